From an optimization exercise on the open Yosys and OpenROAD flow, aimed at a short achievable clock period and few clock cycles; shortcuts taken in it are not production practice.
Only simulation tests tie the RTL to the original design; equivalence was not proved.
Runs are listed by start time; runs that overlapped did not see each other's results, and the first one shown may already differ from the original design.
The series may have gaps, and a smaller design here may also do less where the tests do not look.
Power is estimated from default activity; no workload was simulated.

--- design/flow/config.mk ---
export PLATFORM = sky130hd
export DESIGN_NAME = cpu
export DESIGN_NICKNAME = cpu
export VERILOG_FILES = /design/flow/design.v
export SDC_FILE = /design/flow/constraint.sdc
export NUM_CORES = 4
export LEC_CHECK = 0
export CAP_MARGIN = 20
export CORE_MARGIN = 2
export CORE_UTILIZATION = 40
export SLEW_MARGIN = 20
--- design/flow/constraint.sdc ---
create_clock -name core_clock -period 10.5 [get_ports {clk}]
set_input_delay 2.1000 -clock core_clock [delete_from_list [all_inputs] [get_ports {clk}]]
set_output_delay 2.1000 -clock core_clock [all_outputs]
set_load 0.01 [all_outputs]
--- design/flow/design.v ---
module register_file(clk, reset, rin1, rout1, rin2, rout2, we, waddr, win);
  input clk, reset, we;
  input [4:0] rin1, rin2, waddr;
  input [31:0] win;
  output [31:0] rout1, rout2;
  reg [31:0] R[31:0];
  assign rout1 = R[rin1];
  assign rout2 = R[rin2];
  integer i;
  always @(posedge clk) begin
    if (reset) begin
      for (i = 0; i <= 31; i = i + 1)
        R[i] <= 32'b0;
    end else begin
      if (we)
        if (waddr!=0)
          R[waddr] <= win;
    end
  end
endmodule
module fetch_stage(clk, reset, ctrbus, inst, imem_addr, imem_data);
  input clk, reset;
  input [34:0] ctrbus;
  output [31:0] inst;
  reg [31:0] inst;
  output [11:0] imem_addr;    
  input [31:0] imem_data;     
  reg [31:0] pc;
  wire valid;
  wire brch;
  wire kill;
  wire [31:0] brchaddr;
  assign valid = ctrbus[34];
  assign brch = ctrbus[33];
  assign kill = ctrbus[32];
  assign brchaddr = ctrbus[31:0];
  wire [31:0] rom_out;
  reg rom_en;
  assign imem_addr = pc[13:2];
  assign rom_out = imem_data;
  always @(posedge clk) begin
    if (reset)
      rom_en <= 0;
    else
      rom_en <= 1;
  end
  always @(posedge clk) begin
    if (reset) begin
      pc <= 0;
    end else if (brch) begin
      pc <= brchaddr;
    end else if (valid) begin
      pc <= pc + 4;
    end else begin
      pc <= pc;
    end
  end
  always @(posedge clk) begin
    if (reset)
      inst <= 0;
    else if (kill)
      inst <= 0;
    else
      inst <= rom_en ? rom_out : 32'h00000000;
  end
endmodule  
module decode_stage(clk, reset, inst, ex_dst, mem_dst, wb_dst, wbbus, ctrbus, idbus, halt);
  input clk, reset;
  output halt;   
  input [31:0] inst;
  input [4:0] ex_dst, mem_dst, wb_dst;
  input [37:0] wbbus;
  output [105:0] idbus;
  output [34:0] ctrbus;
  reg [105:0] idbus;
  reg kill;
  wire wbbus_valid;
  wire [4:0] wbbus_dst;
  wire [31:0] wbbus_data;
  reg idbus_valid;
  wire [3:0] idbus_op;
  reg [4:0] idbus_dst;
  wire [31:0] idbus_r1;
  wire [31:0] idbus_r2;
  reg [31:0] idbus_imm;
  reg ctrbus_valid;
  reg ctrbus_brch;
  reg ctrbus_kill;
  reg [31:0] ctrbus_addr;
  assign wbbus_valid = wbbus[37];
  assign wbbus_dst = wbbus[36:32];
  assign wbbus_data = wbbus[31:0];
  reg [31:0] saved_inst;
  reg saved;
  always @(posedge clk) begin
    if (reset) begin
      saved <= 1'b0;
      saved_inst <= 0;
    end else begin
      if (ctrbus_valid) begin
        saved <= 1'b0;
        saved_inst <= 0;
      end else if (!saved) begin
        saved <= 1'b1;
        saved_inst <= inst;
      end
    end
  end
  reg [31:0] cur_inst;
  always @(*) begin
    if (!saved)
      cur_inst <= inst;
    else
      cur_inst <= saved_inst;
  end
  reg [4:0] reg_addr1, reg_addr2;
  always @(*) begin
    if (cur_inst[31:28]==4'b1011 || cur_inst[31:28]==4'b1100 ||
        cur_inst[31:28]==4'b1101 || cur_inst[31:28]==4'b1110 || cur_inst[31:28]==4'b1111) begin
      reg_addr1 <= cur_inst[27:23];
      reg_addr2 <= 0;
      idbus_dst <= 0;
      idbus_imm <= {9'b000000000, cur_inst[22:0]};
    end else if (cur_inst[31:28]==4'b1001) begin
      reg_addr1 <= cur_inst[27:23];
      reg_addr2 <= cur_inst[22:18];
      idbus_dst <= 0;
      idbus_imm <= {{15{cur_inst[17]}}, cur_inst[16:0]};
    end else if (cur_inst[31:28]==4'b0100 || cur_inst[31:28]==4'b0101 ||
        cur_inst[31:28]==4'b0110 || cur_inst[31:28]==4'b0111 || cur_inst[31:28]==4'b1000) begin
      reg_addr1 <= cur_inst[22:18];
      reg_addr2 <= 0;
      idbus_dst <= cur_inst[27:23];
      idbus_imm <= {{15{cur_inst[17]}}, cur_inst[16:0]};
    end else if (cur_inst[31:28]==4'b0001 || cur_inst[31:28]==4'b0010 ||
        cur_inst[31:28]==4'b0011) begin
      reg_addr1 <= cur_inst[22:18];
      reg_addr2 <= cur_inst[17:13];
      idbus_dst <= cur_inst[27:23];
      idbus_imm <= 0;
    end else if (cur_inst[31:28]==4'b1010) begin
      reg_addr1 <= 0;
      reg_addr2 <= 0;
      idbus_dst <= 0;
      idbus_imm <= {4'b0000, cur_inst[27:0]};
    end else begin
      reg_addr1 <= 0;
      reg_addr2 <= 0;
      idbus_dst <= 0;
      idbus_imm <= 0;
    end
  end
  register_file registers(.clk(clk), .reset(reset), .rin1(reg_addr1), .rout1(idbus_r1),
  .rin2(reg_addr2), .rout2(idbus_r2), .we(wbbus_valid), .waddr(wbbus_dst), .win(wbbus_data));
  assign idbus_op = cur_inst[31:28];
  reg reset_over;
  always @(posedge clk) begin
    if (reset)
      reset_over <= 0;
    else
      reset_over <= 1;
  end
  always @(*) begin
    if (reset_over) begin
      ctrbus_valid <= 1'b1;
    end else begin
      ctrbus_valid <= 1'b0;
    end
    if (cur_inst[31:28]==4'b1111) begin
       ctrbus_valid <= 1'b0;
    end else if (cur_inst[31:28]==4'b1011 || cur_inst[31:28]==4'b1100 ||
        cur_inst[31:28]==4'b1101 || cur_inst[31:28]==4'b1110) begin
       if ((cur_inst[27:23]!=0)&&((cur_inst[27:23]==ex_dst)||(cur_inst[27:23]==mem_dst)||(cur_inst[27:23]==wb_dst)))
         ctrbus_valid <= 1'b0;
    end else if (cur_inst[31:28]==4'b1001) begin
      if (((cur_inst[27:23]!=0)&&((cur_inst[27:23]==ex_dst)||(cur_inst[27:23]==mem_dst)||(cur_inst[27:23]==wb_dst)))||
          ((cur_inst[22:18]!=0)&&((cur_inst[22:18]==ex_dst)||(cur_inst[22:18]==mem_dst)||(cur_inst[22:18]==wb_dst))))
         ctrbus_valid <= 1'b0;
    end else if (cur_inst[31:28]==4'b0100 || cur_inst[31:28]==4'b0101 ||
        cur_inst[31:28]==4'b0110 || cur_inst[31:28]==4'b0111 || cur_inst[31:28]==4'b1000) begin
      if ((cur_inst[22:18]!=0)&&((cur_inst[22:18]==ex_dst)||(cur_inst[22:18]==mem_dst)||(cur_inst[22:18]==wb_dst)))
         ctrbus_valid <= 1'b0;
    end else if (cur_inst[31:28]==4'b0001 || cur_inst[31:28]==4'b0010 || cur_inst[31:28]==4'b0011) begin
      if (((cur_inst[22:18]!=0)&&((cur_inst[22:18]==ex_dst)||(cur_inst[22:18]==mem_dst)||(cur_inst[22:18]==wb_dst)))||
          ((cur_inst[17:13]!=0)&&((cur_inst[17:13]==ex_dst)||(cur_inst[17:13]==mem_dst)||(cur_inst[17:13]==wb_dst))))
         ctrbus_valid <= 1'b0;
    end
  end
  always @(*) begin
    ctrbus_brch <= 1'b0;
    ctrbus_kill <= 1'b0;
    ctrbus_addr <= 32'h00000000;
    if (cur_inst[31:28]==4'b1010) begin
      ctrbus_brch <= 1'b1;
      ctrbus_addr <= {4'b0000, cur_inst[27:0]};
      ctrbus_kill <= 1'b1;
    end else if (cur_inst[31:28]==4'b1011 || cur_inst[31:28]==4'b1100 ||
        cur_inst[31:28]==4'b1101 || cur_inst[31:28]==4'b1110) begin
          if ((cur_inst[27:23]==0)||((cur_inst[27:23]!=ex_dst)&&(cur_inst[27:23]!=mem_dst)&&(cur_inst[27:23]!=wb_dst))) begin
            case(cur_inst[31:28])
              4'b1011:begin
                  if (idbus_r1==0) begin
                    ctrbus_brch <= 1'b1;
                    ctrbus_addr <= {9'b000000000, cur_inst[22:0]};
                    ctrbus_kill <= 1'b1;
                  end
                end
              4'b1100:begin
                  if (idbus_r1[31]==0&&idbus_r1[30:0]!=0) begin
                    ctrbus_brch <= 1'b1;
                    ctrbus_addr <= {9'b000000000, cur_inst[22:0]};
                    ctrbus_kill <= 1'b1;
                  end
                end
              4'b1101:begin
                  if (idbus_r1[31]==1) begin
                    ctrbus_brch <= 1'b1;
                    ctrbus_addr <= {9'b000000000, cur_inst[22:0]};
                    ctrbus_kill <= 1'b1;
                  end
                end
              4'b1110:begin
                  if (idbus_r1[31]==0) begin
                    ctrbus_brch <= 1'b1;
                    ctrbus_addr <= {9'b000000000, cur_inst[22:0]};
                    ctrbus_kill <= 1'b1;
                  end
                end
            endcase
          end
    end
  end
  always @(posedge clk) begin
    if (reset)
      idbus_valid <= 0;
    else
      idbus_valid <= ctrbus_valid;
  end
  assign halt = reset_over && (cur_inst[31:28]==4'b1111);
  assign ctrbus[34] = ctrbus_valid;
  assign ctrbus[33] = ctrbus_brch;
  assign ctrbus[32] = ctrbus_kill;
  assign ctrbus[31:0] = ctrbus_addr;
  always @(posedge clk) begin
    if (reset) begin
      idbus <= 0;
    end else begin
      idbus[105] <= (!reset)&(ctrbus_valid);
      idbus[104:101] <= idbus_op;
      idbus[100:96] <= idbus_dst;
      idbus[95:64] <= idbus_r1;
      idbus[63:32] <= idbus_r2;
      idbus[31:0] <= idbus_imm;
    end
  end
endmodule
module alu_stage(clk, reset, idbus, exbus, ex_dst, ex_bypass);
  input clk, reset;
  input [105:0] idbus;
  output [73:0] exbus;
  output [4:0] ex_dst;
  output [32:0] ex_bypass;
  reg [32:0] ex_bypass;
  reg [73:0] exbus;
  reg [4:0] ex_dst;
  wire idbus_valid;
  wire [3:0] idbus_op;
  wire [4:0] idbus_dst;
  wire [31:0] idbus_r1;
  wire [31:0] idbus_r2;
  wire [31:0] idbus_imm;
  reg exbus_valid;
  reg [3:0] exbus_op;
  reg [4:0] exbus_dst;
  reg [31:0] exbus_res;
  reg [31:0] exbus_stval;
  assign idbus_valid = idbus[105];
  assign idbus_op = idbus[104:101];
  assign idbus_dst = idbus[100:96];
  assign idbus_r1 = idbus[95:64];
  assign idbus_r2 = idbus[63:32];
  assign idbus_imm = idbus[31:0];
  always @(*) begin
    if (idbus_valid)
      ex_dst <= idbus_dst;
    else
      ex_dst <= 0;
  end
  always @(*) begin
    exbus_valid <= 0;
    exbus_op <= 0;
    exbus_dst <= 0;
    exbus_res <= 32'h00000000;
    exbus_stval <= 32'h00000000;
    if (idbus_valid) begin
      exbus_valid <= 1'b1;
      exbus_op <= idbus_op;
      exbus_dst <= idbus_dst;
      case(idbus_op)
        4'b0001:begin
          exbus_res <= idbus_r1 + idbus_r2;
        end
        4'b0010:begin
          exbus_res <= idbus_r1 - idbus_r2;
        end
        4'b0011:begin
          exbus_res <= idbus_r1 * idbus_r2;
        end
        4'b0100:begin
          exbus_res <= idbus_r1 + idbus_imm;
        end
        4'b0101:begin
          exbus_res <= idbus_r1 - idbus_imm;
        end
        4'b0110:begin
          exbus_res <= idbus_r1 * idbus_imm;
        end
        4'b0111:begin
          exbus_res <= idbus_r1 << idbus_imm[3:0];
        end
        4'b1000:begin
          exbus_res <= idbus_r1 + idbus_imm;
        end
        4'b1001:begin
          exbus_res <= idbus_r2 + idbus_imm;
          exbus_stval <= idbus_r1;
        end
      endcase
    end
  end
  always @(posedge clk) begin
    if (reset)
      exbus <= 0;
    else begin
      exbus[73] <= exbus_valid;
      exbus[72:69] <= exbus_op;
      exbus[68:64] <= exbus_dst;
      exbus[63:32] <= exbus_res;
      exbus[31:0] <= exbus_stval;
      if ((exbus_op[3]==1'b0)) begin
        ex_bypass[31:0] <= exbus_res;
        ex_bypass[32] <= exbus_valid;
      end else begin 
        ex_bypass <= 0;
      end
    end
  end
endmodule
module mem_stage(clk, reset, exbus, membus, mem_dst, mem_bypass, dmem_addr, dmem_we, dmem_wdata, dmem_rdata);
  input clk, reset;
  output [15:0] dmem_addr;    
  output dmem_we;             
  output [31:0] dmem_wdata;   
  input [31:0] dmem_rdata;    
  input [73:0] exbus;
  output [73:0] membus;
  output [4:0] mem_dst;
  output [32:0] mem_bypass;
  reg [73:0] membus;
  reg [4:0] mem_dst;
  reg [32:0] mem_bypass;
  wire exbus_valid;
  wire [3:0] exbus_op;
  wire [4:0] exbus_dst;
  wire [31:0] exbus_res;
  wire [31:0] exbus_stval;
  wire membus_valid;
  wire [3:0] membus_op;
  wire [5:0] membus_dst;
  wire [31:0] membus_res;
  wire [31:0] membus_memres;
  assign exbus_valid = exbus[73];
  assign exbus_op = exbus[72:69];
  assign exbus_dst = exbus[68:64];
  assign exbus_res = exbus[63:32];
  assign exbus_stval = exbus[31:0];
  always @(*) begin
    if (exbus_valid)
      mem_dst <= exbus_dst;
    else
      mem_dst <= 0;
  end
  reg rd_we;
  always @(*) begin
    rd_we <= 0;
    if (exbus_op==4'b1001)
      rd_we <= 1;
  end
  assign membus_valid = exbus_valid;
  assign membus_op = exbus_op;
  assign membus_dst = exbus_dst;
  assign membus_res = exbus_res;
  assign dmem_addr = exbus_res[17:2];
  assign dmem_we = rd_we;
  assign dmem_wdata = exbus_stval;
  assign membus_memres = dmem_rdata;
  always @(posedge clk) begin
    if (reset)
      membus <= 0;
    else begin
      membus[73] <= membus_valid;
      membus[72:69] <= membus_op;
      membus[68:64] <= membus_dst;
      membus[63:32] <= membus_res;
      membus[31:0] <= membus_memres;
      if ((membus_op[3]==1'b0)||(membus_op==4'b1000)) begin
        mem_bypass[31:0] <= (membus_op==4'b1000)? membus_memres:membus_res;
        mem_bypass[32] <= membus_valid;
      end else begin 
        mem_bypass <= 0;
      end
    end
  end
endmodule
module wb_stage(clk, reset, membus, wbbus, wb_dst);
  input clk, reset;
  input [73:0] membus;
  output [37:0] wbbus;
  output [4:0] wb_dst;
  reg [37:0] wbbus;
  reg [4:0] wb_dst;
  wire membus_valid;
  wire [3:0] membus_op;
  wire [5:0] membus_dst;
  wire [31:0] membus_res;
  wire [31:0] membus_memres;
  reg wbbus_valid;
  reg [4:0] wbbus_dst;
  reg [31:0] wbbus_data;
  assign membus_valid = membus[73];
  assign membus_op = membus[72:69];
  assign membus_dst = membus[68:64];
  assign membus_res = membus[63:32];
  assign membus_memres = membus[31:0];
  always @(*) begin
    if (membus_valid)
      wb_dst <= membus_dst;
    else
      wb_dst <= 0;
  end
  always @(*) begin
    wbbus_valid <= 0;
    wbbus_dst <= 0;
    wbbus_data <= 0;
    if (membus_valid) begin
      if ((membus_op[3]==1'b0)||(membus_op==4'b1000)) begin
        wbbus_valid <= 1'b1;
        wbbus_dst <= membus_dst;
        wbbus_data <= (membus_op==4'b1000)? membus_memres:membus_res;
      end
    end
  end
  always @(*) begin
    wbbus[37] <= wbbus_valid;
    wbbus[36:32] <= wbbus_dst;
    wbbus[31:0] <= wbbus_data;
  end
endmodule
module cpu(clk, reset, imem_addr, imem_data, dmem_addr, dmem_we, dmem_wdata, dmem_rdata, over);
  input clk, reset;
  output [11:0] imem_addr;
  input [31:0] imem_data;
  output [15:0] dmem_addr;
  output dmem_we;
  output [31:0] dmem_wdata;
  input [31:0] dmem_rdata;
  output over;
  reg over;
  wire [34:0] ctrbus;
  wire [31:0] inst;
  wire [4:0] ex_dst, mem_dst, wb_dst;
  wire [37:0] wbbus;
  wire [105:0] idbus;
  wire [73:0] exbus;
  wire [73:0] membus;
  wire halt;
  fetch_stage fetch(.clk(clk), .reset(reset), .ctrbus(ctrbus), .inst(inst), .imem_addr(imem_addr), .imem_data(imem_data));
  decode_stage decode(.clk(clk), .reset(reset), .inst(inst), .ex_dst(ex_dst), .mem_dst(mem_dst),
                      .wb_dst(wb_dst), .wbbus(wbbus), .ctrbus(ctrbus), .idbus(idbus), .halt(halt));
  alu_stage alu(.clk(clk), .reset(reset), .idbus(idbus), .exbus(exbus), .ex_dst(ex_dst));
  mem_stage mem(.clk(clk), .reset(reset), .exbus(exbus), .membus(membus), .mem_dst(mem_dst),
                .dmem_addr(dmem_addr), .dmem_we(dmem_we), .dmem_wdata(dmem_wdata), .dmem_rdata(dmem_rdata));
  wb_stage wb(.clk(clk), .reset(reset), .membus(membus), .wbbus(wbbus), .wb_dst(wb_dst));
  always @(posedge clk) begin
    if (reset)
      over <= 1'b0;
    else if (halt && !idbus[105] && !exbus[73])
      over <= 1'b1;
  end
endmodule
--- design/flow/run.sh ---
#!/bin/bash
# synth_recipe.tcl (not shown) runs the flow's synth.tcl, then flattens the netlist and writes it again
# the make line also repeats each setting of config.mk as NAME=value (left out here)
make -C /OpenROAD-flow-scripts/flow DESIGN_CONFIG=/design/flow/config.mk WORK_HOME=/design/flow/orfs CLKGATE_MAP_FILE= SYNTH_SCRIPT=/design/flow/synth_recipe.tcl finish
==> results of run 1 <==
-- path summary, 6_finish.rpt --
path | startpoint | end | slack, ns | cells after the start
max | decode.saved$_SDFF_PP0_ | fetch.inst[24]$_SDFF_PP0_ | 1.75 | 17
min | alu.exbus[50]$_SDFF_PP0_ | mem.membus[50]$_SDFF_PP0_ | 0.46 | 1
max reg2reg | decode.saved$_SDFF_PP0_ | fetch.inst[24]$_SDFF_PP0_ | 1.75 | 17
min reg2reg | alu.exbus[50]$_SDFF_PP0_ | mem.membus[50]$_SDFF_PP0_ | 0.46 | 1
-- state kept, by name, summed over array words and instances (netlist names) --
| register | count |
|---|---|
| decode.registers.R | 1024 |
| decode.idbus | 103 |
| alu.exbus | 74 |
| mem.membus | 74 |
| decode.saved_inst | 32 |
| fetch.inst | 32 |
| fetch.pc | 12 |
| decode.reset_over | 1 |
| decode.saved | 1 |
| over | 1 |
-- routing by layer --
layer / GRT usage (%) / vias up
met2: 49.1 / 6363
met3: 8.20 / 1713
met4: 21.5 / 32
met5: 0 / -
met1: 39.7 / 44300
li1: - / 37600
-- cell families (layout without fill, tap and decap cells) --
kind of cell,after synthesis,after routing
compound gates,1234,1234
xor+xnor,248,248
fa+ha+maj,1128,1128
buf+inv,1849,1524
flops,1354,1354
mux,325,325
other cells,1,50
simple gates,5439,5439
-- area by class of cell --
type	count	area, um^2
fill	24500	144000
multi-input combinational	8406	59800
sequential	1354	37400
clock buffer	194	4260
tap	3384	4230
timing repair buffer	374	3390
inverter	858	3220
clock inverter	98	963
antenna	18	45.0
-- cells in the mapped netlist, types with 20 or more instances --
master,count,share of area (%)
o21ai_0,137,0.66
mux2_2,43,0.47
edfxtp_1,1024,30
fa_1,818,16
a211oi_1,83,0.60
ha_1,310,3.7
buf_4,55,0.40
a21o_1,57,0.41
a31oi_1,158,0.95
nand2_1,2485,9.0
buf_2,46,0.22
a21oi_1,208,1.0
nand4_1,46,0.28
o211ai_1,30,0.22
xnor2_1,173,1.5
nor2b_1,100,0.60
a22oi_1,31,0.22
xor2_1,75,0.63
buf_1,49,0.18
a32oi_1,43,0.36
and2_1,559,3.4
nor4b_1,20,0.17
o22ai_1,29,0.18
nand2b_1,33,0.20
nor2_1,1270,4.6
mux2i_1,257,2.5
inv_1,856,3.1
nand3_1,508,2.5
nor4bb_1,35,0.34
nor3b_1,22,0.16
nor3_1,64,0.31
dfxtp_1,330,6.4
a221oi_1,59,0.50
and3_1,191,1.2
o2111ai_1,25,0.21
or3_1,44,0.27
a311oi_1,210,1.8
clkbuf_1,840,3.0
-- critical path, cell delays in order (launching register included) --
cell and delay (ns):
dfxtp_2 0.79, buf_4 0.55, mux2i_2 0.26, buf_4 0.32
a221o_1 0.67, o21a_4 0.63, buf_4 0.55, mux2i_1 0.26
mux2i_1 0.10, o2111ai_1 0.70, and4_1 0.69, nand4_1 0.15
nor4b_1 0.44, nand4b_1 0.39, mux2i_1 0.26, o21ai_1 0.46
nand2_2 0.69, nor4bb_1 0.57
-- power groups by stage --
stage | clock [W] | sequential (W) | combinational (W)
6_report | 0.00565 | 0.00621 | 0.00626
5_1_grt | 0.00586 | 0.00622 | 0.00686
4_1_cts | 0.00566 | 0.00620 | 0.00620
3_5_place_dp | 0 | 0.00631 | 0.00616
3_3_place_gp | 0 | 0.00630 | 0.00611
2_1_floorplan | 0 | 0.00614 | 0.00425
-- metrics by stage --
step | cell area, um^2 | setup slack (ns)
floorplan | 104000 | 2.54
global placement | 108000 | 1.84
detailed placement | 108000 | 1.96
CTS | 113000 | 1.90
global route | 113000 | 1.45
finish | 113000 | 1.75
==> impl_results.md, run 1 <==
- Status: no timing/DRC/antenna violations
- Gate Count Post-Synth: 11600
- Post-Synth Simple-Gate Area: 23.4%
- Number of iterations in the first detailed-routing pass: 6
- Adder-cell share of the synthesized area: 19.6%
- Clk buf depth: 3
- Synth warn: 7
- Fin. Hold Viols: 0
- P_sw: 0.00671 W
- Ys flop type: edfxtp_1
- Internal: 0.0114 W
- Clock power frac: 31.2%
- GPL Wtd Cong: 0.962
- XOR/XNOR Fraction of Synth Area: 2.10%
- Asr flop ratio synth: 0%
- Post-synth EDFFs: 1024
- Startpoint types: flop
- CTS Hold Buffers Added: 0
- Inst Count DP: 14400
- Sw Ratio: 37.0%
- Wire length on met1: 153000 um
- Overall Power: 0.0181 W
- Largest net degree at the start of global routing: 163
- DRC errors left: 0
- Seq/Total Area, Yosys: 36.1%
- Worst-Margin Slew: 1.24 ns
- Total clock sinks: 1354
- Die W: 513 um
- Max_cap viols: 0
- Mean post-synth cell area: 8.94 um^2
- CTS H-Tree Depth: 4
- Worst relative slew slack: 17.4%
- Final Cycle Share: 83.4%
- Drt wl/cell: 29.3 um
- LEAKAGE: 45.3 nW
- Gr usage total: 32.0%
- Worst skew pair latency: 0.88 ns
- Yosys reg bits: 1354
- Global-route wire length before repair: 616000 um
- Io pins: 128
- Area grow syn2layout: 9.43%
- Commonest non-fill, non-tap cell in the layout: nand2_1
- Hold WS: 0.462 ns
- Die Y: 513 um
- Flop pwr share: 34.3%
- RSZ-0062 raised after global routing: no
- IO buf count: 127
- HPWL after DPL: 265000 um
- Non-Filler Instances: 14700
- Post-synthesis compound-gate area fraction: 8.44%
- PD cells: 160 nW/um^2
- Die Area: 263000 um^2
- Hold Path Class: flop to flop
- Top layer in use: met5
- GRT overflow: 0
- Synthesized cell area: 104000 um^2
- Starting density of the core: 40.3%
- VDD IR-drop max: 0.402 mV
- Post-DRT Antenna Nets: 0
- Initial DRC Count: 12500
- Crit path required time: 11.19 ns
- Post-CTS Setup Inserts: 0
- Peak Freq: 0.114 GHz
- Crit. End Element: flop
- Worst EP arrival: 9.44 ns
- Crit Path Category: flop to flop
- CTS buffer count: 157
- Endpoints failing setup: 0
- CTS root buffer: clkbuf_16
- Main combinational cell family by area after synthesis: simple AND/OR/NAND/NOR gates
- Vias per inst: 6.13
- Number of gates resized after CTS: 0
- Routed WL: 430000 um
- Fin util: 44.1%
- Nets@finish: 12300
- Synth cell types: 92
- Commonest cells after routing, fill and taps aside: nand2_1 (2396), nor2_1 (1255), edfxtp_1 (1024)
- Tmin final: 8.75 ns
- Share of cells above drive strength 1: 6.58%
- WL met3: 53200 um
- Clk_skew: 0.0750 ns
- Initial antenna violation count: 41
- Detailed-route via count: 90100
- Vias in the first global route: 88200
- CTS tree: done
- Final Max Slew Viols: 0
- Logic pwr share: 34.6%
- Wire length on met2: 188000 um
- Clk slew on worst S/H paths: 0.06 ns
- Core footprint: 257000 um^2
- Total negative setup slack: 0 ns
- Placement Rows: 186
- Mux cell area share after synthesis: 3.41%
- Worst Path Max Fanout: 44
Testbench counts, summed over its fixed seeds: cycles 36,526.
--- run 2: outline of the changes from run 1 ---
design/flow/design.v: 490 -> 1396 lines; modules unchanged: 0
  register_file: edited, 20 -> 32 lines
  mul_pipe: new, 1193 lines, shown in part
  cpu: edited, 32 -> 171 lines
  removed: fetch_stage, decode_stage, alu_stage, mem_stage, wb_stage
==> module register_file as of run 2 <==
module register_file(clk, reset, ra1, rd1, ra2, rd2, ra3, rd3, we, waddr, wdata);
  input clk, reset, we;
  input [4:0] ra1, ra2, ra3, waddr;
  input [31:0] wdata;
  output [31:0] rd1, rd2, rd3;
  reg [31:0] R [1:31];
  integer i;
  always @(posedge clk) begin
    if (reset) begin
      for (i = 1; i <= 31; i = i + 1)
        R[i] <= 32'b0;
    end else if (we && waddr != 5'd0) begin
      R[waddr] <= wdata;
    end
  end
  reg [31:0] rd1, rd2, rd3;
  always @(*) begin
    if (ra1 == 5'd0) rd1 = 32'b0;
    else if (we && waddr == ra1) rd1 = wdata;
    else rd1 = R[ra1];
  end
  always @(*) begin
    if (ra2 == 5'd0) rd2 = 32'b0;
    else if (we && waddr == ra2) rd2 = wdata;
    else rd2 = R[ra2];
  end
  always @(*) begin
    if (ra3 == 5'd0) rd3 = 32'b0;
    else if (we && waddr == ra3) rd3 = wdata;
    else rd3 = R[ra3];
  end
endmodule
==> module mul_pipe as of run 2, first 27 of 1193 lines <==
module mul_pipe(clk, a, b, y);
  input clk;
  input [31:0] a, b;
  output [31:0] y;
  wire m1_s0 = (a[28] & b[0]) ^ (a[27] & b[1]);
  wire m1_c0 = (a[28] & b[0]) & (a[27] & b[1]);
  wire m1_s1 = (a[29] & b[0]) ^ (a[28] & b[1]) ^ (a[27] & b[2]);
  wire m1_c1 = ((a[29] & b[0]) & (a[28] & b[1])) | ((a[29] & b[0]) & (a[27] & b[2])) | ((a[28] & b[1]) & (a[27] & b[2]));
  wire m1_s2 = (a[26] & b[3]) ^ (a[25] & b[4]);
  wire m1_c2 = (a[26] & b[3]) & (a[25] & b[4]);
  wire m1_s3 = (a[30] & b[0]) ^ (a[29] & b[1]) ^ (a[28] & b[2]);
  wire m1_c3 = ((a[30] & b[0]) & (a[29] & b[1])) | ((a[30] & b[0]) & (a[28] & b[2])) | ((a[29] & b[1]) & (a[28] & b[2]));
  wire m1_s4 = (a[27] & b[3]) ^ (a[26] & b[4]) ^ (a[25] & b[5]);
  wire m1_c4 = ((a[27] & b[3]) & (a[26] & b[4])) | ((a[27] & b[3]) & (a[25] & b[5])) | ((a[26] & b[4]) & (a[25] & b[5]));
  wire m1_s5 = (a[24] & b[6]) ^ (a[23] & b[7]);
  wire m1_c5 = (a[24] & b[6]) & (a[23] & b[7]);
  wire m1_s6 = (a[31] & b[0]) ^ (a[30] & b[1]) ^ (a[29] & b[2]);
  wire m1_c6 = ((a[31] & b[0]) & (a[30] & b[1])) | ((a[31] & b[0]) & (a[29] & b[2])) | ((a[30] & b[1]) & (a[29] & b[2]));
  wire m1_s7 = (a[28] & b[3]) ^ (a[27] & b[4]) ^ (a[26] & b[5]);
  wire m1_c7 = ((a[28] & b[3]) & (a[27] & b[4])) | ((a[28] & b[3]) & (a[26] & b[5])) | ((a[27] & b[4]) & (a[26] & b[5]));
  wire m1_s8 = (a[25] & b[6]) ^ (a[24] & b[7]) ^ (a[23] & b[8]);
  wire m1_c8 = ((a[25] & b[6]) & (a[24] & b[7])) | ((a[25] & b[6]) & (a[23] & b[8])) | ((a[24] & b[7]) & (a[23] & b[8]));
  wire m1_s9 = (a[22] & b[9]) ^ (a[21] & b[10]);
  wire m1_c9 = (a[22] & b[9]) & (a[21] & b[10]);
  wire m1_s10 = (a[19] & b[0]) ^ (a[18] & b[1]);
  wire m1_c10 = (a[19] & b[0]) & (a[18] & b[1]);
  wire m1_s11 = (a[20] & b[0]) ^ (a[19] & b[1]) ^ (a[18] & b[2]);
==> module cpu as of run 2 <==
module cpu(clk, reset, imem_addr, imem_data, dmem_addr, dmem_we, dmem_wdata, dmem_rdata, over);
  input clk, reset;
  output [11:0] imem_addr;
  input [31:0] imem_data;
  output [15:0] dmem_addr;
  output dmem_we;
  output [31:0] dmem_wdata;
  input [31:0] dmem_rdata;
  output over;
  reg over;
  localparam OP_NOP = 4'b0000, OP_ADD = 4'b0001, OP_SUB = 4'b0010, OP_MUL = 4'b0011,
             OP_ADDI = 4'b0100, OP_SUBI = 4'b0101, OP_MULI = 4'b0110, OP_SLLI = 4'b0111,
             OP_LD = 4'b1000, OP_ST = 4'b1001, OP_JMP = 4'b1010, OP_BZ = 4'b1011,
             OP_BGTZ = 4'b1100, OP_BLTZ = 4'b1101, OP_BGEZ = 4'b1110, OP_HALT = 4'b1111;
  reg  [11:0] pc;           
  reg         vD;
  reg  [31:0] ir;
  reg  [11:0] pcD;
  reg         predD;        
  reg         vE;
  reg         wrE, ldE, stE, mulE, brE, subE, shE;
  reg  [3:0]  opE;
  reg  [4:0]  rdE;
  reg  [31:0] aE, bE, sE;   
  reg         aM_E, aW_E, bM_E, bW_E, sM_E, sW_E;   
  reg         predE;
  reg  [11:0] altE;         
  reg         wrM, ldM, mulM;
  reg  [4:0]  rdM;
  reg  [31:0] resM;
  reg  [15:0] daddrM;
  reg         weM;
  reg  [31:0] wdataM;
  reg         wrW;
  reg  [4:0]  rdW;
  reg  [31:0] resW;
  wire [31:0] a = aM_E ? resM : (aW_E ? resW : aE);
  wire [31:0] b = bM_E ? resM : (bW_E ? resW : bE);
  wire [31:0] s = sM_E ? resM : (sW_E ? resW : sE);
  wire [31:0] sum = a + b;
  wire [31:0] dif = a - b;
  wire [31:0] shl = a << b[3:0];
  wire [31:0] aluE = shE ? shl : (subE ? dif : sum);
  wire s_zero = (s == 32'd0);
  wire s_neg = s[31];
  reg  takenE;
  always @(*) begin
    case (opE[1:0])
      2'b11: takenE = s_zero;              
      2'b00: takenE = !s_neg && !s_zero;   
      2'b01: takenE = s_neg;               
      default: takenE = !s_neg;            
    endcase
  end
  wire redir = vE && brE && (takenE != predE);
  wire [31:0] mulres;
  mul_pipe mul(.clk(clk), .a(a), .b(b), .y(mulres));
  wire [3:0] op = ir[31:28];
  wire [4:0] f_rd = ir[27:23];
  wire [4:0] f_rs = ir[22:18];
  wire [4:0] f_rt = ir[17:13];
  wire [31:0] immD = {{14{ir[17]}}, ir[17:0]};
  wire isR  = (op == OP_ADD) || (op == OP_SUB) || (op == OP_MUL);
  wire isI  = (op >= OP_ADDI) && (op <= OP_LD);
  wire isST = (op == OP_ST);
  wire isBR = (op >= OP_BZ) && (op <= OP_BGEZ);
  wire isHALT = (op == OP_HALT);
  wire useA = isR || isI || isST;
  wire useB = isR;
  wire useS = isST || isBR;
  wire wrD  = (isR || isI) && (f_rd != 5'd0);
  wire [31:0] rf1, rf2, rf3;
  register_file regs(.clk(clk), .reset(reset),
                     .ra1(f_rs), .rd1(rf1), .ra2(f_rt), .rd2(rf2), .ra3(f_rd), .rd3(rf3),
                     .we(wrW), .waddr(rdW), .wdata(resW));
  wire aE_hit = useA && vE && wrE && (rdE == f_rs);
  wire bE_hit = useB && vE && wrE && (rdE == f_rt);
  wire sE_hit = useS && vE && wrE && (rdE == f_rd);
  wire aM_hit = useA && wrM && (rdM == f_rs);
  wire bM_hit = useB && wrM && (rdM == f_rt);
  wire sM_hit = useS && wrM && (rdM == f_rd);
  wire slowE = ldE || mulE;    
  wire hazard = (aE_hit || bE_hit || sE_hit) && slowE;
  wire stallD = vD && (hazard || isHALT);
  wire issue = vD && !stallD && !redir;
  wire [3:0] fop = imem_data[31:28];
  wire [11:0] ftgt = imem_data[13:2];
  wire f_jmp = (fop == OP_JMP);
  wire f_br = (fop >= OP_BZ) && (fop <= OP_BGEZ);
  wire f_r0 = (imem_data[27:23] == 5'd0);
  wire f_back = (ftgt <= pc);
  wire f_pred = f_jmp || (f_br && (f_r0 ? (fop == OP_BZ || fop == OP_BGEZ) : f_back));
  always @(posedge clk) begin
    if (reset)
      pc <= 12'd0;
    else if (redir)
      pc <= altE;
    else if (!stallD)
      pc <= f_pred ? ftgt : pc + 12'd1;
  end
  always @(posedge clk) begin
    if (reset || redir)
      vD <= 1'b0;
    else if (!stallD)
      vD <= 1'b1;
    if (!stallD) begin
      ir <= imem_data;
      pcD <= pc;
      predD <= f_pred;
    end
  end
  always @(posedge clk) begin
    if (reset)
      vE <= 1'b0;
    else
      vE <= issue && (isR || isI || isST || isBR);
    wrE  <= wrD;
    ldE  <= (op == OP_LD);
    stE  <= isST;
    mulE <= (op == OP_MUL) || (op == OP_MULI);
    brE  <= isBR;
    subE <= (op == OP_SUB) || (op == OP_SUBI);
    shE  <= (op == OP_SLLI);
    opE  <= op;
    rdE  <= f_rd;
    aE   <= rf1;
    bE   <= isR ? rf2 : immD;
    sE   <= rf3;
    aM_E <= aE_hit;
    aW_E <= !aE_hit && aM_hit;
    bM_E <= bE_hit;
    bW_E <= !bE_hit && bM_hit;
    sM_E <= sE_hit;
    sW_E <= !sE_hit && sM_hit;
    predE <= predD;
    altE <= predD ? pcD + 12'd1 : ir[13:2];
  end
  always @(posedge clk) begin
    if (reset) begin
      wrM <= 1'b0;
      weM <= 1'b0;
    end else begin
      wrM <= vE && wrE;
      weM <= vE && stE;
    end
    ldM <= ldE;
    mulM <= mulE;
    rdM <= rdE;
    resM <= aluE;
    daddrM <= aluE[17:2];
    wdataM <= s;
  end
  assign dmem_addr = daddrM;
  assign dmem_we = weM;
  assign dmem_wdata = wdataM;
  always @(posedge clk) begin
    if (reset)
      wrW <= 1'b0;
    else
      wrW <= wrM;
    rdW <= rdM;
    resW <= ldM ? dmem_rdata : (mulM ? mulres : resM);
  end
  always @(posedge clk) begin
    if (reset)
      over <= 1'b0;
    else if (vD && isHALT && !vE)
      over <= 1'b1;
  end
  assign imem_addr = pc;
endmodule
==> impl_results.md, run 2 <==
- Status: no timing/DRC/antenna violations
- Starting density of the core: 40.2% (-0.10 points)
- Ys flop type: edfxtp_1
- VDD IR-drop max: 0.752 mV (+87%)
- # fillers: 21900 (-11%)
- Post-CTS Setup Inserts: 0 (unchanged)
- Top cells by area, synth: edfxtp_1 (33%), mux4_2 (22%), dfxtp_1 (11%)
- RR Endpoint: resM[30]$_DFF_P_
- CTS root buffer: clkbuf_16
- Worst skew pair latency: 0.88 ns (about the same)
- Max reg flops: 1024 (unchanged)
- Die Y: 500 um (-2.4%)
- Clk slew on worst S/H paths: 0.06 ns (about the same)
- Area grow syn2layout: 10.9%
- Gate Count Post-Synth: 7631 (-34%)
- Vias in the first global route: 67400 (-24%)
- Worst Path Max Fanout: 79 (+80%)
- Synth top cells by count: edfxtp_1 (1069), and2_1 (1003), mux4_2 (961)
- Io pins: 128 (unchanged)
- Count leader, synth: edfxtp_1
- Initial DRC Count: 9354 (-25%)
- IO buf count: 127 (unchanged)
- Post-synth EDFFs: 1069 (+4.4%)
- Worst Hold Launch: ldE$_DFF_P_
- CTS buffer count: 177 (+13%)
- Number of gates resized after CTS: 0 (unchanged)
- Synth cell types: 82 (-11%)
- Commonest non-fill, non-tap cell in the layout: edfxtp_1
- Synthesized cell area: 98600 um^2 (-4.8%)
- Asr flop ratio synth: 0% (unchanged)
- Total negative setup slack: 0 ns (unchanged)
- Seq/Total Area, Yosys: 43.2% (+7.1 points)
- Worst relative slew slack: 17.8% (+0.35 points)
- Final Cycle Share: 55.4% (-28 points)
- Fin. Hold Viols: 0 (unchanged)
- CTS H-Tree Depth: 4 (unchanged)
- Clk_skew: 0.0566 ns (-0.0184 ns)
- Die W: 500 um (-2.4%)
- Global-route wire length before repair: 516000 um (-16%)
- Total clock sinks: 1591 (+18%)
- R2R Setup Slk: 4.68 ns (+2.94 ns)
- Post-DRT Antenna Nets: 0 (unchanged)
- Vias per inst: 6.13 (about the same)
- Endpoints failing setup: 0 (unchanged)
- DRC errors left: 0 (unchanged)
- Synth area leader: edfxtp_1
- Synth top area share: 32.6% (+2.9 points)
- RSZ-0062 raised after global routing: no
- Placement Rows: 182 (-2.2%)
- Peak Freq: 0.172 GHz (+51%)
- CTS tree: done
- Hold Path Sink: ldM$_DFF_P_
- Startpoint types: flop
- Detailed-route via count: 66700 (-26%)
- HPWL after DPL: 243000 um (-8.5%)
- Commonest cells after routing, fill and taps aside: edfxtp_1 (1069), and2_1 (1003), mux4_2 (961)
- CTS Hold Buffers Added: 0 (unchanged)
- Initial antenna violation count: 31 (-24%)
- Yosys reg bits: 1591 (+18%)
- Overall Power: 0.0292 W (+61%)
- Routed WL: 368000 um (-14%)
- Mean post-synth cell area: 12.9 um^2 (+44%)
- Clk buf depth: 3 (unchanged)
- PD cells: 267 nW/um^2 (+67%)
- Reg2Reg Depth: 16 (-1)
- Core footprint: 245000 um^2 (-4.5%)
- Top reg by flops: regs.R
- Worst-Margin Slew: 1.23 ns (-0.00814 ns)
- GPL Wtd Cong: 0.978 (+1.7%)
- Die Area: 250000 um^2 (-4.7%)
- Drt wl/cell: 33.8 um (+16%)
- Worst EP arrival: 6.59 ns (-2.85 ns)
- Max_cap viols: 0 (unchanged)
- Share of cells above drive strength 1: 21.2% (+15 points)
- R2r startpoint: bM_E$_DFF_P_
- Number of iterations in the first detailed-routing pass: 10 (+4)
- Crit. End Element: flop
- LEAKAGE: 41.5 nW (-8.4%)
- Gr usage total: 29.2% (-2.8 points)
- Top flop regs: regs.R: 1024 flops, mul.q: 252 flops
- Tmin final: 5.82 ns (-2.94 ns)
- Largest net degree at the start of global routing: 141 (-13%)
- Nets@finish: 8069 (-35%)
- GRT overflow: 0 (unchanged)
- Hold Path Class: flop to flop
- Crit path required time: 11.27 ns (+0.08 ns)
- Crit Path Category: flop to flop
- Final Max Slew Viols: 0 (unchanged)
- Synth warn: 3 (-4)
- Hold Crit Depth: 0 (-1)
## run 2: cell types whose count changed after synthesis, sizes merged, moves of 208 or more
cell	change
a311oi	-208
and2	+443
clkbuf	-349
fa	-410
inv	-335
mux4	+944
nand2	-2086
nand3	-466
nor2	-667
## run 2: cell families (layout without fill, tap and decap cells)
kind of cell               count (synthesis)  after routing  share of synthesized area (%)
AOI/OAI and AO/OA                        627            627                           4.03
xor gates and xnor gates                 191            191                           1.70
adders and majority gates                515            515                           9.64
buffers and inverters                   1209           1187                           4.80
DFF                                     1591           1591                           43.2
muxes                                   1239           1239                           24.8
other                                      1             47                        0.00380
and+or+nand+nor                         2258           2258                           11.8
## run 2: routing by layer
layer | global-route usage (%) | routed length [um] | vias up
met4 | 16.1 | 24100 | 8
met5 | 0 | 56 | -
li1 | - | - | 27100
met3 | 6.59 | 39100 | 971
met2 | 45.3 | 167000 | 4202
met1 | 38.0 | 137000 | 34400
## run 2: worst max-delay path by stage
stage | from | endpoint | slack (ns) | cells past startpoint
final | bM_E$_DFF_P_ | resM[30]$_DFF_P_ | 4.68 | 16
after global placement | reset | regs.R[11][20]$_SDFFCE_PN0P_ | 4.51 | 5
after global routing | bM_E$_DFF_P_ | resM[30]$_DFF_P_ | 4.43 | 16
after CTS | bM_E$_DFF_P_ | resM[30]$_DFF_P_ | 4.83 | 16
after floorplan | bW_E$_DFF_P_ | resM[30]$_DFF_P_ | 5.58 | 24
after detailed placement | reset | regs.R[11][21]$_SDFFCE_PN0P_ | 4.45 | 5
## run 2: per-stage QoR
stage	utilization [%]	cells	area (um^2)	setup slack, ns	hold slack, ns
2_1_floorplan	-	7662	98700	5.58	0.343
3_3_place_gp	42.0	10500	103000	4.51	0.357
3_5_place_dp	42.1	10500	103000	4.45	0.353
4_1_cts	44.5	10900	109000	4.83	0.391
5_1_grt	44.5	10900	109000	4.43	0.395
6_report	44.5	10900	109000	4.68	0.385
## run 2: final cells by class
class	instances	area (um^2)	area share, %
flip-flops and latches	1591	42600	39.0
repair buffers	330	2890	2.64
diodes	15	37.5	0.0343
clock inverters	92	1020	0.933
inverters	526	1970	1.81
well taps	3220	4030	3.69
clock buffers	239	4960	4.54
multi-input cells	4862	51800	47.4
## run 2: worst max-delay path, stage by stage (launching register included)
cell and delay, ns:
dfxtp_4 0.91, o21a_2 0.43, buf_4 0.51, ha_1 0.30
and4_1 0.27, and4_1 0.30, and3_1 0.30, a21oi_1 0.11
xnor2_1 0.17, ha_1 0.44, and3_1 0.22, nand3_1 0.20
a211oi_1 0.30, o21ai_1 0.19, o21ai_1 0.41, mux2_1 0.36
a211oi_1 0.22
## run 2: power breakdown
group	internal (W)	switching [W]	leakage, nW	total (W)
clock network	0.00371	0.00280	2.93	0.00651
registers	0.00741	0.000800	15.4	0.00821
logic	0.00519	0.00928	23.2	0.0145
Testbench counts for the RTL of run 2, summed over its fixed seeds: cycles 25,767.
==> run 3, diff against run 2 <==
--- a/design/flow/design.v
+++ b/design/flow/design.v
@@ -1,39 +1,32 @@
-module register_file(clk, reset, ra1, rd1, ra2, rd2, ra3, rd3, we, waddr, wdata);
-  input clk, reset, we;
+module register_file(clk, reset, ra1, rd1, ra2, rd2, ra3, rd3, z3, we, waddr, wdata, wzero);
+  input clk, reset, we, wzero;
   input [4:0] ra1, ra2, ra3, waddr;
   input [31:0] wdata;
   output [31:0] rd1, rd2, rd3;
+  output z3;
   reg [31:0] R [1:31];
+  reg Z [1:31];
   integer i;
   always @(posedge clk) begin
     if (reset) begin
-      for (i = 1; i <= 31; i = i + 1)
+      for (i = 1; i <= 31; i = i + 1) begin
         R[i] <= 32'b0;
+        Z[i] <= 1'b1;
+      end
     end else if (we && waddr != 5'd0) begin
       R[waddr] <= wdata;
+      Z[waddr] <= wzero;
     end
   end
-  reg [31:0] rd1, rd2, rd3;
-  always @(*) begin
-    if (ra1 == 5'd0) rd1 = 32'b0;
-    else if (we && waddr == ra1) rd1 = wdata;
-    else rd1 = R[ra1];
-  end
-  always @(*) begin
-    if (ra2 == 5'd0) rd2 = 32'b0;
-    else if (we && waddr == ra2) rd2 = wdata;
-    else rd2 = R[ra2];
-  end
-  always @(*) begin
-    if (ra3 == 5'd0) rd3 = 32'b0;
-    else if (we && waddr == ra3) rd3 = wdata;
-    else rd3 = R[ra3];
-  end
+  assign rd1 = (ra1 == 5'd0) ? 32'b0 : R[ra1];
+  assign rd2 = (ra2 == 5'd0) ? 32'b0 : R[ra2];
+  assign rd3 = (ra3 == 5'd0) ? 32'b0 : R[ra3];
+  assign z3 = (ra3 == 5'd0) ? 1'b1 : Z[ra3];
 endmodule
-module mul_pipe(clk, a, b, y);
+module mul_pipe(clk, a, b, ra, rb);
   input clk;
   input [31:0] a, b;
-  output [31:0] y;
+  output [31:0] ra, rb;
   wire m1_s0 = (a[28] & b[0]) ^ (a[27] & b[1]);
   wire m1_c0 = (a[28] & b[0]) & (a[27] & b[1]);
   wire m1_s1 = (a[29] & b[0]) ^ (a[28] & b[1]) ^ (a[27] & b[2]);
@@ -1219,9 +1212,8 @@
   wire m2_c463 = (m2_s433 & m2_c401) | (m2_s433 & m2_c432) | (m2_c401 & m2_c432);
   wire m2_s464 = m2_s434 ^ m2_c403 ^ m2_c433;
   wire m2_c464 = (m2_s434 & m2_c403) | (m2_s434 & m2_c433) | (m2_c403 & m2_c433);
-  wire [31:0] ra = {m2_s464, m2_s463, m2_s462, m2_s461, m2_s460, m2_s459, m2_s458, m2_s457, m2_s456, m2_s455, m2_s454, m2_s453, m2_s452, m2_s451, m2_s450, m2_s449, m2_s448, m2_s447, m2_s446, m2_s445, m2_s444, m2_s443, m2_s442, m2_s441, m2_s440, m2_s439, m2_s438, m2_s437, m2_s436, m2_s435, q[1], q[0]};
-  wire [31:0] rb = {m2_c463, m2_c462, m2_c461, m2_c460, m2_c459, m2_c458, m2_c457, m2_c456, m2_c455, m2_c454, m2_c453, m2_c452, m2_c451, m2_c450, m2_c449, m2_c448, m2_c447, m2_c446, m2_c445, m2_c444, m2_c443, m2_c442, m2_c441, m2_c440, m2_c439, m2_c438, m2_c437, m2_c436, m2_c435, q[5], q[2], 1'b0};
-  assign y = ra + rb;
+  assign ra = {m2_s464, m2_s463, m2_s462, m2_s461, m2_s460, m2_s459, m2_s458, m2_s457, m2_s456, m2_s455, m2_s454, m2_s453, m2_s452, m2_s451, m2_s450, m2_s449, m2_s448, m2_s447, m2_s446, m2_s445, m2_s444, m2_s443, m2_s442, m2_s441, m2_s440, m2_s439, m2_s438, m2_s437, m2_s436, m2_s435, q[1], q[0]};
+  assign rb = {m2_c463, m2_c462, m2_c461, m2_c460, m2_c459, m2_c458, m2_c457, m2_c456, m2_c455, m2_c454, m2_c453, m2_c452, m2_c451, m2_c450, m2_c449, m2_c448, m2_c447, m2_c446, m2_c445, m2_c444, m2_c443, m2_c442, m2_c441, m2_c440, m2_c439, m2_c438, m2_c437, m2_c436, m2_c435, q[5], q[2], 1'b0};
 endmodule
 module cpu(clk, reset, imem_addr, imem_data, dmem_addr, dmem_we, dmem_wdata, dmem_rdata, over);
   input clk, reset;
@@ -1242,44 +1234,32 @@
   reg  [31:0] ir;
   reg  [11:0] pcD;
   reg         predD;        
+  reg         hEa, hEb, hEs, hMa, hMb, hMs, hWa, hWb, hWs;
   reg         vE;
-  reg         wrE, ldE, stE, mulE, brE, subE, shE;
-  reg  [3:0]  opE;
+  reg         wrE, ldE, stE, mulE, subE, shE;
   reg  [4:0]  rdE;
   reg  [31:0] aE, bE, sE;   
-  reg         aM_E, aW_E, bM_E, bW_E, sM_E, sW_E;   
-  reg         predE;
-  reg  [11:0] altE;         
+  reg  [31:0] maE, mbE;     
   reg         wrM, ldM, mulM;
   reg  [4:0]  rdM;
   reg  [31:0] resM;
   reg  [15:0] daddrM;
   reg         weM;
   reg  [31:0] wdataM;
-  reg         wrW;
+  reg         wrW, mulW;
   reg  [4:0]  rdW;
-  reg  [31:0] resW;
-  wire [31:0] a = aM_E ? resM : (aW_E ? resW : aE);
-  wire [31:0] b = bM_E ? resM : (bW_E ? resW : bE);
-  wire [31:0] s = sM_E ? resM : (sW_E ? resW : sE);
-  wire [31:0] sum = a + b;
-  wire [31:0] dif = a - b;
-  wire [31:0] shl = a << b[3:0];
+  reg  [31:0] raW, rbW;     
+  reg  [31:0] valW;         
+  reg         zW;           
+  wire [31:0] sum = aE + bE;
+  wire [31:0] dif = aE - bE;
+  wire [31:0] shl = aE << bE[3:0];
   wire [31:0] aluE = shE ? shl : (subE ? dif : sum);
-  wire s_zero = (s == 32'd0);
-  wire s_neg = s[31];
-  reg  takenE;
-  always @(*) begin
-    case (opE[1:0])
-      2'b11: takenE = s_zero;              
-      2'b00: takenE = !s_neg && !s_zero;   
-      2'b01: takenE = s_neg;               
-      default: takenE = !s_neg;            
-    endcase
-  end
-  wire redir = vE && brE && (takenE != predE);
-  wire [31:0] mulres;
-  mul_pipe mul(.clk(clk), .a(a), .b(b), .y(mulres));
+  wire [31:0] mra, mrb;
+  mul_pipe mul(.clk(clk), .a(maE), .b(mbE), .ra(mra), .rb(mrb));
+  wire [31:0] resMx = ldM ? dmem_rdata : resM;    
+  wire [31:0] resW = raW + rbW;
+  wire zresW = ~|(raW ^ rbW ^ {raW[30:0] | rbW[30:0], 1'b0});
   wire [3:0] op = ir[31:28];
   wire [4:0] f_rd = ir[27:23];
   wire [4:0] f_rs = ir[22:18];
@@ -1289,25 +1269,51 @@
   wire isI  = (op >= OP_ADDI) && (op <= OP_LD);
   wire isST = (op == OP_ST);
   wire isBR = (op >= OP_BZ) && (op <= OP_BGEZ);
+  wire isMUL = (op == OP_MUL) || (op == OP_MULI);
   wire isHALT = (op == OP_HALT);
   wire useA = isR || isI || isST;
   wire useB = isR;
   wire useS = isST || isBR;
   wire wrD  = (isR || isI) && (f_rd != 5'd0);
-  wire [31:0] rf1, rf2, rf3;
+  wire [31:0] rr1, rr2, rr3;
+  wire rrz3;
   register_file regs(.clk(clk), .reset(reset),
-                     .ra1(f_rs), .rd1(rf1), .ra2(f_rt), .rd2(rf2), .ra3(f_rd), .rd3(rf3),
-                     .we(wrW), .waddr(rdW), .wdata(resW));
-  wire aE_hit = useA && vE && wrE && (rdE == f_rs);
-  wire bE_hit = useB && vE && wrE && (rdE == f_rt);
-  wire sE_hit = useS && vE && wrE && (rdE == f_rd);
-  wire aM_hit = useA && wrM && (rdM == f_rs);
-  wire bM_hit = useB && wrM && (rdM == f_rt);
-  wire sM_hit = useS && wrM && (rdM == f_rd);
+                     .ra1(f_rs), .rd1(rr1), .ra2(f_rt), .rd2(rr2), .ra3(f_rd), .rd3(rr3), .z3(rrz3),
+                     .we(wrW), .waddr(rdW), .wdata(resW), .wzero(zresW));
+  wire aE_hit = useA && hEa;
+  wire bE_hit = useB && hEb;
+  wire sE_hit = useS && hEs;
+  wire aM_hit = useA && hMa;
+  wire bM_hit = useB && hMb;
+  wire sM_hit = useS && hMs;
+  wire sW_hit = hWs;
   wire slowE = ldE || mulE;    
-  wire hazard = (aE_hit || bE_hit || sE_hit) && slowE;
-  wire stallD = vD && (hazard || isHALT);
-  wire issue = vD && !stallD && !redir;
+  wire hazard = ((aE_hit || bE_hit || sE_hit) && slowE) ||
+                ((aM_hit || bM_hit || sM_hit) && mulM);
+  wire [31:0] rf1 = hWa ? resW : rr1;
+  wire [31:0] rf2 = hWb ? resW : rr2;
+  wire [31:0] rf3 = hWs ? resW : rr3;
+  wire ezero_add = ~|(aE ^ bE ^ {aE[30:0] | bE[30:0], 1'b0});
+  wire ezero_sub = (aE == bE);
+  wire ezE = subE ? ezero_sub : ezero_add;
+  wire enE = subE ? dif[31] : sum[31];
+  wire addE = !ldE && !mulE && !shE;    
+  wire availD = sE_hit ? addE : (sM_hit ? !(ldM || mulM) : !(sW_hit && mulW));
+  wire zD = sE_hit ? ezE : (sM_hit ? (resM == 32'd0) : (sW_hit ? zW : rrz3));
+  wire nD = sE_hit ? enE : (sM_hit ? resM[31] : (sW_hit ? valW[31] : rr3[31]));
+  reg  takenD;
+  always @(*) begin
+    case (op[1:0])
+      2'b11: takenD = zD;              
+      2'b00: takenD = !nD && !zD;      
+      2'b01: takenD = nD;              
+      default: takenD = !nD;           
+    endcase
+  end
+  wire stallD = vD && (hazard || isHALT || (isBR && !availD));
+  wire issue = vD && !stallD;
+  wire redirD = vD && isBR && availD && (takenD != predD);
+  wire [11:0] altD = predD ? pcD + 12'd1 : ir[13:2];
   wire [3:0] fop = imem_data[31:28];
   wire [11:0] ftgt = imem_data[13:2];
   wire f_jmp = (fop == OP_JMP);
@@ -1315,16 +1321,15 @@
   wire f_r0 = (imem_data[27:23] == 5'd0);
   wire f_back = (ftgt <= pc);
   wire f_pred = f_jmp || (f_br && (f_r0 ? (fop == OP_BZ || fop == OP_BGEZ) : f_back));
+  wire [11:0] pc_nr = stallD ? pc : (f_pred ? ftgt : pc + 12'd1);
   always @(posedge clk) begin
     if (reset)
       pc <= 12'd0;
-    else if (redir)
-      pc <= altE;
-    else if (!stallD)
-      pc <= f_pred ? ftgt : pc + 12'd1;
+    else
+      pc <= redirD ? altD : pc_nr;
   end
   always @(posedge clk) begin
-    if (reset || redir)
+    if (reset || redirD)
       vD <= 1'b0;
     else if (!stallD)
       vD <= 1'b1;
@@ -1334,31 +1339,43 @@
       predD <= f_pred;
     end
   end
+  wire [4:0] n_rs = stallD ? f_rs : imem_data[22:18];
+  wire [4:0] n_rt = stallD ? f_rt : imem_data[17:13];
+  wire [4:0] n_rd = stallD ? f_rd : imem_data[27:23];
+  wire wrEn = issue && wrD;        
+  wire wrMn = vE && wrE;           
+  always @(posedge clk) begin
+    hEa <= wrEn && (f_rd == imem_data[22:18]);
+    hEb <= wrEn && (f_rd == imem_data[17:13]);
+    hEs <= wrEn && (f_rd == imem_data[27:23]);
+    hMa <= wrMn && (rdE == n_rs);
+    hMb <= wrMn && (rdE == n_rt);
+    hMs <= wrMn && (rdE == n_rd);
+    hWa <= wrM && (rdM == n_rs);
+    hWb <= wrM && (rdM == n_rt);
+    hWs <= wrM && (rdM == n_rd);
+  end
+  wire [31:0] a_next = aE_hit ? aluE : (aM_hit ? resMx : rf1);
+  wire [31:0] b_next = bE_hit ? aluE : (bM_hit ? resMx : rf2);
   always @(posedge clk) begin
     if (reset)
       vE <= 1'b0;
     else
-      vE <= issue && (isR || isI || isST || isBR);
+      vE <= issue && (isR || isI || isST);
     wrE  <= wrD;
     ldE  <= (op == OP_LD);
     stE  <= isST;
-    mulE <= (op == OP_MUL) || (op == OP_MULI);
-    brE  <= isBR;
+    mulE <= isMUL;
     subE <= (op == OP_SUB) || (op == OP_SUBI);
     shE  <= (op == OP_SLLI);
-    opE  <= op;
     rdE  <= f_rd;
-    aE   <= rf1;
-    bE   <= isR ? rf2 : immD;
-    sE   <= rf3;
-    aM_E <= aE_hit;
-    aW_E <= !aE_hit && aM_hit;
-    bM_E <= bE_hit;
-    bW_E <= !bE_hit && bM_hit;
-    sM_E <= sE_hit;
-    sW_E <= !sE_hit && sM_hit;
-    predE <= predD;
-    altE <= predD ? pcD + 12'd1 : ir[13:2];
+    aE   <= a_next;
+    bE   <= isR ? b_next : immD;
+    sE   <= sE_hit ? aluE : (sM_hit ? resMx : rf3);
+    if (issue && isMUL) begin
+      maE <= a_next;
+      mbE <= isR ? b_next : immD;
+    end
   end
   always @(posedge clk) begin
     if (reset) begin
@@ -1373,7 +1390,7 @@
     rdM <= rdE;
     resM <= aluE;
     daddrM <= aluE[17:2];
-    wdataM <= s;
+    wdataM <= sE;
   end
   assign dmem_addr = daddrM;
   assign dmem_we = weM;
@@ -1384,7 +1401,11 @@
     else
       wrW <= wrM;
     rdW <= rdM;
-    resW <= ldM ? dmem_rdata : (mulM ? mulres : resM);
+    mulW <= mulM;
+    raW <= mulM ? mra : resMx;
+    rbW <= mulM ? mrb : 32'd0;
+    valW <= resMx;
+    zW <= (resMx == 32'd0);
   end
   always @(posedge clk) begin
     if (reset)
==> design/flow/flow/run.sh (new file) <==
#!/bin/bash
# Own flow: the standard synthesis unchanged, then the standard ORFS layout.
# From clock tree synthesis on, timing repair is given a larger setup-slack
# margin, so that it keeps working towards a shorter period than the 10.5 ns
# the constraints ask for. Constraints, clock tree and all else are standard.
set -o pipefail
MARGIN=7.5
bash standard.sh synth > synth.log 2>&1 || exit 1
bash standard.sh place > place.log 2>&1 || exit 1
bash standard.sh SETUP_SLACK_MARGIN=$MARGIN finish > finish.log 2>&1 || exit 1
==> design/flow/standard.sh (new file) <==
#!/bin/bash
# synth_recipe.tcl (not shown) runs the flow's synth.tcl, then flattens the netlist and writes it again
# the make line also repeats each setting of config.mk as NAME=value (left out here)
make -C /OpenROAD-flow-scripts/flow DESIGN_CONFIG=/design/flow/config.mk WORK_HOME=/design/flow/orfs CLKGATE_MAP_FILE= SYNTH_SCRIPT=/design/flow/synth_recipe.tcl "${@:-finish}"
--- a/design/flow/config.mk
+++ b/design/flow/config.mk
@@ -5,6 +5,7 @@
 export SDC_FILE = /design/flow/constraint.sdc
 export NUM_CORES = 4
 export LEC_CHECK = 0
+export ABC_CLOCK_PERIOD_IN_PS = 3000
 export CAP_MARGIN = 20
 export CORE_MARGIN = 2
 export CORE_UTILIZATION = 40
removed: design/flow/run.sh
==> impl_results.md, run 3 <==
- Total clock sinks: 1708 (+7.4%)
- IO buf count: 127 (unchanged)
- DP Worst Slack: 4.53 ns (+0.0764 ns)
- Non-Filler Instances: 12400 (+14%)
- Placement Rows: 186 (+2.2%)
- Hold Crit Depth: 0 (unchanged)
- VDD IR-drop max: 0.244 mV (-68%)
- CP max stage delay: 0.45 ns (-0.46 ns)
- Met2 Use GR: 49.3% (+4.0 points)
- Die W: 512 um (+2.3%)
- Max_cap viols: 0 (unchanged)
- Tmin final: 4.27 ns (-1.54 ns)
- Commonest non-fill, non-tap cell in the layout: edfxtp_1
- Inst Count DP: 11200 (+6.3%)
- Nets@finish: 9467 (+17%)
- Synth cell types: 94 (+15%)
- # fillers: 20900 (-4.6%)
- Asr flop ratio synth: 0% (unchanged)
- Synth top cells by count: nor2_1 (1171), edfxtp_1 (1134), mux4_2 (990)
- Synth area leader: edfxtp_1
- Worst Path Max Fanout: 4 (-95%)
- Status: no timing/DRC/antenna violations
- Yosys reg bits: 1708 (+7.4%)
- Critical Path Stages: 17 (+1)
- Mean post-synth cell area: 12.7 um^2 (-1.9%)
- CTS Hold Buffers Added: 0 (unchanged)
- RR Endpoint: pc[7]$_SDFFE_PP0P_
- Cell family with the largest share of critical-path delay: compound AO/OA/AOI/OAI gates
- DRC errors left: 0 (unchanged)
- Routed WL: 467000 um (+27%)
- Top reg by flops: regs.R
- Worst skew pair latency: 0.88 ns (about the same)
- Max reg flops: 1024 (unchanged)
- Worst-Margin Slew: 1.37 ns (+0.140 ns)
- Initial DRC Count: 14100 (+50%)
- GRT overflow: 0 (unchanged)
- Detailed-route via count: 81400 (+22%)
- CTS tree: done
- CTS H-Tree Depth: 4 (unchanged)
- Top cells by area, synth: edfxtp_1 (33%), mux4_2 (22%), dfxtp_1 (11%)
- Startpoint types: flop
- Worst Hold Launch: sE[9]$_DFF_P_
- Synth top area share: 33.0% (+0.44 points)
- Clk slew on worst S/H paths: 0.06 ns (about the same)
- GPL Wtd Cong: 0.959 (-1.9%)
- Gate Count Post-Synth: 8140 (+6.7%)
- Ys flop type: edfxtp_1
- Starting density of the core: 40.2% (about the same)
- Commonest cells after routing, fill and taps aside: edfxtp_1 (1134), mux4_2 (990), nor2_1 (895)
- Synthesized cell area: 103000 um^2 (+4.7%)
- LEAKAGE: 51.5 nW (+24%)
- Crit Path Category: flop to flop
- Post-synth EDFFs: 1134 (+6.1%)
- CTS root buffer: clkbuf_16
- HPWL after DPL: 257000 um (+6.0%)
- Busiest layer in global routing: met2
- Vias in the first global route: 78700 (+17%)
- R2R Setup Slk: 6.23 ns (+1.54 ns)
- Io pins: 128 (unchanged)
- Core footprint: 257000 um^2 (+4.6%)
- Initial antenna violation count: 39 (+26%)
- Global-route wire length before repair: 624000 um (+21%)
- Final Max Slew Viols: 0 (unchanged)
- Hold Path Sink: wdataM[9]$_DFF_P_
- Share of cells above drive strength 1: 37.9% (+17 points)
- Count leader, synth: nor2_1
- Cell Chain, Critical Path: buf_12 > clkinvlp_4 > ha_4 > buf_4 > o211ai_1 > o21a_1 > a211o_4 > a2111oi_4 > o211ai_1 > a31o_2 > a21oi_4 > mux2i_4 > nand4b_1 > a31o_4 > a21oi_4 > buf_6 > mux2_2
- Hold Path Class: flop to flop
- Synth warn: 3 (unchanged)
- Final Cycle Share: 40.7% (-15 points)
- Worst Setup Slack, final: 6.23 ns (+1.54 ns)
- RSZ-0062 raised after global routing: yes
- Die Y: 512 um (+2.3%)
- Seq/Total Area, Yosys: 44.1% (+0.98 points)
- Number of iterations in the first detailed-routing pass: 6 (-4)
- Fin. Hold Viols: 0 (unchanged)
- Top flop regs: regs.R: 1024 flops, mul.q: 252 flops
- Peak Freq: 0.234 GHz (+36%)
- Crit path required time: 11.28 ns (about the same)
- Worst EP arrival: 5.05 ns (-1.54 ns)
- CP Buf/Inv Count: 4 (+3)
- Clk buf depth: 3 (unchanged)
- Clk_skew: 0.0674 ns (+0.0108 ns)
- CP max-delay cell: a2111oi_4
- R2r startpoint: bE[3]$_DFF_P_
- Worst relative slew slack: 8.51% (-9.2 points)
- Largest net degree at the start of global routing: 64 (-55%)
- Area grow syn2layout: 30.2%
- CTS buffer count: 192 (+8.5%)
- Die Area: 262000 um^2 (+4.6%)
- CP startpoint: bE[3]$_DFF_P_
- PD cells: 225 nW/um^2 (-16%)
- Post-DRT Antenna Nets: 0 (unchanged)
- Routing usage on met1: 41.6% (+3.6 points)
- Endpoints failing setup: 0 (unchanged)
- Drt wl/cell: 37.7 um (+12%)
- GR Layer Usage met3: 13.8% (+7.2 points)
- Gr usage total: 34.0% (+4.8 points)
- Crit. End Element: flop
- Vias per inst: 6.57 (+7.2%)
- Total negative setup slack: 0 ns (unchanged)
- Reg2Reg Depth: 17 (+1)
run 3: cell count changes after synthesis, moves of 55 or more:
cell,delta
and2_1,-627
nor2_1,+568
o221ai_1,+55
edfxtp_1,+65
inv_1,+162
a21oi_1,+90
mux2i_1,-76
ha_1,+90
run 3: cell type report:
class / instances / area [um^2] / share of cell area, %
well taps: 3384 / 4230 / 3.15
repair buffers: 1083 / 15500 / 11.6
clock inverters: 108 / 1200 / 0.895
diodes: 33 / 82.6 / 0.0615
repair inverters: 2 / 10.0 / 0.00745
flip-flops and latches: 1708 / 45800 / 34.1
inverters: 683 / 2600 / 1.94
clock buffers: 255 / 5310 / 3.95
multi-input cells: 5125 / 59500 / 44.3
run 3: logic make-up (layout without fill, tap and decap cells):
logic type	after synthesis	count (layout)	synth area share, %
other	1	66	0.00363
buffers and inverters	1371	2131	5.20
AOI/OAI and AO/OA	755	757	4.78
and+or+nand+nor	2252	2281	9.72
xor gates and xnor gates	236	237	2.00
adders and majority gates	606	606	10.3
muxes	1211	1211	23.8
DFF	1708	1708	44.1
run 3: power by group:
part	internal (W)	switching, W	leakage, nW
clock network	0.00398	0.00308	3.16
logic	0.00616	0.00858	31.9
registers	0.00781	0.000618	16.5
total	0.0180	0.0123	51.5
run 3: worst register-to-register path, cell delays in order (launching register included):
cell and delay, ns:
dfxtp_4 0.36, buf_12 0.11, clkinvlp_4 0.13, ha_4 0.31, buf_4 0.11, o211ai_1 0.08, o21a_1 0.23, a211o_4 0.37
a2111oi_4 0.45, o211ai_1 0.15, a31o_2 0.24, a21oi_4 0.17, mux2i_4 0.33, nand4b_1 0.20, a31o_4 0.29, a21oi_4 0.15
buf_6 0.15, mux2_2 0.33
run 3: how the worst max path moves through the flow:
stage / to
after floorplan: pc[10]$_SDFFE_PP0P_
after global placement: pc[7]$_SDFFE_PP0P_
after detailed placement: pc[4]$_SDFFE_PP0P_
after CTS: pc[4]$_SDFFE_PP0P_
after global routing: pc[4]$_SDFFE_PP0P_
final: pc[7]$_SDFFE_PP0P_
run 3: repair_timing:
item                       in CTS  in global routing
cloned                        154                 42
buffers inserted              427                169
gates resized for setup      1812                825
pin swaps                     261                350
setup endpoints to repair    2431               1464
run 3: per-layer routing:
metal	share of wire, %	wire length [um]
met2	42	198000
met4	8.2	38200
met3	16	74400
met1	33	155000
met5	0.11	516
run 3: stage by stage:
step	utilization, %	hold slack [ns]	area (um^2)	power [W]
after global placement	42.1	0.311	108000	0.0165
after CTS	50.1	0.325	129000	0.0277
after detailed placement	42.1	0.312	108000	0.0165
final	52.3	0.325	134000	0.0302
after global routing	52.3	0.329	134000	0.0307
after floorplan	-	0.310	103000	0.0128
Testbench counts for the RTL of run 3, summed over its fixed seeds: cycles 25,001.
==> run 4, diff against run 3 <==
--- a/design/flow/design.v
+++ b/design/flow/design.v
@@ -23,6 +23,64 @@
   assign rd3 = (ra3 == 5'd0) ? 32'b0 : R[ra3];
   assign z3 = (ra3 == 5'd0) ? 1'b1 : Z[ra3];
 endmodule
+module sign_add(a, b, cin, s);
+  input [31:0] a, b;
+  input cin;
+  output s;
+  wire [31:0] g0, t0;
+  assign g0 = {1'b0, a[30:1] & b[30:1], (a[0] & b[0]) | ((a[0] | b[0]) & cin)};
+  assign t0 = {1'b1, a[30:1] | b[30:1], 1'b0};
+  wire [15:0] g1, t1;
+  wire [7:0] g2, t2;
+  wire [3:0] g3, t3;
+  wire [1:0] g4, t4;
+  genvar i;
+  generate
+    for (i = 0; i < 16; i = i + 1) begin : l1
+      assign g1[i] = g0[2*i+1] | (t0[2*i+1] & g0[2*i]);
+      assign t1[i] = t0[2*i+1] & t0[2*i];
+    end
+    for (i = 0; i < 8; i = i + 1) begin : l2
+      assign g2[i] = g1[2*i+1] | (t1[2*i+1] & g1[2*i]);
+      assign t2[i] = t1[2*i+1] & t1[2*i];
+    end
+    for (i = 0; i < 4; i = i + 1) begin : l3
+      assign g3[i] = g2[2*i+1] | (t2[2*i+1] & g2[2*i]);
+      assign t3[i] = t2[2*i+1] & t2[2*i];
+    end
+    for (i = 0; i < 2; i = i + 1) begin : l4
+      assign g4[i] = g3[2*i+1] | (t3[2*i+1] & g3[2*i]);
+      assign t4[i] = t3[2*i+1] & t3[2*i];
+    end
+  endgenerate
+  wire c31 = g4[1] | (t4[1] & g4[0]);
+  assign s = a[31] ^ b[31] ^ c31;
+endmodule
+module le12(a, b, le);
+  input [11:0] a, b;
+  output le;
+  wire [15:0] g0 = {4'b0, a & ~b};    
+  wire [15:0] l0 = {4'b0, ~a & b};    
+  wire [7:0] g1, l1;
+  wire [3:0] g2, l2;
+  wire [1:0] g3, l3;
+  genvar i;
+  generate
+    for (i = 0; i < 8; i = i + 1) begin : c1
+      assign g1[i] = g0[2*i+1] | (~l0[2*i+1] & g0[2*i]);
+      assign l1[i] = l0[2*i+1] | (~g0[2*i+1] & l0[2*i]);
+    end
+    for (i = 0; i < 4; i = i + 1) begin : c2
+      assign g2[i] = g1[2*i+1] | (~l1[2*i+1] & g1[2*i]);
+      assign l2[i] = l1[2*i+1] | (~g1[2*i+1] & l1[2*i]);
+    end
+    for (i = 0; i < 2; i = i + 1) begin : c3
+      assign g3[i] = g2[2*i+1] | (~l2[2*i+1] & g2[2*i]);
+      assign l3[i] = l2[2*i+1] | (~g2[2*i+1] & l2[2*i]);
+    end
+  endgenerate
+  assign le = !(g3[1] | (~l3[1] & g3[0]));
+endmodule
 module mul_pipe(clk, a, b, ra, rb);
   input clk;
   input [31:0] a, b;
@@ -1237,9 +1295,11 @@
   reg         hEa, hEb, hEs, hMa, hMb, hMs, hWa, hWb, hWs;
   reg         vE;
   reg         wrE, ldE, stE, mulE, subE, shE;
+  reg         eSum, eDif, eShl;   
   reg  [4:0]  rdE;
   reg  [31:0] aE, bE, sE;   
   reg  [31:0] maE, mbE;     
+  reg  [31:0] fa, fb;       
   reg         wrM, ldM, mulM;
   reg  [4:0]  rdM;
   reg  [31:0] resM;
@@ -1254,7 +1314,7 @@
   wire [31:0] sum = aE + bE;
   wire [31:0] dif = aE - bE;
   wire [31:0] shl = aE << bE[3:0];
-  wire [31:0] aluE = shE ? shl : (subE ? dif : sum);
+  wire [31:0] aluE = ({32{eSum}} & sum) | ({32{eDif}} & dif) | ({32{eShl}} & shl);
   wire [31:0] mra, mrb;
   mul_pipe mul(.clk(clk), .a(maE), .b(mbE), .ra(mra), .rb(mrb));
   wire [31:0] resMx = ldM ? dmem_rdata : resM;    
@@ -1293,10 +1353,13 @@
   wire [31:0] rf1 = hWa ? resW : rr1;
   wire [31:0] rf2 = hWb ? resW : rr2;
   wire [31:0] rf3 = hWs ? resW : rr3;
-  wire ezero_add = ~|(aE ^ bE ^ {aE[30:0] | bE[30:0], 1'b0});
-  wire ezero_sub = (aE == bE);
+  wire ezero_add = ~|(fa ^ fb ^ {fa[30:0] | fb[30:0], 1'b0});
+  wire ezero_sub = (fa == fb);
   wire ezE = subE ? ezero_sub : ezero_add;
-  wire enE = subE ? dif[31] : sum[31];
+  wire sgn_sum, sgn_dif;
+  sign_add sgs(.a(fa), .b(fb), .cin(1'b0), .s(sgn_sum));
+  sign_add sgd(.a(fa), .b(~fb), .cin(1'b1), .s(sgn_dif));
+  wire enE = subE ? sgn_dif : sgn_sum;
   wire addE = !ldE && !mulE && !shE;    
   wire availD = sE_hit ? addE : (sM_hit ? !(ldM || mulM) : !(sW_hit && mulW));
   wire zD = sE_hit ? ezE : (sM_hit ? (resM == 32'd0) : (sW_hit ? zW : rrz3));
@@ -1319,14 +1382,19 @@
   wire f_jmp = (fop == OP_JMP);
   wire f_br = (fop >= OP_BZ) && (fop <= OP_BGEZ);
   wire f_r0 = (imem_data[27:23] == 5'd0);
-  wire f_back = (ftgt <= pc);
+  wire f_back;              
+  le12 cmp(.a(ftgt), .b(pc), .le(f_back));
   wire f_pred = f_jmp || (f_br && (f_r0 ? (fop == OP_BZ || fop == OP_BGEZ) : f_back));
-  wire [11:0] pc_nr = stallD ? pc : (f_pred ? ftgt : pc + 12'd1);
+  wire [11:0] pc_seq = stallD ? pc : pc + 12'd1;
   always @(posedge clk) begin
     if (reset)
       pc <= 12'd0;
+    else if (redirD)
+      pc <= altD;
+    else if (f_pred && !stallD)
+      pc <= ftgt;
     else
-      pc <= redirD ? altD : pc_nr;
+      pc <= pc_seq;
   end
   always @(posedge clk) begin
     if (reset || redirD)
@@ -1339,24 +1407,34 @@
       predD <= f_pred;
     end
   end
-  wire [4:0] n_rs = stallD ? f_rs : imem_data[22:18];
-  wire [4:0] n_rt = stallD ? f_rt : imem_data[17:13];
-  wire [4:0] n_rd = stallD ? f_rd : imem_data[27:23];
   wire wrEn = issue && wrD;        
   wire wrMn = vE && wrE;           
+  wire [4:0] i_rs = imem_data[22:18];
+  wire [4:0] i_rt = imem_data[17:13];
+  wire [4:0] i_rd = imem_data[27:23];
   always @(posedge clk) begin
-    hEa <= wrEn && (f_rd == imem_data[22:18]);
-    hEb <= wrEn && (f_rd == imem_data[17:13]);
-    hEs <= wrEn && (f_rd == imem_data[27:23]);
-    hMa <= wrMn && (rdE == n_rs);
-    hMb <= wrMn && (rdE == n_rt);
-    hMs <= wrMn && (rdE == n_rd);
-    hWa <= wrM && (rdM == n_rs);
-    hWb <= wrM && (rdM == n_rt);
-    hWs <= wrM && (rdM == n_rd);
+    hEa <= wrEn && (f_rd == i_rs);
+    hEb <= wrEn && (f_rd == i_rt);
+    hEs <= wrEn && (f_rd == i_rd);
+    hMa <= wrMn && (stallD ? (rdE == f_rs) : (rdE == i_rs));
+    hMb <= wrMn && (stallD ? (rdE == f_rt) : (rdE == i_rt));
+    hMs <= wrMn && (stallD ? (rdE == f_rd) : (rdE == i_rd));
+    hWa <= wrM && (stallD ? (rdM == f_rs) : (rdM == i_rs));
+    hWb <= wrM && (stallD ? (rdM == f_rt) : (rdM == i_rt));
+    hWs <= wrM && (stallD ? (rdM == f_rd) : (rdM == i_rd));
   end
-  wire [31:0] a_next = aE_hit ? aluE : (aM_hit ? resMx : rf1);
-  wire [31:0] b_next = bE_hit ? aluE : (bM_hit ? resMx : rf2);
+  function [31:0] fwd;
+    input hitE, hitM, pSum, pDif, pShl;
+    input [31:0] vSum, vDif, vShl, vM, vRF;
+    begin
+      fwd = ({32{hitE && pSum}} & vSum) | ({32{hitE && pDif}} & vDif) |
+            ({32{hitE && pShl}} & vShl) | ({32{!hitE && hitM}} & vM) |
+            ({32{!hitE && !hitM}} & vRF);
+    end
+  endfunction
+  wire [31:0] a_next = fwd(aE_hit, aM_hit, eSum, eDif, eShl, sum, dif, shl, resMx, rf1);
+  wire [31:0] b_next = fwd(bE_hit, bM_hit, eSum, eDif, eShl, sum, dif, shl, resMx, rf2);
+  wire [31:0] s_next = fwd(sE_hit, sM_hit, eSum, eDif, eShl, sum, dif, shl, resMx, rf3);
   always @(posedge clk) begin
     if (reset)
       vE <= 1'b0;
@@ -1368,14 +1446,21 @@
     mulE <= isMUL;
     subE <= (op == OP_SUB) || (op == OP_SUBI);
     shE  <= (op == OP_SLLI);
+    eSum <= !(op == OP_SUB || op == OP_SUBI || op == OP_SLLI);
+    eDif <= (op == OP_SUB) || (op == OP_SUBI);
+    eShl <= (op == OP_SLLI);
     rdE  <= f_rd;
     aE   <= a_next;
     bE   <= isR ? b_next : immD;
-    sE   <= sE_hit ? aluE : (sM_hit ? resMx : rf3);
+    sE   <= s_next;
     if (issue && isMUL) begin
       maE <= a_next;
       mbE <= isR ? b_next : immD;
     end
+    if (issue && wrD) begin
+      fa <= a_next;
+      fb <= isR ? b_next : immD;
+    end
   end
   always @(posedge clk) begin
     if (reset) begin
==> design/flow/flow/run.sh (replaced) <==
#!/bin/bash
# Own flow: the standard synthesis unchanged, then the standard ORFS layout
# with three changes to how it is optimised (constraints, clock tree and all
# else are the standard flow's):
#  - the port buffers are buf_6 cells instead of the default choice;
#  - sizing may change a cell's footprint (MATCH_CELL_FOOTPRINT=0);
#  - from clock tree synthesis on, timing repair is given a larger setup-slack
#    margin, so that it keeps working towards a shorter period than the
#    10.5 ns the constraints ask for.
# Each step's output goes to its own log here; ORFS keeps its logs in orfs/.
set -o pipefail
MARGIN=7
OPTS=(MATCH_CELL_FOOTPRINT=0 "BUFFER_PORTS_ARGS=-buffer_cell sky130_fd_sc_hd__buf_6")
bash standard.sh synth > synth.log 2>&1 || exit 1
bash standard.sh "${OPTS[@]}" place > place.log 2>&1 || exit 1
bash standard.sh "${OPTS[@]}" SETUP_SLACK_MARGIN=$MARGIN finish > finish.log 2>&1 || exit 1
--- a/design/flow/config.mk
+++ b/design/flow/config.mk
@@ -8,5 +8,5 @@
 export ABC_CLOCK_PERIOD_IN_PS = 3000
 export CAP_MARGIN = 20
 export CORE_MARGIN = 2
-export CORE_UTILIZATION = 40
+export CORE_UTILIZATION = 60
 export SLEW_MARGIN = 20
==> impl_results.md, run 4 <==
- Status: no timing/DRC/antenna violations
- Max_cap viols: 0 (unchanged)
- Die W: 430 um (-16%)
- Clk slew on worst S/H paths: 0.06 ns (about the same)
- Final Cycle Share: 36.0% (-4.7 points)
- IO buf count: 127 (unchanged)
- DRC errors left: 0 (unchanged)
- HPWL after DPL: 289000 um (+12%)
- Total clock sinks: 1773 (+3.8%)
- Gate Count Post-Synth: 8702 (+6.9%)
- Io pins: 128 (unchanged)
- Area grow syn2layout: 19.0%
- Yosys reg bits: 1773 (+3.8%)
- Post-DRT Antenna Nets: 0 (unchanged)
- Initial DRC Count: 14600 (+4.0%)
- Top reg by flops: regs.R
- Starting density of the core: 60.3% (+20 points)
- Synthesized cell area: 109000 um^2 (+5.6%)
- Routed WL: 457000 um (-2.0%)
- Die Area: 185000 um^2 (-29%)
- Tmin final: 3.78 ns (-0.496 ns)
- VDD IR-drop max: 0.259 mV (+5.9%)
- Count leader, synth: edfxtp_1
- Hold Crit Depth: 0 (unchanged)
- Reg2Reg Depth: 13 (-4)
- Core footprint: 181000 um^2 (-30%)
- Peak Freq: 0.265 GHz (+13%)
- Startpoint types: flop
- Die Y: 430 um (-16%)
- Endpoints failing setup: 0 (unchanged)
- Asr flop ratio synth: 0% (unchanged)
- CTS buffer count: 189 (-1.6%)
- Commonest cells after routing, fill and taps aside: edfxtp_1 (1198), nor2_1 (1124), mux4_2 (985)
- Drt wl/cell: 39.6 um (+5.0%)
- RSZ-0062 raised after global routing: yes
- CTS root buffer: clkbuf_16
- Top flop regs: regs.R: 1024 flops, mul.q: 252 flops
- Max reg flops: 1024 (unchanged)
- R2R Setup Slk: 6.72 ns (+0.50 ns)
- Worst skew pair latency: 0.90 ns (+0.02 ns)
- CTS H-Tree Depth: 4 (unchanged)
- Top cells by area, synth: edfxtp_1 (33%), mux4_2 (20%), dfxtp_1 (11%)
- Crit. End Element: flop
- Vias per inst: 7.31 (+11%)
- Seq/Total Area, Yosys: 43.6% (-0.56 points)
- Placement Rows: 156 (-16%)
- Fin. Hold Viols: 0 (unchanged)
- CTS tree: done
- Largest net degree at the start of global routing: 73 (+14%)
- Hold Path Class: flop to flop
- Clk_skew: 0.0657 ns (-0.00171 ns)
- Vias in the first global route: 81300 (+3.2%)
- CTS Hold Buffers Added: 0 (unchanged)
- Worst relative slew slack: 15.9% (+7.3 points)
- Synth top cells by count: edfxtp_1 (1198), nor2_1 (1152), mux4_2 (985)
- Worst EP arrival: 4.32 ns (-0.73 ns)
- GRT overflow: 0 (unchanged)
- GPL Wtd Cong: 1.02 (+6.8%)
- Commonest non-fill, non-tap cell in the layout: edfxtp_1
- Fin util: 71.8% (+20 points)
- Number of iterations in the first detailed-routing pass: 9 (+3)
- Gr usage total: 48.3% (+14 points)
- Synth warn: 3 (unchanged)
- PD cells: 215 nW/um^2 (-4.5%)
- Final Max Slew Viols: 0 (unchanged)
- Share of cells above drive strength 1: 31.2% (-6.6 points)
- Worst-Margin Slew: 1.26 ns (-0.108 ns)
- # fillers: 11900 (-43%)
- Post-synth EDFFs: 1198 (+5.6%)
- Worst Path Max Fanout: 3 (-1)
- LEAKAGE: 51.1 nW (-0.81%)
- Crit Path Category: flop to flop
- Synth top area share: 33.0% (about the same)
- Clk buf depth: 3 (unchanged)
- Crit path required time: 11.04 ns (-0.24 ns)
- Initial antenna violation count: 42 (+7.7%)
- Mean post-synth cell area: 12.5 um^2 (-1.2%)
- Synth area leader: edfxtp_1
- Nets@finish: 9763 (+3.1%)
- Ys flop type: edfxtp_1
- Global-route wire length before repair: 620000 um (-0.69%)
- Total negative setup slack: 0 ns (unchanged)
- Synth cell types: 104 (+11%)
- Detailed-route via count: 84500 (+3.8%)
==> run 4: cell types whose count changed after synthesis, sizes merged, moves of 20 or more <==
cell / delta
inv: +30
nor3: +25
clkbuf: -28
edfxtp: +64
buf: +53
ha: +80
and3: +86
nand3: +23
mux2i: -20
o22ai: +43
nor4: +21
a221oi: +23
mux2: +46
nand2b: +51
==> run 4: power by group <==
| part | internal, W | switching [W] | total (W) |
|---|---|---|---|
| clock network | 0.00392 | 0.00308 | 0.00700 |
| registers | 0.00815 | 0.000671 | 0.00882 |
| logic | 0.00441 | 0.00767 | 0.0121 |
| total | 0.0165 | 0.0114 | 0.0279 |
==> run 4: timing repair <==
item / in CTS / in global routing
pin swaps: 124 / 154
endpoints found under the setup margin: 1741 / 858
gates resized for setup: 861 / 354
gates cloned: 61 / 21
buffers inserted: 217 / 173
==> run 4: stage by stage <==
step / power, W / area [um^2] / std cells / hold slack, ns / setup slack (ns)
3_3_place_gp: 0.0174 / 113000 / 10700 / 0.313 / 4.91
6_report: 0.0279 / 130000 / 11600 / 0.329 / 6.72
3_5_place_dp: 0.0175 / 113000 / 10700 / 0.312 / 4.99
5_1_grt: 0.0283 / 130000 / 11500 / 0.335 / 6.73
2_1_floorplan: 0.0135 / 109000 / 8734 / 0.310 / 6.19
4_1_cts: 0.0260 / 126000 / 11300 / 0.330 / 6.77
==> run 4: path summary, 6_finish.rpt <==
| kind | startpoint | to |
|---|---|---|
| min | sE[18]$_DFF_P_ | wdataM[18]$_DFF_P_ |
| max reg2reg | rbW[1]$_SDFF_PN0_ | maE[11]$_DFFE_PP_ |
| min reg2reg | sE[18]$_DFF_P_ | wdataM[18]$_DFF_P_ |
| max | rbW[1]$_SDFF_PN0_ | maE[11]$_DFFE_PP_ |
==> run 4: per-layer routing <==
| metal | global-route usage [%] | vias to the layer above | part of all wire, % |
|---|---|---|---|
| met5 | 0.0260 | - | 0.051 |
| met4 | 36.3 | 30 | 10 |
| met3 | 19.4 | 2233 | 16 |
| met2 | 70.4 | 7940 | 42 |
| met1 | 57.9 | 42100 | 32 |
| li1 | - | 32200 | - |
==> run 4: worst max-delay path: stages (launching register included) <==
cell and delay [ns]:
dfxtp_2 0.33, ha_4 0.16, fa_2 0.37, a21o_1 0.20, nand3_2 0.09, a21o_1 0.17, and2_4 0.19, o21bai_1 0.07
a21o_1 0.21, xnor2_4 0.19, clkbuf_16 0.21, clkinvlp_4 0.14, a222oi_1 0.87, nor3_2 0.20
==> run 4: cell type report <==
class | count | area (um^2) | share of cell area, %
timing repair buffer | 780 | 9330 | 7.19
multi-input combinational | 5557 | 60600 | 46.7
inverter | 710 | 2720 | 2.09
antenna | 11 | 27.5 | 0.0212
clock inverter | 108 | 1210 | 0.934
clock buffer | 245 | 5160 | 3.98
sequential | 1773 | 47700 | 36.8
tap | 2370 | 2970 | 2.29
==> run 4: logic make-up after synthesis <==
| group | Yosys count | share of synthesized area (%) |
|---|---|---|
| AO/OA/AOI/OAI | 891 | 5.42 |
| XOR/XNOR | 215 | 1.74 |
| adder cells (fa/ha/maj) | 689 | 10.7 |
| buffers and inverters | 1423 | 5.22 |
| flip-flops | 1773 | 43.6 |
| multiplexers | 1232 | 22.8 |
| other | 1 | 0.00344 |
| AND/OR/NAND/NOR | 2478 | 10.5 |
Testbench counts for the RTL of run 4, summed over its fixed seeds: cycles 25,001.
==> run 5, diff against run 4 <==
--- a/design/flow/design.v
+++ b/design/flow/design.v
@@ -1,9 +1,10 @@
-module register_file(clk, reset, ra1, rd1, ra2, rd2, ra3, rd3, z3, we, waddr, wdata, wzero);
+module register_file(clk, reset, ra1, rd1, ra2, rd2, ra3, rd3, z3, ra4, z4, n4,
+                     we, waddr, wdata, wzero);
   input clk, reset, we, wzero;
-  input [4:0] ra1, ra2, ra3, waddr;
+  input [4:0] ra1, ra2, ra3, ra4, waddr;
   input [31:0] wdata;
   output [31:0] rd1, rd2, rd3;
-  output z3;
+  output z3, z4, n4;
   reg [31:0] R [1:31];
   reg Z [1:31];
   integer i;
@@ -22,6 +23,9 @@
   assign rd2 = (ra2 == 5'd0) ? 32'b0 : R[ra2];
   assign rd3 = (ra3 == 5'd0) ? 32'b0 : R[ra3];
   assign z3 = (ra3 == 5'd0) ? 1'b1 : Z[ra3];
+  assign z4 = (ra4 == 5'd0) ? 1'b1 : Z[ra4];
+  wire [31:0] r4 = R[ra4];
+  assign n4 = (ra4 == 5'd0) ? 1'b0 : r4[31];
 endmodule
 module sign_add(a, b, cin, s);
   input [31:0] a, b;
@@ -1293,6 +1297,7 @@
   reg  [11:0] pcD;
   reg         predD;        
   reg         hEa, hEb, hEs, hMa, hMb, hMs, hWa, hWb, hWs;
+  reg         zP, nP;
   reg         vE;
   reg         wrE, ldE, stE, mulE, subE, shE;
   reg         eSum, eDif, eShl;   
@@ -1336,9 +1341,10 @@
   wire useS = isST || isBR;
   wire wrD  = (isR || isI) && (f_rd != 5'd0);
   wire [31:0] rr1, rr2, rr3;
-  wire rrz3;
+  wire rrz3, rfz4, rfn4;
   register_file regs(.clk(clk), .reset(reset),
                      .ra1(f_rs), .rd1(rr1), .ra2(f_rt), .rd2(rr2), .ra3(f_rd), .rd3(rr3), .z3(rrz3),
+                     .ra4(imem_data[27:23]), .z4(rfz4), .n4(rfn4),
                      .we(wrW), .waddr(rdW), .wdata(resW), .wzero(zresW));
   wire aE_hit = useA && hEa;
   wire bE_hit = useB && hEb;
@@ -1362,8 +1368,8 @@
   wire enE = subE ? sgn_dif : sgn_sum;
   wire addE = !ldE && !mulE && !shE;    
   wire availD = sE_hit ? addE : (sM_hit ? !(ldM || mulM) : !(sW_hit && mulW));
-  wire zD = sE_hit ? ezE : (sM_hit ? (resM == 32'd0) : (sW_hit ? zW : rrz3));
-  wire nD = sE_hit ? enE : (sM_hit ? resM[31] : (sW_hit ? valW[31] : rr3[31]));
+  wire zD = sE_hit ? ezE : (sM_hit ? (resM == 32'd0) : (sW_hit ? zW : zP));
+  wire nD = sE_hit ? enE : (sM_hit ? resM[31] : (sW_hit ? valW[31] : nP));
   reg  takenD;
   always @(*) begin
     case (op[1:0])
@@ -1423,6 +1429,22 @@
     hWb <= wrM && (stallD ? (rdM == f_rt) : (rdM == i_rt));
     hWs <= wrM && (stallD ? (rdM == f_rd) : (rdM == i_rd));
   end
+  always @(posedge clk) begin
+    if (stallD) begin
+      if (wrW && rdW == f_rd) begin
+        zP <= zresW;
+        nP <= resW[31];
+      end
+    end else begin
+      if (wrW && rdW == i_rd) begin
+        zP <= zresW;
+        nP <= resW[31];
+      end else begin
+        zP <= rfz4;
+        nP <= rfn4;
+      end
+    end
+  end
   function [31:0] fwd;
     input hitE, hitM, pSum, pDif, pShl;
     input [31:0] vSum, vDif, vShl, vM, vRF;
@@ -1457,7 +1479,10 @@
       maE <= a_next;
       mbE <= isR ? b_next : immD;
     end
-    if (issue && wrD) begin
+    if (reset) begin
+      fa <= 32'd0;
+      fb <= 32'd0;
+    end else begin
       fa <= a_next;
       fb <= isR ? b_next : immD;
     end
==> impl_results.md, run 5 <==
- Share of cells above drive strength 1: 32.5% (+1.3 points)
- Seq/Total Area, Yosys: 42.9% (-0.63 points)
- Io pins: 128 (unchanged)
- CP Buf/Inv Count: 2 (unchanged)
- Die Area: 185000 um^2 (+0.23%)
- CTS tree: done
- Largest net degree at the start of global routing: 63 (-14%)
- Drt wl/cell: 42.7 um (+7.9%)
- Area grow syn2layout: 20.6%
- Placement Rows: 156 (unchanged)
- GRT overflow: 0 (unchanged)
- Status: no timing/DRC/antenna violations
- GPL Wtd Cong: 1.09 (+6.1%)
- Hold Path Class: flop to flop
- # fillers: 11700 (-2.0%)
- Reg2Reg Depth: 9 (-4)
- Post-synth EDFFs: 1136 (-5.2%)
- Nets@finish: 9928 (+1.7%)
- Vias in the first global route: 84700 (+4.2%)
- Top flop regs: regs.R: 1024 flops, mul.q: 252 flops
- CTS root buffer: clkbuf_16
- Detailed-route via count: 89300 (+5.7%)
- Synth top area share: 31.2% (-1.8 points)
- Cell mode on critical path: mux4_2
- Post-DRT Antenna Nets: 0 (unchanged)
- Die W: 431 um (+0.12%)
- Cell family with the largest share of critical-path delay: multiplexers
- Worst Hold Launch: sE[9]$_DFF_P_
- Routed WL: 502000 um (+9.7%)
- Asr flop ratio synth: 0% (unchanged)
- Yosys reg bits: 1775 (+0.11%)
- Ys flop type: edfxtp_1
- Startpoint types: flop
- Commonest non-fill, non-tap cell in the layout: edfxtp_1
- Initial DRC Count: 17400 (+19%)
- Worst EP arrival: 4.74 ns (+0.42 ns)
- Hold Crit Depth: 0 (unchanged)
- CTS buffer count: 194 (+2.6%)
- HPWL after DPL: 308000 um (+6.6%)
- Worst Path Max Fanout: 10 (+7)
- RSZ-0062 raised after global routing: yes
- Vias per inst: 7.61 (+4.0%)
- Synthesized cell area: 109000 um^2 (+0.23%)
- Top reg by flops: regs.R
- Worst-Margin Slew: 1.35 ns (+0.0923 ns)
- Synth top cells by count: nor2_1 (1185), edfxtp_1 (1136), mux4_2 (1010)
- Final Cycle Share: 38.2% (+2.2 points)
- Total clock sinks: 1775 (+0.11%)
- Synth warn: 3 (unchanged)
- Hold WS: 0.325 ns (-0.00410 ns)
- Synth cell types: 95 (-8.7%)
- Final Max Slew Viols: 0 (unchanged)
- Tmin final: 4.01 ns (+0.233 ns)
- Crit path required time: 11.23 ns (+0.19 ns)
- Fin area: 132000 um^2 (+1.6%)
- IO buf count: 127 (unchanged)
- Gr usage total: 52.4% (+4.1 points)
- DRC errors left: 0 (unchanged)
- Worst relative slew slack: 7.92% (-7.9 points)
- Endpoints failing setup: 0 (unchanged)
- Clk_skew: 0.0653 ns (-0.000354 ns)
- Clk slew on worst S/H paths: 0.06 ns (about the same)
- Commonest cells after routing, fill and taps aside: edfxtp_1 (1136), nor2_1 (1110), mux4_2 (1010)
- Crit Path Category: flop to flop
- Die Y: 431 um (+0.12%)
- Clk buf depth: 3 (unchanged)
- Starting density of the core: 60.4% (+0.075 points)
- Initial antenna violation count: 58 (+38%)
- Critical Path Stages: 9 (-4)
- Count leader, synth: nor2_1
- PD cells: 229 nW/um^2 (+6.5%)
- Global-route wire length before repair: 666000 um (+7.5%)
- Total negative setup slack: 0 ns (unchanged)
- Max reg flops: 1024 (unchanged)
- Worst skew pair latency: 0.91 ns (about the same)
- Mean post-synth cell area: 12.4 um^2 (-1.1%)
- LEAKAGE: 51.6 nW (+1.0%)
- CP max-delay cell: mux2i_2
- Peak Freq: 0.249 GHz (-5.8%)
- Core footprint: 181000 um^2 (+0.11%)
- Cell Chain, Critical Path: buf_4 > buf_6 > mux4_2 > mux4_2 > mux2i_2 > o22ai_1 > nand2_1 > a21oi_2 > nor2b_1
- Synth area leader: edfxtp_1
- VDD IR-drop max: 0.276 mV (+6.6%)
- CP max stage delay: 0.69 ns (-0.18 ns)
- Fin. Hold Viols: 0 (unchanged)
- Inst Count DP: 10800 (+1.1%)
- Non-Filler Instances: 11700 (+1.6%)
- Max_cap viols: 0 (unchanged)
- Fin util: 72.9% (+1.1 points)
- Placed Area: 113000 um^2 (+0.39%)
- Number of iterations in the first detailed-routing pass: 13 (+4)
- Gate Count Post-Synth: 8822 (+1.4%)
- Crit. End Element: flop
- Top cells by area, synth: edfxtp_1 (31%), mux4_2 (21%), dfxtp_1 (12%)
- CTS H-Tree Depth: 4 (unchanged)
-- run 5: cell types whose count changed in the layout (fill, tap and decap cells not counted), moves of 18 or more --
cell,previous run,this run
buf_12,88,109
xor2_1,56,83
dfxtp_4,49,72
nor2_4,14,44
edfxtp_1,1198,1136
mux4_2,985,1010
nor2_2,14,33
mux2i_1,106,56
dfxtp_1,499,524
diode_2,11,29
o21a_1,9,28
nor2b_1,32,67
-- run 5: cell families (layout without fill, tap and decap cells) --
group / after synthesis / in the layout / share of synthesized area (%)
compound gates: 915 / 915 / 5.63
xor+xnor: 243 / 243 / 1.95
fa+ha+maj: 689 / 689 / 10.7
buf+inv: 1418 / 1882 / 5.12
flops: 1775 / 1775 / 42.9
mux: 1213 / 1213 / 22.8
other cells: 1 / 62 / 0.00343
simple gates: 2568 / 2593 / 10.9
-- run 5: what timing repair did --
item / 4_1_cts / 5_1_grt
buffers inserted: 218 / 192
gates cloned: 80 / 21
resized for setup: 856 / 581
pin swaps: 116 / 186
hold buffers: 0 / 0
endpoints found under the setup margin: 2148 / 1029
-- run 5: power by group --
| group | total (W) | internal [W] | switching (W) |
|---|---|---|---|
| clock | 0.00745 | 0.00432 | 0.00313 |
| sequential | 0.00887 | 0.00812 | 0.000745 |
| combinational | 0.0139 | 0.00502 | 0.00884 |
-- run 5: per-layer routing --
| metal | GRT usage, % | wire [um] |
|---|---|---|
| met5 | 0.338 | 709 |
| met4 | 46.1 | 62400 |
| met3 | 24.2 | 86000 |
| met2 | 74.2 | 206000 |
| met1 | 59.7 | 146000 |
-- run 5: layout make-up --
type,count,area [um^2],share of cell area (%)
tap,2370,2970,2.25
timing repair inverter,1,5.00,0.00380
inverter,698,2670,2.03
sequential,1775,47200,35.8
multi-input combinational,5686,62100,47.1
clock buffer,255,5480,4.16
timing repair buffer,820,9960,7.56
antenna,29,72.6,0.0551
clock inverter,108,1310,0.991
-- run 5: worst register-to-register path, delay by kind of cell, from the launching register on --
| kind | cells | cell delay, ns |
|---|---|---|
| compound gates | 2 | 0.45 |
| buf+inv | 2 | 0.60 |
| flops | 1 | 0.45 |
| mux | 3 | 1.96 |
| simple gates | 2 | 0.41 |
-- run 5: worst paths after layout --
kind,endpoint,slack (ns)
worst max-delay path,fb[9]$_SDFF_PP0_,6.49
worst min-delay path,wdataM[9]$_DFF_P_,0.32
worst max register to register,fb[9]$_SDFF_PP0_,6.49
worst min register to register,wdataM[9]$_DFF_P_,0.32
-- run 5: through the flow --
step	total power, W	setup slack [ns]
floorplan	0.0138	6.04
global placement	0.0181	4.40
detailed placement	0.0182	4.76
CTS	0.0277	6.74
global route	0.0303	6.68
finish	0.0302	6.49
Testbench counts for the RTL of run 5, summed over its fixed seeds: cycles 25,001.
==> run 6, diff against run 5 <==
--- a/design/flow/flow/run.sh
+++ b/design/flow/flow/run.sh
@@ -9,7 +9,7 @@
 #    10.5 ns the constraints ask for.
 # Each step's output goes to its own log here; ORFS keeps its logs in orfs/.
 set -o pipefail
-MARGIN=7
+MARGIN=7.3
 OPTS=(MATCH_CELL_FOOTPRINT=0 "BUFFER_PORTS_ARGS=-buffer_cell sky130_fd_sc_hd__buf_6")
 bash standard.sh synth > synth.log 2>&1 || exit 1
 bash standard.sh "${OPTS[@]}" place > place.log 2>&1 || exit 1
--- a/design/flow/config.mk
+++ b/design/flow/config.mk
@@ -8,5 +8,5 @@
 export ABC_CLOCK_PERIOD_IN_PS = 3000
 export CAP_MARGIN = 20
 export CORE_MARGIN = 2
-export CORE_UTILIZATION = 60
+export CORE_UTILIZATION = 50
 export SLEW_MARGIN = 20
==> impl_results.md, run 6 <==
- Top reg by flops: regs.R
- Max_cap viols: 0 (unchanged)
- Cell Chain, Critical Path: buf_16 > clkbuf_16 > mux4_2 > mux4_2 > mux2i_1 > o221ai_1 > a221o_2 > nor2b_4
- Placed Area: 114000 um^2 (+0.71%)
- Io pins: 128 (unchanged)
- Gate Count Post-Synth: 8822 (unchanged)
- Gr usage total: 46.0% (-6.4 points)
- Fin. Hold Viols: 0 (unchanged)
- Commonest non-fill, non-tap cell in the layout: edfxtp_1
- Status: no timing/DRC/antenna violations
- CTS buffer count: 196 (+1.0%)
- CTS tree: done
- Clk_skew: 0.0558 ns (-0.00952 ns)
- Initial antenna violation count: 52 (-10%)
- Post-DRT Antenna Nets: 0 (unchanged)
- Placement Rows: 171 (+9.6%)
- Top cells by area, synth: edfxtp_1 (31%), mux4_2 (21%), dfxtp_1 (12%)
- Synth top cells by count: nor2_1 (1185), edfxtp_1 (1136), mux4_2 (1010)
- Yosys reg bits: 1775 (unchanged)
- Share of cells above drive strength 1: 39.5% (+6.9 points)
- Total clock sinks: 1775 (unchanged)
- Starting density of the core: 50.3% (-10 points)
- Largest net degree at the start of global routing: 73 (+16%)
- Commonest cells after routing, fill and taps aside: edfxtp_1 (1136), mux4_2 (1010), nor2_1 (890)
- Mean post-synth cell area: 12.4 um^2 (unchanged)
- Worst-Margin Slew: 1.42 ns (+0.0657 ns)
- Synth warn: 3 (unchanged)
- Initial DRC Count: 14800 (-15%)
- Nets@finish: 10300 (+3.6%)
- Drt wl/cell: 41.8 um (-2.2%)
- Worst Path Max Fanout: 19 (+9)
- Final Max Slew Viols: 0 (unchanged)
- Die Area: 222000 um^2 (+20%)
- Hold WS: 0.323 ns (-0.00161 ns)
- CTS H-Tree Depth: 4 (unchanged)
- CP Buf/Inv Count: 2 (unchanged)
- Peak Freq: 0.262 GHz (+5.0%)
- PD cells: 228 nW/um^2 (-0.52%)
- Worst EP arrival: 4.57 ns (-0.17 ns)
- Die W: 471 um (+9.5%)
- Endpoints failing setup: 0 (unchanged)
- Asr flop ratio synth: 0% (unchanged)
- IO buf count: 127 (unchanged)
- Max reg flops: 1024 (unchanged)
- Crit path required time: 11.25 ns (+0.02 ns)
- Worst skew pair latency: 0.93 ns (+0.02 ns)
- Count leader, synth: nor2_1
- Vias per inst: 7.05 (-7.3%)
- Clk buf depth: 3 (unchanged)
- Synth cell types: 95 (unchanged)
- Crit Path Category: flop to flop
- Crit. End Element: flop
- Synthesized cell area: 109000 um^2 (unchanged)
- Routed WL: 526000 um (+4.9%)
- Startpoint types: flop
- CTS root buffer: clkbuf_16
- Worst relative slew slack: 5.33% (-2.6 points)
- LEAKAGE: 54.6 nW (+5.7%)
- Number of iterations in the first detailed-routing pass: 9 (-4)
- Worst Setup Slack, final: 6.68 ns (+0.192 ns)
- Vias in the first global route: 84200 (-0.54%)
- Cell family with the largest share of critical-path delay: multiplexers
- Fin util: 65.1% (-7.8 points)
- CTS Hold Buffers Added: 0 (unchanged)
- CP max-delay cell: mux4_2
- # fillers: 15700 (+35%)
- Synth area leader: edfxtp_1
- GPL Wtd Cong: 1.04 (-4.0%)
- Final Cycle Share: 36.4% (-1.8 points)
- Top flop regs: regs.R: 1024 flops, mul.q: 252 flops
- Cell mode on critical path: mux4_2
- CP max stage delay: 0.61 ns (-0.08 ns)
- Global-route wire length before repair: 700000 um (+5.0%)
- Post-synth EDFFs: 1136 (unchanged)
- Seq/Total Area, Yosys: 42.9% (unchanged)
- Total negative setup slack: 0 ns (unchanged)
- Tmin final: 3.82 ns (-0.192 ns)
- Core footprint: 217000 um^2 (+20%)
- HPWL after DPL: 316000 um (+2.6%)
- Fin area: 141000 um^2 (+7.3%)
- Die Y: 471 um (+9.5%)
- DP Worst Slack: 5.01 ns (+0.246 ns)
- Area grow syn2layout: 29.5%
- Detailed-route via count: 88800 (-0.59%)
- Hold Path Class: flop to flop
- Clk slew on worst S/H paths: 0.06 ns (about the same)
- Ys flop type: edfxtp_1
- DRC errors left: 0 (unchanged)
- Synth top area share: 31.2% (unchanged)
- GRT overflow: 0 (unchanged)
- RSZ-0062 raised after global routing: yes
- VDD IR-drop max: 0.299 mV (+8.2%)
[run 6: power breakdown]
group / leakage [nW] / internal (W) / switching (W)
logic: 34.3 / 0.00625 / 0.00978
clock network: 3.27 / 0.00416 / 0.00317
registers: 17.0 / 0.00813 / 0.000717
[run 6: per-layer routing]
metal / share of wire [%] / global-route usage (%)
met2: 42 / 65.7
met4: 9.2 / 32.3
met3: 16 / 19.0
met5: 0.14 / 0.606
met1: 33 / 56.6
[run 6: final cells by class]
type,count,area [um^2],area share [%]
Timing Repair inverter,2,16.3,0.0115
Inverter,698,2750,1.94
Multi-Input combinational cell,5701,65400,46.2
Tap cell,2854,3570,2.53
Timing Repair Buffer,1161,15600,11.0
Clock buffer,254,5480,3.87
Clock inverter,113,1250,0.881
Antenna cell,40,100,0.0708
Sequential cell,1775,47300,33.4
[run 6: cell families after synthesis]
kind of cell               count (synthesis)  synth area share, %
AOI/OAI and AO/OA                        915                 5.63
and+or+nand+nor                         2568                 10.9
adders and majority gates                689                 10.7
buffers and inverters                   1418                 5.12
xor gates and xnor gates                 243                 1.95
DFF                                     1775                 42.9
other                                      1              0.00343
muxes                                   1213                 22.8
[run 6: path summary, 6_finish.rpt]
check	from	endpoint	slack, ns	cells after the start
setup / recovery	flop	fa[27]$_SDFF_PP0_	6.68	8
hold reg to reg	sE[6]$_DFF_P_	wdataM[6]$_DFF_P_	0.32	0
setup reg to reg	flop	fa[27]$_SDFF_PP0_	6.68	8
hold / removal	sE[6]$_DFF_P_	wdataM[6]$_DFF_P_	0.32	0
[run 6: metrics by stage]
stage	std cells	power [W]
finish	12600	0.0322
global route	12600	0.0326
detailed placement	11300	0.0181
global placement	11300	0.0181
floorplan	8854	0.0138
CTS	12300	0.0294
[run 6: worst register-to-register path, delay by kind of cell (launching register included)]
kind,cells,cell delay [ns]
DFF,1,0.43
AOI/OAI and AO/OA,2,1.01
buffers and inverters,2,0.45
muxes,3,1.59
and+or+nand+nor,1,0.16
[run 6: repair_timing]
action	CTS	global route
gates cloned	134	34
pin swaps	272	317
setup buffers	493	202
resized for setup	1612	872
endpoints found under the setup margin	2326	1679
==> run 7, diff against run 6 <==
--- a/design/flow/design.v
+++ b/design/flow/design.v
@@ -1475,10 +1475,8 @@
     aE   <= a_next;
     bE   <= isR ? b_next : immD;
     sE   <= s_next;
-    if (issue && isMUL) begin
-      maE <= a_next;
-      mbE <= isR ? b_next : immD;
-    end
+    maE <= (issue && isMUL) ? a_next : 32'd0;
+    mbE <= (issue && isMUL) ? (isR ? b_next : immD) : 32'd0;
     if (reset) begin
       fa <= 32'd0;
       fb <= 32'd0;
--- a/design/flow/flow/run.sh
+++ b/design/flow/flow/run.sh
@@ -9,7 +9,7 @@
 #    10.5 ns the constraints ask for.
 # Each step's output goes to its own log here; ORFS keeps its logs in orfs/.
 set -o pipefail
-MARGIN=7.3
+MARGIN=7
 OPTS=(MATCH_CELL_FOOTPRINT=0 "BUFFER_PORTS_ARGS=-buffer_cell sky130_fd_sc_hd__buf_6")
 bash standard.sh synth > synth.log 2>&1 || exit 1
 bash standard.sh "${OPTS[@]}" place > place.log 2>&1 || exit 1
--- a/design/flow/config.mk
+++ b/design/flow/config.mk
@@ -8,5 +8,5 @@
 export ABC_CLOCK_PERIOD_IN_PS = 3000
 export CAP_MARGIN = 20
 export CORE_MARGIN = 2
-export CORE_UTILIZATION = 50
+export CORE_UTILIZATION = 60
 export SLEW_MARGIN = 20
==> impl_results.md, run 7 <==
- Status: no timing/DRC/antenna violations
- Vias in the first global route: 82000 (-2.6%)
- Die W: 431 um (-8.5%)
- CTS root buffer: clkbuf_16
- Synth top cells by count: nor2_1 (1252), edfxtp_1 (1072), mux4_2 (1009)
- HPWL after DPL: 300000 um (-5.0%)
- Fin. Hold Viols: 0 (unchanged)
- Worst Path Max Fanout: 16 (-3)
- Global-route wire length before repair: 627000 um (-10%)
- Top flop regs: regs.R: 1024 flops, mul.q: 252 flops
- Wire length on met1: 148000 um (-15%)
- Largest net degree at the start of global routing: 54 (-26%)
- CTS H-Tree Depth: 4 (unchanged)
- Initial DRC Count: 16000 (+7.7%)
- Total negative setup slack: 0 ns (unchanged)
- Nets@finish: 9921 (-3.6%)
- Die Y: 431 um (-8.5%)
- Worst EP arrival: 4.45 ns (-0.12 ns)
- Synth top area share: 29.4% (-1.8 points)
- Max reg flops: 1024 (unchanged)
- Tmin final: 3.79 ns (-0.0253 ns)
- Detailed-route via count: 86700 (-2.3%)
- DRC errors left: 0 (unchanged)
- Worst Setup Slack, final: 6.71 ns (+0.0253 ns)
- Final Max Slew Viols: 0 (unchanged)
- Starting density of the core: 60.5% (+10 points)
- Cell Chain, Critical Path: buf_12 > clkbuf_16 > buf_16 > mux4_2 > mux4_2 > mux2i_4 > nor2_1 > a21oi_2 > nor2_1 > a31oi_1 > a31oi_1
- CP Buf/Inv Count: 3 (+1)
- Vias per inst: 7.40 (+5.0%)
- CTS tree: done
- IO buf count: 127 (unchanged)
- Worst-Margin Slew: 1.32 ns (-0.103 ns)
- Clk_skew: 0.0579 ns (+0.00212 ns)
- Seq/Total Area, Yosys: 42.3% (-0.69 points)
- Drt wl/cell: 39.4 um (-5.7%)
- Clk buf depth: 3 (unchanged)
- Routed WL: 462000 um (-12%)
- Cell family with the largest share of critical-path delay: multiplexers
- Worst relative slew slack: 11.9% (+6.6 points)
- Top layer in use: met5
- Initial antenna violation count: 42 (-19%)
- Count leader, synth: nor2_1
- Asr flop ratio synth: 0% (unchanged)
- Core footprint: 181000 um^2 (-17%)
- CTS buffer count: 192 (-2.0%)
- Crit. End Element: flop
- Crit path required time: 11.16 ns (-0.09 ns)
- Post-DRT Antenna Nets: 0 (unchanged)
- Die Area: 186000 um^2 (-16%)
- Max_cap viols: 0 (unchanged)
- Mean post-synth cell area: 12.1 um^2 (-2.0%)
- Peak Freq: 0.264 GHz (+0.67%)
- Placement Rows: 156 (-8.8%)
- PD cells: 181 nW/um^2 (-21%)
- Crit Path Category: flop to flop
- WL met3: 76600 um (-6.8%)
- Synthesized cell area: 109000 um^2 (+0.25%)
- GRT overflow: 0 (unchanged)
- DP Worst Slack: 4.77 ns (-0.240 ns)
- Share of cells above drive strength 1: 29.2% (-10 points)
- Top cells by area, synth: edfxtp_1 (29%), mux4_2 (21%), dfxtp_1 (13%)
- LEAKAGE: 50.5 nW (-7.5%)
- CP max-delay cell: mux4_2
- CP max stage delay: 0.58 ns (-0.03 ns)
- VDD IR-drop max: 0.175 mV (-42%)
- Synth area leader: edfxtp_1
- Synth cell types: 107 (+13%)
- Worst skew pair latency: 0.92 ns (about the same)
- Yosys reg bits: 1775 (unchanged)
- RSZ-0062 raised after global routing: yes
- Endpoints failing setup: 0 (unchanged)
- Gr usage total: 48.4% (+2.3 points)
- Startpoint types: flop
- Number of iterations in the first detailed-routing pass: 10 (+1)
- Clk slew on worst S/H paths: 0.07 ns (about the same)
- Ys flop type: edfxtp_1
- Hold Path Class: flop to flop
- Io pins: 128 (unchanged)
- Gate Count Post-Synth: 9020 (+2.2%)
- Wire length on met2: 194000 um (-12%)
- Post-synth EDFFs: 1072 (-5.6%)
- Commonest non-fill, non-tap cell in the layout: nor2_1
- Area grow syn2layout: 17.5%
- GPL Wtd Cong: 1.05 (+0.44%)
- Commonest cells after routing, fill and taps aside: nor2_1 (1232), edfxtp_1 (1072), mux4_2 (1009)
- Synth warn: 3 (unchanged)
- Top reg by flops: regs.R
- Total clock sinks: 1775 (unchanged)
- Final Cycle Share: 36.1% (-0.24 points)
[run 7: cell count changes after synthesis, sizes merged, moves of 30 or more]
cell,delta
dfxtp,+64
edfxtp,-64
inv,+52
nand2b,-33
nand3,+30
nor2,+66
nor2b,-33
[run 7: repair_timing]
action | CTS | global route
setup buffers | 142 | 129
gates cloned | 50 | 29
resized for setup | 735 | 394
hold buffers | 0 | 0
pin swaps | 79 | 143
setup endpoints to repair | 2081 | 782
[run 7: final cells by class]
| class | instances | area, um^2 |
|---|---|---|
| fill | 12200 | 52300 |
| inverter | 748 | 2860 |
| timing repair inverter | 2 | 13.8 |
| clock inverter | 117 | 1420 |
| multi-input combinational | 5820 | 62300 |
| tap | 2370 | 2970 |
| clock buffer | 243 | 5170 |
| antenna | 18 | 45.0 |
| sequential | 1775 | 46600 |
| timing repair buffer | 630 | 7290 |
[run 7: metal layers]
metal | global-route usage (%) | vias up
met5 | 0 | -
met4 | 31.2 | 54
met3 | 19.7 | 2178
met2 | 69.5 | 8499
met1 | 60.8 | 43100
li1 | - | 32900
[run 7: logic make-up (layout without fill, tap and decap cells)]
kind of cell,count (synthesis),count (layout),share of synthesized area [%]
compound gates,950,951,5.85
xor+xnor,238,238,1.90
fa+ha+maj,688,688,10.7
buf+inv,1485,1740,5.32
flops,1775,1775,42.3
mux,1229,1229,22.9
other cells,1,51,0.00343
simple gates,2654,2681,11.1
[run 7: metrics by stage]
stage                     cells  total power, W  instance area, um^2  hold WS (ns)  util [%]
after CTS                 11500          0.0220               125000         0.313      69.1
after global placement    11000          0.0142               113000         0.310      62.4
after floorplan            9052          0.0116               110000         0.310         -
after detailed placement  11000          0.0142               113000         0.312      62.4
final                     11700          0.0233               129000         0.312      71.1
after global routing      11700          0.0235               129000         0.318      71.1
[run 7: worst register-to-register path, stage by stage, from the launching register on]
cell	delay, ns
dfxtp_4	0.37
buf_12	0.13
clkbuf_16	0.18
buf_16	0.21
mux4_2	0.58
mux4_2	0.58
mux2i_4	0.29
nor2_1	0.11
a21oi_2	0.32
nor2_1	0.23
a31oi_1	0.27
a31oi_1	0.26
[run 7: power by group]
| part | internal [W] | switching [W] |
|---|---|---|
| clock network | 0.00412 | 0.00312 |
| logic | 0.00267 | 0.00488 |
| registers | 0.00788 | 0.000598 |
| total | 0.0147 | 0.00859 |
[run 7: worst paths after layout]
path                                      from                 end  slack (ns)  cells after the start
worst max-delay path                      flop  maE[13]$_SDFF_PN0_        6.71                     11
worst min-delay path            sE[10]$_DFF_P_  wdataM[10]$_DFF_P_        0.31                      0
worst max register to register            flop  maE[13]$_SDFF_PN0_        6.71                     11
worst min register to register  sE[10]$_DFF_P_  wdataM[10]$_DFF_P_        0.31                      0
Testbench counts for the RTL of run 7, summed over its fixed seeds: cycles 25,001.
==> run 8, diff against run 7 <==
--- a/design/flow/flow/run.sh
+++ b/design/flow/flow/run.sh
@@ -9,7 +9,7 @@
 #    10.5 ns the constraints ask for.
 # Each step's output goes to its own log here; ORFS keeps its logs in orfs/.
 set -o pipefail
-MARGIN=7
+MARGIN=7.3
 OPTS=(MATCH_CELL_FOOTPRINT=0 "BUFFER_PORTS_ARGS=-buffer_cell sky130_fd_sc_hd__buf_6")
 bash standard.sh synth > synth.log 2>&1 || exit 1
 bash standard.sh "${OPTS[@]}" place > place.log 2>&1 || exit 1
--- a/design/flow/config.mk
+++ b/design/flow/config.mk
@@ -8,5 +8,5 @@
 export ABC_CLOCK_PERIOD_IN_PS = 3000
 export CAP_MARGIN = 20
 export CORE_MARGIN = 2
-export CORE_UTILIZATION = 60
+export CORE_UTILIZATION = 50
 export SLEW_MARGIN = 20
==> impl_results.md, run 8 <==
- Status: no timing/DRC/antenna violations
- Total clock sinks: 1775 (unchanged)
- R2R Setup Slk: 6.69 ns (-0.02 ns)
- Commonest cells after routing, fill and taps aside: edfxtp_1 (1072), mux4_2 (1009), nor2_1 (961)
- Drt wl/cell: 42.6 um (+8.2%)
- Worst-Margin Slew: 1.35 ns (+0.0370 ns)
- CTS H-Tree Depth: 4 (unchanged)
- Logic pwr share: 38.5% (+6.0 points)
- P_sw: 0.00983 W (+14%)
- Asr flop ratio synth: 0% (unchanged)
- Worst Setup Slack, final: 6.69 ns (-0.0152 ns)
- Cell Chain, Critical Path: buf_12 > buf_16 > buf_16 > buf_4 > mux4_2 > mux4_2 > mux2i_4 > o22ai_4 > a222oi_1 > o211ai_1
- Top flop regs: regs.R: 1024 flops, mul.q: 252 flops
- Clk slew on worst S/H paths: 0.06 ns (about the same)
- DRC errors left: 0 (unchanged)
- GPL Wtd Cong: 1.00 (-4.6%)
- Initial DRC Count: 15600 (-2.4%)
- Worst skew pair latency: 0.94 ns (+0.02 ns)
- Tmin final: 3.81 ns (+0.0152 ns)
- Vias in the first global route: 87800 (+7.0%)
- Number of iterations in the first detailed-routing pass: 7 (-3)
- Wire length on met2: 231000 um (+19%)
- Peak Freq: 0.263 GHz (-0.40%)
- Die Area: 223000 um^2 (+20%)
- Inst Count DP: 11600 (+5.1%)
- Clock power frac: 28.6% (-2.5 points)
- Count leader, synth: nor2_1
- Vias per inst: 7.15 (-3.3%)
- HPWL after DPL: 317000 um (+5.8%)
- Gr usage total: 47.6% (-0.76 points)
- Core footprint: 217000 um^2 (+20%)
- Synth top cells by count: nor2_1 (1252), edfxtp_1 (1072), mux4_2 (1009)
- Mean post-synth cell area: 12.1 um^2 (unchanged)
- Seq/Total Area, Yosys: 42.3% (unchanged)
- Detailed-route via count: 92500 (+6.6%)
- Nets@finish: 10600 (+7.2%)
- Share of cells above drive strength 1: 40.1% (+11 points)
- Area grow syn2layout: 31.2%
- Synthesized cell area: 109000 um^2 (unchanged)
- Non-Filler Instances: 12900 (+10%)
- Sw Ratio: 38.3% (+1.3 points)
- RR Endpoint: sE[13]$_DFF_P_
- Total negative setup slack: 0 ns (unchanged)
- Initial antenna violation count: 59 (+40%)
- Post-synth EDFFs: 1072 (unchanged)
- Routed WL: 551000 um (+19%)
- Placement Rows: 171 (+9.6%)
- Starting density of the core: 50.4% (-10 points)
- Gate Count Post-Synth: 9020 (unchanged)
- GRT overflow: 0 (unchanged)
- Synth top area share: 29.4% (unchanged)
- Global-route wire length before repair: 724000 um (+16%)
- Flop pwr share: 32.9% (-3.5 points)
- Clk buf depth: 3 (unchanged)
- Final Max Slew Viols: 0 (unchanged)
- Post-DRT Antenna Nets: 0 (unchanged)
- Crit Path Category: flop to flop
- Synth area leader: edfxtp_1
- DP Worst Slack: 4.30 ns (-0.468 ns)
- Max reg flops: 1024 (unchanged)
- Commonest non-fill, non-tap cell in the layout: edfxtp_1
- PD cells: 179 nW/um^2 (-1.1%)
- Internal: 0.0159 W (+8.1%)
- VDD IR-drop max: 0.227 mV (+30%)
- CTS root buffer: clkbuf_16
- CTS buffer count: 198 (+3.1%)
- IO buf count: 127 (unchanged)
- Final Cycle Share: 36.3% (+0.14 points)
- Top cells by area, synth: edfxtp_1 (29%), mux4_2 (21%), dfxtp_1 (13%)
- # fillers: 15800 (+29%)
- Crit. End Element: flop
- WL met3: 84300 um (+10%)
- Reg2Reg Depth: 10 (-1)
- Die Y: 472 um (+9.5%)
- Ys flop type: edfxtp_1
- Clk_skew: 0.0747 ns (+0.0168 ns)
- LEAKAGE: 55.9 nW (+11%)
- Fin. Hold Viols: 0 (unchanged)
- Crit path required time: 11.21 ns (+0.05 ns)
- CP max-delay cell: a222oi_1
- Hold Path Class: flop to flop
- Critical Path End: sE[13]$_DFF_P_
- Worst EP arrival: 4.51 ns (+0.06 ns)
- Synth cell types: 107 (unchanged)
- Worst Path Max Fanout: 14 (-2)
- RSZ-0062 raised after global routing: yes
- CTS tree: done
- Endpoints failing setup: 0 (unchanged)
- Top reg by flops: regs.R
- Yosys reg bits: 1775 (unchanged)
- Worst relative slew slack: 9.76% (-2.1 points)
- Startpoint types: flop
- Top layer in use: met5
- Io pins: 128 (unchanged)
- Max_cap viols: 0 (unchanged)
- Fin util: 66.1% (-5.0 points)
- Wire length on met1: 171000 um (+16%)
- Synth warn: 3 (unchanged)
- Largest net degree at the start of global routing: 84 (+56%)
- CP max stage delay: 0.77 ns (+0.19 ns)
- Die W: 472 um (+9.5%)
## run 8: layout make-up
type | instances | area, um^2 | area share (%)
diodes | 28 | 70.1 | 0.0488
clock buffers | 258 | 5490 | 3.82
clock inverters | 110 | 1200 | 0.837
inverters | 748 | 2910 | 2.03
multi-input cells | 5811 | 66500 | 46.3
flip-flops and latches | 1775 | 46600 | 32.4
well taps | 2854 | 3570 | 2.49
repair buffers | 1342 | 17400 | 12.1
repair inverters | 3 | 27.5 | 0.0192
## run 8: timing repair
| action | 4_1_cts | 5_1_grt |
|---|---|---|
| cloned | 159 | 43 |
| gates resized for setup | 1768 | 923 |
| setup buffers | 511 | 260 |
| pin swaps | 364 | 356 |
| hold buffers | 0 | 0 |
| setup endpoints to repair | 2429 | 980 |
## run 8: kinds of logic (layout without fill, tap and decap cells)
logic type / count (synthesis) / count (layout) / share of synthesized area [%]
adders and majority gates: 688 / 688 / 10.7
AOI/OAI and AO/OA: 950 / 950 / 5.85
DFF: 1775 / 1775 / 42.3
and+or+nand+nor: 2654 / 2673 / 11.1
buffers and inverters: 1485 / 2461 / 5.32
other: 1 / 61 / 0.00343
xor gates and xnor gates: 238 / 238 / 1.90
muxes: 1229 / 1229 / 22.9
## run 8: metrics by stage
stage	instance area, um^2	power [W]	hold slack (ns)
5_1_grt	144000	0.0259	0.333
6_report	144000	0.0257	0.325
3_5_place_dp	114000	0.0145	0.312
3_3_place_gp	114000	0.0145	0.314
2_1_floorplan	110000	0.0116	0.310
4_1_cts	137000	0.0240	0.327
## run 8: power groups by stage
| stage | combinational, W | sequential, W | clock [W] |
|---|---|---|---|
| 6_report | 0.00989 | 0.00847 | 0.00735 |
| 5_1_grt | 0.00984 | 0.00847 | 0.00759 |
| 4_1_cts | 0.00828 | 0.00841 | 0.00730 |
| 2_1_floorplan | 0.00340 | 0.00822 | 0 |
| 3_5_place_dp | 0.00595 | 0.00856 | 0 |
| 3_3_place_gp | 0.00595 | 0.00854 | 0 |
## run 8: worst min-delay path by stage
stage | slack [ns] | endpoint | startpoint | cells past startpoint
finish | 0.33 | wdataM[6]$_DFF_P_ | sE[6]$_DFF_P_ | 0
global route | 0.33 | wdataM[25]$_DFF_P_ | sE[25]$_DFF_P_ | 0
CTS | 0.33 | wdataM[28]$_DFF_P_ | sE[28]$_DFF_P_ | 0
detailed placement | 0.31 | wdataM[28]$_DFF_P_ | sE[28]$_DFF_P_ | 0
global placement | 0.31 | wdataM[12]$_DFF_P_ | sE[12]$_DFF_P_ | 0
floorplan | 0.31 | wdataM[0]$_DFF_P_ | sE[0]$_DFF_P_ | 0
## run 8: worst max-delay path, delay by kind of cell, from the launching register on
kind            cells  cell delay (ns)
buf+inv             4             0.74
flops               1             0.42
mux                 3             1.22
compound gates      3             1.19
## run 8: layer usage
| metal | vias to the layer above | GRT usage (%) |
|---|---|---|
| li1 | 34400 | - |
| met1 | 45900 | 55.6 |
| met2 | 9065 | 69.3 |
| met3 | 3039 | 18.4 |
| met4 | 46 | 39.6 |
| met5 | - | 0.606 |
==> run 9, diff against run 8 <==
--- a/design/flow/flow/run.sh
+++ b/design/flow/flow/run.sh
@@ -9,7 +9,7 @@
 #    10.5 ns the constraints ask for.
 # Each step's output goes to its own log here; ORFS keeps its logs in orfs/.
 set -o pipefail
-MARGIN=7.3
+MARGIN=7
 OPTS=(MATCH_CELL_FOOTPRINT=0 "BUFFER_PORTS_ARGS=-buffer_cell sky130_fd_sc_hd__buf_6")
 bash standard.sh synth > synth.log 2>&1 || exit 1
 bash standard.sh "${OPTS[@]}" place > place.log 2>&1 || exit 1
--- a/design/flow/config.mk
+++ b/design/flow/config.mk
@@ -8,5 +8,5 @@
 export ABC_CLOCK_PERIOD_IN_PS = 3000
 export CAP_MARGIN = 20
 export CORE_MARGIN = 2
-export CORE_UTILIZATION = 50
+export CORE_UTILIZATION = 55
 export SLEW_MARGIN = 20
==> impl_results.md, run 9 <==
- Count leader, synth: nor2_1
- CP max stage delay: 0.61 ns (-0.16 ns)
- CTS buffer count: 196 (-1.0%)
- Main combinational cell family by area after synthesis: multiplexers
- Hold Path Sink: wdataM[28]$_DFF_P_
- Routed WL: 479000 um (-13%)
- Largest net degree at the start of global routing: 91 (+8.3%)
- IO buf count: 127 (unchanged)
- VDD IR-drop max: 0.174 mV (-23%)
- Cell mode on critical path: buf_6
- Synth cell types: 107 (unchanged)
- Reg2Reg Depth: 7 (-3)
- Clk buf depth: 3 (unchanged)
- Detailed-route via count: 86000 (-7.1%)
- Post-DRT Antenna Nets: 0 (unchanged)
- Worst EP arrival: 4.39 ns (-0.12 ns)
- Die W: 450 um (-4.6%)
- Internal: 0.0146 W (-7.7%)
- Inst Count DP: 11300 (-2.2%)
- CTS H-Tree Depth: 4 (unchanged)
- Crit path required time: 11.18 ns (-0.03 ns)
- Starting density of the core: 55.4% (+5.0 points)
- Post-Synth Simple-Gate Area: 11.1% (unchanged)
- Crit. End Element: flop
- Fin util: 65.9% (-0.19 points)
- Number of iterations in the first detailed-routing pass: 8 (+1)
- Sw Ratio: 37.4% (-0.85 points)
- Yosys reg bits: 1775 (unchanged)
- Mean post-synth cell area: 12.1 um^2 (unchanged)
- Top cells by area, synth: edfxtp_1 (29%), mux4_2 (21%), dfxtp_1 (13%)
- Area grow syn2layout: 19.0%
- CP max-delay cell: dfxtp_4
- Die Area: 203000 um^2 (-9.0%)
- Asr flop ratio synth: 0% (unchanged)
- Io pins: 128 (unchanged)
- # fillers: 14600 (-7.6%)
- Top reg by flops: regs.R
- Nets@finish: 10000 (-5.9%)
- Synth area leader: edfxtp_1
- Worst Hold Launch: sE[28]$_DFF_P_
- Vias per inst: 7.11 (-0.54%)
- Clk slew on worst S/H paths: 0.07 ns (about the same)
- PD cells: 180 nW/um^2 (+0.45%)
- Crit Path Category: flop to flop
- Total clock sinks: 1775 (unchanged)
- Placement Rows: 163 (-4.7%)
- Initial antenna violation count: 49 (-17%)
- RR Endpoint: sE[13]$_DFF_P_
- Fin. Hold Viols: 0 (unchanged)
- Worst Path Max Fanout: 25 (+11)
- RSZ-0062 raised after global routing: yes
- Vias in the first global route: 81800 (-6.9%)
- CTS root buffer: clkbuf_16
- HPWL after DPL: 313000 um (-1.3%)
- Top flop regs: regs.R: 1024 flops, mul.q: 252 flops
- Worst relative slew slack: 15.5% (+5.7 points)
- Peak Freq: 0.269 GHz (+2.6%)
- Initial DRC Count: 14700 (-5.8%)
- Ys flop type: edfxtp_1
- Commonest non-fill, non-tap cell in the layout: nor2_1
- Share of cells above drive strength 1: 30.4% (-9.7 points)
- Hold Path Class: flop to flop
- Adder-cell share of the synthesized area: 10.7% (unchanged)
- Synthesized cell area: 109000 um^2 (unchanged)
- Clk_skew: 0.0759 ns (+0.00118 ns)
- Mux cell area share after synthesis: 22.9% (unchanged)
- Synth warn: 3 (unchanged)
- Cell Chain, Critical Path: buf_6 > buf_6 > mux4_2 > mux2i_2 > o22ai_4 > a222oi_1 > o211ai_1
- Worst-Margin Slew: 1.27 ns (-0.0861 ns)
- Synth top cells by count: nor2_1 (1252), edfxtp_1 (1072), mux4_2 (1009)
- Startpoint types: flop
- Post-synth EDFFs: 1072 (unchanged)
- CTS tree: done
- Tmin final: 3.71 ns (-0.0956 ns)
- CTS Hold Buffers Added: 0 (unchanged)
- Final Cycle Share: 35.3% (-0.91 points)
- Status: no timing/DRC/antenna violations
- LEAKAGE: 51.2 nW (-8.4%)
- R2R Setup Slk: 6.79 ns (+0.10 ns)
- Commonest cells after routing, fill and taps aside: nor2_1 (1217), edfxtp_1 (1072), mux4_2 (1009)
- Hold Crit Depth: 0 (unchanged)
- P_sw: 0.00875 W (-11%)
- Final Max Slew Viols: 0 (unchanged)
- Flop pwr share: 36.1% (+3.2 points)
- XOR/XNOR Fraction of Synth Area: 1.90% (unchanged)
- Clock power frac: 30.5% (+1.9 points)
- Max_cap viols: 0 (unchanged)
- Total negative setup slack: 0 ns (unchanged)
- Gr usage total: 46.5% (-1.1 points)
- Endpoints failing setup: 0 (unchanged)
- Drt wl/cell: 39.7 um (-6.8%)
- Global-route wire length before repair: 653000 um (-9.8%)
- Seq/Total Area, Yosys: 42.3% (unchanged)
- Non-Filler Instances: 12100 (-6.6%)
- Synth top area share: 29.4% (unchanged)
- Reg area: 46500 um^2 (-0.17%)
- Logic pwr share: 33.4% (-5.1 points)
- Multi-input logic area: 62300 um^2 (-6.2%)
- Hold WS: 0.325 ns (-0.000481 ns)
- Post-synthesis compound-gate area fraction: 5.85% (unchanged)
- Gate Count Post-Synth: 9020 (unchanged)
- GRT overflow: 0 (unchanged)
- DRC errors left: 0 (unchanged)
- GPL Wtd Cong: 1.02 (+2.1%)
- Max reg flops: 1024 (unchanged)
- Core footprint: 198000 um^2 (-9.1%)
- Die Y: 450 um (-4.6%)
- Worst skew pair latency: 0.89 ns (-0.05 ns)
## run 9: cell types whose count changed in the layout (fill, tap and decap cells not counted), moves of 32 or more
cell,previous run,this run
o21ai_0,63,110
inv_1,680,725
buf_4,621,381
inv_2,43,9
nor2_1,961,1217
mux2i_4,83,51
dfxtp_1,565,607
a21oi_1,178,219
clkbuf_16,337,259
buf_6,293,166
nor2_4,237,6
buf_12,187,72
## run 9: power by group through the flow
stage | Combinational (W) | Clock [W] | Sequential, W
after floorplan | 0.00340 | 0 | 0.00822
after global placement | 0.00588 | 0 | 0.00854
after detailed placement | 0.00588 | 0 | 0.00856
after CTS | 0.00680 | 0.00713 | 0.00840
after global routing | 0.00781 | 0.00739 | 0.00846
final | 0.00781 | 0.00714 | 0.00845
## run 9: per-layer routing
layer	global-route usage, %	up-vias	part of all wire (%)
met5	0	-	0.058
met4	29.2	34	8.4
met3	17.6	1786	16
met2	67.2	7731	43
met1	59.0	43300	33
li1	-	33100	-
## run 9: worst max-delay path: cells and delay by family, from the launching register on
kind / cells / cell delay (ns)
compound gates: 3 / 0.93
flops: 1 / 0.61
buf+inv: 2 / 0.89
mux: 2 / 0.91
## run 9: what timing repair did
| item | CTS | global route |
|---|---|---|
| buffers inserted | 137 | 180 |
| setup endpoints to repair | 2262 | 917 |
| pin swaps | 85 | 125 |
| cloned | 60 | 17 |
| resized for setup | 809 | 408 |
## run 9: metrics by stage
stage          worst slack, ns  total power, W  area (um^2)
2_1_floorplan             5.79          0.0116       110000
4_1_cts                   6.79          0.0223       126000
5_1_grt                   6.77          0.0237       130000
6_report                  6.79          0.0234       130000
3_5_place_dp              4.62          0.0144       114000
3_3_place_gp              4.46          0.0144       114000
## run 9: cell families (layout without fill, tap and decap cells)
kind of cell    Yosys count  after routing
compound gates          950            950
buf+inv                1485           1836
xor+xnor                238            238
flops                  1775           1775
mux                    1229           1229
fa+ha+maj               688            688
simple gates           2654           2669
other cells               1             57
## run 9: worst max path at each step
stage | slack, ns | depth (start not counted) | to | startpoint
3_5_place_dp | 4.62 | 7 | regs.R[24][21]$_SDFFCE_PN0P_ | reset
6_report | 6.79 | 7 | sE[13]$_DFF_P_ | flop
4_1_cts | 6.79 | 11 | mbE[3]$_SDFF_PN0_ | flop
2_1_floorplan | 5.79 | 7 | zP$_DFFE_PP_ | imem_data[23]
3_3_place_gp | 4.46 | 7 | regs.R[9][25]$_SDFFCE_PN0P_ | reset
5_1_grt | 6.77 | 13 | pc[4]$_SDFFE_PP0P_ | imem_data[4]
## run 9: cell type report
type                            count  area share [%]
Multi-Input combinational cell   5807            47.9
Sequential cell                  1775            35.7
Timing Repair Buffer              722            6.61
Clock buffer                      269            4.34
Tap cell                         2640            2.54
Inverter                          748            2.19
Clock inverter                     96           0.719
Antenna cell                       24          0.0461
Timing Repair inverter              1         0.00384
==> run 10, diff against run 9 <==
--- a/design/flow/flow/run.sh
+++ b/design/flow/flow/run.sh
@@ -9,7 +9,7 @@
 #    10.5 ns the constraints ask for.
 # Each step's output goes to its own log here; ORFS keeps its logs in orfs/.
 set -o pipefail
-MARGIN=7
+MARGIN=7.5
 OPTS=(MATCH_CELL_FOOTPRINT=0 "BUFFER_PORTS_ARGS=-buffer_cell sky130_fd_sc_hd__buf_6")
 bash standard.sh synth > synth.log 2>&1 || exit 1
 bash standard.sh "${OPTS[@]}" place > place.log 2>&1 || exit 1
--- a/design/flow/config.mk
+++ b/design/flow/config.mk
@@ -8,5 +8,5 @@
 export ABC_CLOCK_PERIOD_IN_PS = 3000
 export CAP_MARGIN = 20
 export CORE_MARGIN = 2
-export CORE_UTILIZATION = 55
+export CORE_UTILIZATION = 60
 export SLEW_MARGIN = 20
==> impl_results.md, run 10 <==
- Status: aborted with a tool error
- Halt Stage: global routing (5_1_grt)
- Error: [ERROR GRT-0232] Routing congestion too high. Check the congestion heatmap in the GUI.
- Die W: 431 um (-4.2%)
- CTS buffer count: 192 (-2.0%)
- Gr usage total: 80.8%
- Io pins: 128 (unchanged)
- Synth warn: 3 (unchanged)
- Total clock sinks: 1775 (unchanged)
- Synth cell types: 107 (unchanged)
- Top cells by area, synth: edfxtp_1 (29%), mux4_2 (21%), dfxtp_1 (13%)
- Starting density of the core: 60.5% (+5.1 points)
- Synth top cells by count: nor2_1 (1252), edfxtp_1 (1072), mux4_2 (1009)
- Largest net degree at the start of global routing: 54
- Die Y: 431 um (-4.2%)
- Inst Count DP: 11000 (-2.7%)
- GPL Wtd Cong: 1.05 (+2.7%)
- IO buf count: 127 (unchanged)
- Mean post-synth cell area: 12.1 um^2 (unchanged)
- GRT overflow: 30
- CTS root buffer: clkbuf_16
- Seq/Total Area, Yosys: 42.3% (unchanged)
- Synth area leader: edfxtp_1
- WEP type: sequential cell input
- Post-synth EDFFs: 1072 (unchanged)
- Count leader, synth: nor2_1
- Synthesized cell area: 109000 um^2 (unchanged)
- Ys flop type: edfxtp_1
- Synth top area share: 29.4% (unchanged)
- HPWL after DPL: 300000 um (-4.3%)
- Initial antenna violation count: 97
- Clk buf depth: 3 (unchanged)
- Gate Count Post-Synth: 9020 (unchanged)
- Asr flop ratio synth: 0% (unchanged)
- CTS H-Tree Depth: 4 (unchanged)
- Placement Rows: 156 (-4.3%)
- Yosys reg bits: 1775 (unchanged)
- Critical endpoint after global-route timing repair: sE[13]$_DFF_P_/D
## run 10: cell counts after synthesis
Identical to the previous run, type by type.
## run 10: layer usage
layer	GRT overflow	GRT usage, %
met5	0	60.6
met4	6	75.0
met3	7	73.3
met2	11	91.7
met1	6	80.2
## run 10: per-stage QoR
stage / utilization (%) / cell area [um^2] / hold slack, ns / total power (W) / worst slack (ns)
floorplan: - / 110000 / 0.310 / 0.0116 / 5.79
global placement: 62.4 / 113000 / 0.310 / 0.0142 / 4.79
detailed placement: 62.4 / 113000 / 0.312 / 0.0142 / 4.77
CTS: 75.2 / 136000 / 0.312 / 0.0237 / 6.97
## run 10: how the worst max path moves through the flow
| stage | from | end | cells after the start | slack [ns] |
|---|---|---|---|---|
| after floorplan | imem_data[23] | zP$_DFFE_PP_ | 7 | 5.79 |
| after global placement | reset | regs.R[13][22]$_SDFFCE_PN0P_ | 7 | 4.79 |
| after detailed placement | reset | regs.R[8][23]$_SDFFCE_PN0P_ | 7 | 4.77 |
| after CTS | daddrM[7]$_DFF_P_ | dmem_addr[7] | 1 | 6.97 |
## run 10: repair_timing
action | 4_1_cts
pin swaps | 458
resized for setup | 1863
gates cloned | 196
hold buffers | 0
hold endpoints to repair | 0
setup endpoints to repair | 2401
buffers inserted | 511
## run 10: cells by family after synthesis
logic type / after synthesis / synth area share, %
fa+ha+maj: 688 / 10.7
xor+xnor: 238 / 1.90
simple gates: 2654 / 11.1
flops: 1775 / 42.3
mux: 1229 / 22.9
buf+inv: 1485 / 5.32
other cells: 1 / 0.00343
compound gates: 950 / 5.85
## run 10: power by group through the flow
stage	Combinational [W]	Sequential, W	Clock, W
3_5_place_dp	0.00564	0.00859	0
2_1_floorplan	0.00340	0.00822	0
3_3_place_gp	0.00564	0.00857	0
4_1_cts	0.00811	0.00843	0.00718

-- afterwards: timing with drivers on the ports --
The results above use ideal ports. As a check the final layouts listed here were re-extracted and re-timed, cells and wires unchanged.
Step 1 sets driving cells, clkbuf_16 on the clock port and buf_2 on the other inputs (assumed; they add their load-dependent delay and slew).
Step 2 times the ports against the registers' clock, not the clock port: input delays grow and output delays shrink by t, the midpoint of the rising clock arrivals with the driver on.
a / b / c = ideal ports / drivers / drivers and shift; a / b = the first two.
run	t, ns	slack for setup (ns)	latest minus earliest clock arrival (ns)
run 1	0.934	1.745 / 1.745 / 1.745	0.081 / 0.081
run 2	0.941	4.684 / 4.684 / 4.474	0.059 / 0.059
run 3	0.949	6.228 / 6.228 / 5.780	0.089 / 0.089
run 4	0.968	6.724 / 6.724 / 5.995	0.069 / 0.069
run 5	0.978	6.490 / 6.490 / 5.848	0.069 / 0.069
run 6	1.002	6.683 / 6.683 / 5.896	0.056 / 0.056
run 7	0.987	6.708 / 6.708 / 5.927	0.058 / 0.058
run 8	1.007	6.693 / 6.693 / 5.822	0.076 / 0.076
run 9	0.956	6.788 / 6.788 / 5.890	0.082 / 0.082
After both steps every run listed still meets setup and hold. The setup slack of run 9, which loses most, moves by 0.000 ns with the drivers and by -0.898 ns with both steps.
